This is an optimization exercise on Yosys and OpenROAD, whose aim is small area, not a production implementation. The RTL was checked by simulation tests, not by an equivalence proof against the original design. Order is by start time. A run may have started before the one above it ended, and the first run may already hold edits. Some runs may be left out. An edit can pass the tests and still lose a function that they never use. Power is estimated from default activity; no workload was simulated. The flow treats the clock pin as an ideal source, which a real chip does not have.

==> flow/design.v <==
module FA(input a, b, c, output s, co);
    assign s = a ^ b ^ c;
    assign co = (a & b) | (a & c) | (b & c);
endmodule
module HA(input a, b, output s, co);
    assign s = a ^ b;
    assign co = a & b;
endmodule
module BPP(input one, two, neg, x1, x0, output pp);
    assign pp = ((one & x1) | (two & x0)) ^ neg;
endmodule
module ALU (
    input [31:0] in1, in2,
    input [2:0] op,
    input sub,
    output [31:0] alu_result,
    output zero_flag
);
    wire mulm = (op == 3'd2);
    wire srlm = (op == 3'd5);
    wire shm  = (op == 3'd1) | srlm;
    wire addm = ~mulm & ~shm;               
    wire subm = (op == 3'd3) | ((op == 3'd0) & sub);
    wire [31:0] a = in1, b = in2;
    wire [31:0] X;
    genvar gi;
    generate for (gi = 0; gi < 32; gi = gi + 1) begin : g_x
        assign X[gi] = srlm ? a[31-gi] : a[gi];
    end endgenerate
    wire [4:0] sa = b[4:0];
    wire one0 = (mulm & (b[0] ^ 1'b0)) | (shm & ((sa == 5'd0))) | addm;
    wire two0 = (mulm & ((b[1] & ~b[0] & ~1'b0) | (~b[1] & b[0] & 1'b0))) | (shm & (sa == 5'd1));
    wire neg0 = (mulm & b[1]) | (shm & (sa == 5'd1));
    wire one1 = (mulm & (b[2] ^ b[1])) | (shm & ((sa == 5'd2) | (sa == 5'd1)));
    wire two1 = (mulm & ((b[3] & ~b[2] & ~b[1]) | (~b[3] & b[2] & b[1]))) | (shm & (sa == 5'd3));
    wire neg1 = (mulm & b[3]) | (shm & (sa == 5'd3));
    wire one2 = (mulm & (b[4] ^ b[3])) | (shm & ((sa == 5'd4) | (sa == 5'd3)));
    wire two2 = (mulm & ((b[5] & ~b[4] & ~b[3]) | (~b[5] & b[4] & b[3]))) | (shm & (sa == 5'd5));
    wire neg2 = (mulm & b[5]) | (shm & (sa == 5'd5));
    wire one3 = (mulm & (b[6] ^ b[5])) | (shm & ((sa == 5'd6) | (sa == 5'd5)));
    wire two3 = (mulm & ((b[7] & ~b[6] & ~b[5]) | (~b[7] & b[6] & b[5]))) | (shm & (sa == 5'd7));
    wire neg3 = (mulm & b[7]) | (shm & (sa == 5'd7));
    wire one4 = (mulm & (b[8] ^ b[7])) | (shm & ((sa == 5'd8) | (sa == 5'd7)));
    wire two4 = (mulm & ((b[9] & ~b[8] & ~b[7]) | (~b[9] & b[8] & b[7]))) | (shm & (sa == 5'd9));
    wire neg4 = (mulm & b[9]) | (shm & (sa == 5'd9));
    wire one5 = (mulm & (b[10] ^ b[9])) | (shm & ((sa == 5'd10) | (sa == 5'd9)));
    wire two5 = (mulm & ((b[11] & ~b[10] & ~b[9]) | (~b[11] & b[10] & b[9]))) | (shm & (sa == 5'd11));
    wire neg5 = (mulm & b[11]) | (shm & (sa == 5'd11));
    wire one6 = (mulm & (b[12] ^ b[11])) | (shm & ((sa == 5'd12) | (sa == 5'd11)));
    wire two6 = (mulm & ((b[13] & ~b[12] & ~b[11]) | (~b[13] & b[12] & b[11]))) | (shm & (sa == 5'd13));
    wire neg6 = (mulm & b[13]) | (shm & (sa == 5'd13));
    wire one7 = (mulm & (b[14] ^ b[13])) | (shm & ((sa == 5'd14) | (sa == 5'd13)));
    wire two7 = (mulm & ((b[15] & ~b[14] & ~b[13]) | (~b[15] & b[14] & b[13]))) | (shm & (sa == 5'd15));
    wire neg7 = (mulm & b[15]) | (shm & (sa == 5'd15));
    wire one8 = (mulm & (b[16] ^ b[15])) | (shm & ((sa == 5'd16) | (sa == 5'd15)));
    wire two8 = (mulm & ((b[17] & ~b[16] & ~b[15]) | (~b[17] & b[16] & b[15]))) | (shm & (sa == 5'd17));
    wire neg8 = (mulm & b[17]) | (shm & (sa == 5'd17));
    wire one9 = (mulm & (b[18] ^ b[17])) | (shm & ((sa == 5'd18) | (sa == 5'd17)));
    wire two9 = (mulm & ((b[19] & ~b[18] & ~b[17]) | (~b[19] & b[18] & b[17]))) | (shm & (sa == 5'd19));
    wire neg9 = (mulm & b[19]) | (shm & (sa == 5'd19));
    wire one10 = (mulm & (b[20] ^ b[19])) | (shm & ((sa == 5'd20) | (sa == 5'd19)));
    wire two10 = (mulm & ((b[21] & ~b[20] & ~b[19]) | (~b[21] & b[20] & b[19]))) | (shm & (sa == 5'd21));
    wire neg10 = (mulm & b[21]) | (shm & (sa == 5'd21));
    wire one11 = (mulm & (b[22] ^ b[21])) | (shm & ((sa == 5'd22) | (sa == 5'd21)));
    wire two11 = (mulm & ((b[23] & ~b[22] & ~b[21]) | (~b[23] & b[22] & b[21]))) | (shm & (sa == 5'd23));
    wire neg11 = (mulm & b[23]) | (shm & (sa == 5'd23));
    wire one12 = (mulm & (b[24] ^ b[23])) | (shm & ((sa == 5'd24) | (sa == 5'd23)));
    wire two12 = (mulm & ((b[25] & ~b[24] & ~b[23]) | (~b[25] & b[24] & b[23]))) | (shm & (sa == 5'd25));
    wire neg12 = (mulm & b[25]) | (shm & (sa == 5'd25));
    wire one13 = (mulm & (b[26] ^ b[25])) | (shm & ((sa == 5'd26) | (sa == 5'd25)));
    wire two13 = (mulm & ((b[27] & ~b[26] & ~b[25]) | (~b[27] & b[26] & b[25]))) | (shm & (sa == 5'd27));
    wire neg13 = (mulm & b[27]) | (shm & (sa == 5'd27));
    wire one14 = (mulm & (b[28] ^ b[27])) | (shm & ((sa == 5'd28) | (sa == 5'd27)));
    wire two14 = (mulm & ((b[29] & ~b[28] & ~b[27]) | (~b[29] & b[28] & b[27]))) | (shm & (sa == 5'd29));
    wire neg14 = (mulm & b[29]) | (shm & (sa == 5'd29));
    wire one15 = (mulm & (b[30] ^ b[29])) | (shm & ((sa == 5'd30) | (sa == 5'd29)));
    wire two15 = (mulm & ((b[31] & ~b[30] & ~b[29]) | (~b[31] & b[30] & b[29]))) | (shm & (sa == 5'd31));
    wire neg15 = (mulm & b[31]) | (shm & (sa == 5'd31));
    wire nx1 = neg1 | subm;
    wire pp0_0;
    BPP u_pp0_0(.one(one0), .two(two0), .neg(neg0), .x1(X[0]), .x0(1'b0), .pp(pp0_0));
    wire pp0_1;
    BPP u_pp0_1(.one(one0), .two(two0), .neg(neg0), .x1(X[1]), .x0(X[0]), .pp(pp0_1));
    wire pp0_2;
    BPP u_pp0_2(.one(one0), .two(two0), .neg(neg0), .x1(X[2]), .x0(X[1]), .pp(pp0_2));
    wire pp0_3;
    BPP u_pp0_3(.one(one0), .two(two0), .neg(neg0), .x1(X[3]), .x0(X[2]), .pp(pp0_3));
    wire pp0_4;
    BPP u_pp0_4(.one(one0), .two(two0), .neg(neg0), .x1(X[4]), .x0(X[3]), .pp(pp0_4));
    wire pp0_5;
    BPP u_pp0_5(.one(one0), .two(two0), .neg(neg0), .x1(X[5]), .x0(X[4]), .pp(pp0_5));
    wire pp0_6;
    BPP u_pp0_6(.one(one0), .two(two0), .neg(neg0), .x1(X[6]), .x0(X[5]), .pp(pp0_6));
    wire pp0_7;
    BPP u_pp0_7(.one(one0), .two(two0), .neg(neg0), .x1(X[7]), .x0(X[6]), .pp(pp0_7));
    wire pp0_8;
    BPP u_pp0_8(.one(one0), .two(two0), .neg(neg0), .x1(X[8]), .x0(X[7]), .pp(pp0_8));
    wire pp0_9;
    BPP u_pp0_9(.one(one0), .two(two0), .neg(neg0), .x1(X[9]), .x0(X[8]), .pp(pp0_9));
    wire pp0_10;
    BPP u_pp0_10(.one(one0), .two(two0), .neg(neg0), .x1(X[10]), .x0(X[9]), .pp(pp0_10));
    wire pp0_11;
    BPP u_pp0_11(.one(one0), .two(two0), .neg(neg0), .x1(X[11]), .x0(X[10]), .pp(pp0_11));
    wire pp0_12;
    BPP u_pp0_12(.one(one0), .two(two0), .neg(neg0), .x1(X[12]), .x0(X[11]), .pp(pp0_12));
    wire pp0_13;
    BPP u_pp0_13(.one(one0), .two(two0), .neg(neg0), .x1(X[13]), .x0(X[12]), .pp(pp0_13));
    wire pp0_14;
    BPP u_pp0_14(.one(one0), .two(two0), .neg(neg0), .x1(X[14]), .x0(X[13]), .pp(pp0_14));
    wire pp0_15;
    BPP u_pp0_15(.one(one0), .two(two0), .neg(neg0), .x1(X[15]), .x0(X[14]), .pp(pp0_15));
    wire pp0_16;
    BPP u_pp0_16(.one(one0), .two(two0), .neg(neg0), .x1(X[16]), .x0(X[15]), .pp(pp0_16));
    wire pp0_17;
    BPP u_pp0_17(.one(one0), .two(two0), .neg(neg0), .x1(X[17]), .x0(X[16]), .pp(pp0_17));
    wire pp0_18;
    BPP u_pp0_18(.one(one0), .two(two0), .neg(neg0), .x1(X[18]), .x0(X[17]), .pp(pp0_18));
    wire pp0_19;
    BPP u_pp0_19(.one(one0), .two(two0), .neg(neg0), .x1(X[19]), .x0(X[18]), .pp(pp0_19));
    wire pp0_20;
    BPP u_pp0_20(.one(one0), .two(two0), .neg(neg0), .x1(X[20]), .x0(X[19]), .pp(pp0_20));
    wire pp0_21;
    BPP u_pp0_21(.one(one0), .two(two0), .neg(neg0), .x1(X[21]), .x0(X[20]), .pp(pp0_21));
    wire pp0_22;
    BPP u_pp0_22(.one(one0), .two(two0), .neg(neg0), .x1(X[22]), .x0(X[21]), .pp(pp0_22));
    wire pp0_23;
    BPP u_pp0_23(.one(one0), .two(two0), .neg(neg0), .x1(X[23]), .x0(X[22]), .pp(pp0_23));
    wire pp0_24;
    BPP u_pp0_24(.one(one0), .two(two0), .neg(neg0), .x1(X[24]), .x0(X[23]), .pp(pp0_24));
    wire pp0_25;
    BPP u_pp0_25(.one(one0), .two(two0), .neg(neg0), .x1(X[25]), .x0(X[24]), .pp(pp0_25));
    wire pp0_26;
    BPP u_pp0_26(.one(one0), .two(two0), .neg(neg0), .x1(X[26]), .x0(X[25]), .pp(pp0_26));
    wire pp0_27;
    BPP u_pp0_27(.one(one0), .two(two0), .neg(neg0), .x1(X[27]), .x0(X[26]), .pp(pp0_27));
    wire pp0_28;
    BPP u_pp0_28(.one(one0), .two(two0), .neg(neg0), .x1(X[28]), .x0(X[27]), .pp(pp0_28));
    wire pp0_29;
    BPP u_pp0_29(.one(one0), .two(two0), .neg(neg0), .x1(X[29]), .x0(X[28]), .pp(pp0_29));
    wire pp0_30;
    BPP u_pp0_30(.one(one0), .two(two0), .neg(neg0), .x1(X[30]), .x0(X[29]), .pp(pp0_30));
    wire pp0_31;
    BPP u_pp0_31(.one(one0), .two(two0), .neg(neg0), .x1(X[31]), .x0(X[30]), .pp(pp0_31));
    wire pp1_2 = ((one1 & X[0]) | (addm & b[2])) ^ nx1;
    wire pp1_3 = ((one1 & X[1]) | (two1 & X[0]) | (addm & b[3])) ^ nx1;
    wire pp1_4 = ((one1 & X[2]) | (two1 & X[1]) | (addm & b[4])) ^ nx1;
    wire pp1_5 = ((one1 & X[3]) | (two1 & X[2]) | (addm & b[5])) ^ nx1;
    wire pp1_6 = ((one1 & X[4]) | (two1 & X[3]) | (addm & b[6])) ^ nx1;
    wire pp1_7 = ((one1 & X[5]) | (two1 & X[4]) | (addm & b[7])) ^ nx1;
    wire pp1_8 = ((one1 & X[6]) | (two1 & X[5]) | (addm & b[8])) ^ nx1;
    wire pp1_9 = ((one1 & X[7]) | (two1 & X[6]) | (addm & b[9])) ^ nx1;
    wire pp1_10 = ((one1 & X[8]) | (two1 & X[7]) | (addm & b[10])) ^ nx1;
    wire pp1_11 = ((one1 & X[9]) | (two1 & X[8]) | (addm & b[11])) ^ nx1;
    wire pp1_12 = ((one1 & X[10]) | (two1 & X[9]) | (addm & b[12])) ^ nx1;
    wire pp1_13 = ((one1 & X[11]) | (two1 & X[10]) | (addm & b[13])) ^ nx1;
    wire pp1_14 = ((one1 & X[12]) | (two1 & X[11]) | (addm & b[14])) ^ nx1;
    wire pp1_15 = ((one1 & X[13]) | (two1 & X[12]) | (addm & b[15])) ^ nx1;
    wire pp1_16 = ((one1 & X[14]) | (two1 & X[13]) | (addm & b[16])) ^ nx1;
    wire pp1_17 = ((one1 & X[15]) | (two1 & X[14]) | (addm & b[17])) ^ nx1;
    wire pp1_18 = ((one1 & X[16]) | (two1 & X[15]) | (addm & b[18])) ^ nx1;
    wire pp1_19 = ((one1 & X[17]) | (two1 & X[16]) | (addm & b[19])) ^ nx1;
    wire pp1_20 = ((one1 & X[18]) | (two1 & X[17]) | (addm & b[20])) ^ nx1;
    wire pp1_21 = ((one1 & X[19]) | (two1 & X[18]) | (addm & b[21])) ^ nx1;
    wire pp1_22 = ((one1 & X[20]) | (two1 & X[19]) | (addm & b[22])) ^ nx1;
    wire pp1_23 = ((one1 & X[21]) | (two1 & X[20]) | (addm & b[23])) ^ nx1;
    wire pp1_24 = ((one1 & X[22]) | (two1 & X[21]) | (addm & b[24])) ^ nx1;
    wire pp1_25 = ((one1 & X[23]) | (two1 & X[22]) | (addm & b[25])) ^ nx1;
    wire pp1_26 = ((one1 & X[24]) | (two1 & X[23]) | (addm & b[26])) ^ nx1;
    wire pp1_27 = ((one1 & X[25]) | (two1 & X[24]) | (addm & b[27])) ^ nx1;
    wire pp1_28 = ((one1 & X[26]) | (two1 & X[25]) | (addm & b[28])) ^ nx1;
    wire pp1_29 = ((one1 & X[27]) | (two1 & X[26]) | (addm & b[29])) ^ nx1;
    wire pp1_30 = ((one1 & X[28]) | (two1 & X[27]) | (addm & b[30])) ^ nx1;
    wire pp1_31 = ((one1 & X[29]) | (two1 & X[28]) | (addm & b[31])) ^ nx1;
    wire pp2_4;
    BPP u_pp2_4(.one(one2), .two(two2), .neg(neg2), .x1(X[0]), .x0(1'b0), .pp(pp2_4));
    wire pp2_5;
    BPP u_pp2_5(.one(one2), .two(two2), .neg(neg2), .x1(X[1]), .x0(X[0]), .pp(pp2_5));
    wire pp2_6;
    BPP u_pp2_6(.one(one2), .two(two2), .neg(neg2), .x1(X[2]), .x0(X[1]), .pp(pp2_6));
    wire pp2_7;
    BPP u_pp2_7(.one(one2), .two(two2), .neg(neg2), .x1(X[3]), .x0(X[2]), .pp(pp2_7));
    wire pp2_8;
    BPP u_pp2_8(.one(one2), .two(two2), .neg(neg2), .x1(X[4]), .x0(X[3]), .pp(pp2_8));
    wire pp2_9;
    BPP u_pp2_9(.one(one2), .two(two2), .neg(neg2), .x1(X[5]), .x0(X[4]), .pp(pp2_9));
    wire pp2_10;
    BPP u_pp2_10(.one(one2), .two(two2), .neg(neg2), .x1(X[6]), .x0(X[5]), .pp(pp2_10));
    wire pp2_11;
    BPP u_pp2_11(.one(one2), .two(two2), .neg(neg2), .x1(X[7]), .x0(X[6]), .pp(pp2_11));
    wire pp2_12;
    BPP u_pp2_12(.one(one2), .two(two2), .neg(neg2), .x1(X[8]), .x0(X[7]), .pp(pp2_12));
    wire pp2_13;
    BPP u_pp2_13(.one(one2), .two(two2), .neg(neg2), .x1(X[9]), .x0(X[8]), .pp(pp2_13));
    wire pp2_14;
    BPP u_pp2_14(.one(one2), .two(two2), .neg(neg2), .x1(X[10]), .x0(X[9]), .pp(pp2_14));
    wire pp2_15;
    BPP u_pp2_15(.one(one2), .two(two2), .neg(neg2), .x1(X[11]), .x0(X[10]), .pp(pp2_15));
    wire pp2_16;
    BPP u_pp2_16(.one(one2), .two(two2), .neg(neg2), .x1(X[12]), .x0(X[11]), .pp(pp2_16));
    wire pp2_17;
    BPP u_pp2_17(.one(one2), .two(two2), .neg(neg2), .x1(X[13]), .x0(X[12]), .pp(pp2_17));
    wire pp2_18;
    BPP u_pp2_18(.one(one2), .two(two2), .neg(neg2), .x1(X[14]), .x0(X[13]), .pp(pp2_18));
    wire pp2_19;
    BPP u_pp2_19(.one(one2), .two(two2), .neg(neg2), .x1(X[15]), .x0(X[14]), .pp(pp2_19));
    wire pp2_20;
    BPP u_pp2_20(.one(one2), .two(two2), .neg(neg2), .x1(X[16]), .x0(X[15]), .pp(pp2_20));
    wire pp2_21;
    BPP u_pp2_21(.one(one2), .two(two2), .neg(neg2), .x1(X[17]), .x0(X[16]), .pp(pp2_21));
    wire pp2_22;
    BPP u_pp2_22(.one(one2), .two(two2), .neg(neg2), .x1(X[18]), .x0(X[17]), .pp(pp2_22));
    wire pp2_23;
    BPP u_pp2_23(.one(one2), .two(two2), .neg(neg2), .x1(X[19]), .x0(X[18]), .pp(pp2_23));
    wire pp2_24;
    BPP u_pp2_24(.one(one2), .two(two2), .neg(neg2), .x1(X[20]), .x0(X[19]), .pp(pp2_24));
    wire pp2_25;
    BPP u_pp2_25(.one(one2), .two(two2), .neg(neg2), .x1(X[21]), .x0(X[20]), .pp(pp2_25));
    wire pp2_26;
    BPP u_pp2_26(.one(one2), .two(two2), .neg(neg2), .x1(X[22]), .x0(X[21]), .pp(pp2_26));
    wire pp2_27;
    BPP u_pp2_27(.one(one2), .two(two2), .neg(neg2), .x1(X[23]), .x0(X[22]), .pp(pp2_27));
    wire pp2_28;
    BPP u_pp2_28(.one(one2), .two(two2), .neg(neg2), .x1(X[24]), .x0(X[23]), .pp(pp2_28));
    wire pp2_29;
    BPP u_pp2_29(.one(one2), .two(two2), .neg(neg2), .x1(X[25]), .x0(X[24]), .pp(pp2_29));
    wire pp2_30;
    BPP u_pp2_30(.one(one2), .two(two2), .neg(neg2), .x1(X[26]), .x0(X[25]), .pp(pp2_30));
    wire pp2_31;
    BPP u_pp2_31(.one(one2), .two(two2), .neg(neg2), .x1(X[27]), .x0(X[26]), .pp(pp2_31));
    wire pp3_6;
    BPP u_pp3_6(.one(one3), .two(two3), .neg(neg3), .x1(X[0]), .x0(1'b0), .pp(pp3_6));
    wire pp3_7;
    BPP u_pp3_7(.one(one3), .two(two3), .neg(neg3), .x1(X[1]), .x0(X[0]), .pp(pp3_7));
    wire pp3_8;
    BPP u_pp3_8(.one(one3), .two(two3), .neg(neg3), .x1(X[2]), .x0(X[1]), .pp(pp3_8));
    wire pp3_9;
    BPP u_pp3_9(.one(one3), .two(two3), .neg(neg3), .x1(X[3]), .x0(X[2]), .pp(pp3_9));
    wire pp3_10;
    BPP u_pp3_10(.one(one3), .two(two3), .neg(neg3), .x1(X[4]), .x0(X[3]), .pp(pp3_10));
    wire pp3_11;
    BPP u_pp3_11(.one(one3), .two(two3), .neg(neg3), .x1(X[5]), .x0(X[4]), .pp(pp3_11));
    wire pp3_12;
    BPP u_pp3_12(.one(one3), .two(two3), .neg(neg3), .x1(X[6]), .x0(X[5]), .pp(pp3_12));
    wire pp3_13;
    BPP u_pp3_13(.one(one3), .two(two3), .neg(neg3), .x1(X[7]), .x0(X[6]), .pp(pp3_13));
    wire pp3_14;
    BPP u_pp3_14(.one(one3), .two(two3), .neg(neg3), .x1(X[8]), .x0(X[7]), .pp(pp3_14));
    wire pp3_15;
    BPP u_pp3_15(.one(one3), .two(two3), .neg(neg3), .x1(X[9]), .x0(X[8]), .pp(pp3_15));
    wire pp3_16;
    BPP u_pp3_16(.one(one3), .two(two3), .neg(neg3), .x1(X[10]), .x0(X[9]), .pp(pp3_16));
    wire pp3_17;
    BPP u_pp3_17(.one(one3), .two(two3), .neg(neg3), .x1(X[11]), .x0(X[10]), .pp(pp3_17));
    wire pp3_18;
    BPP u_pp3_18(.one(one3), .two(two3), .neg(neg3), .x1(X[12]), .x0(X[11]), .pp(pp3_18));
    wire pp3_19;
    BPP u_pp3_19(.one(one3), .two(two3), .neg(neg3), .x1(X[13]), .x0(X[12]), .pp(pp3_19));
    wire pp3_20;
    BPP u_pp3_20(.one(one3), .two(two3), .neg(neg3), .x1(X[14]), .x0(X[13]), .pp(pp3_20));
    wire pp3_21;
    BPP u_pp3_21(.one(one3), .two(two3), .neg(neg3), .x1(X[15]), .x0(X[14]), .pp(pp3_21));
    wire pp3_22;
    BPP u_pp3_22(.one(one3), .two(two3), .neg(neg3), .x1(X[16]), .x0(X[15]), .pp(pp3_22));
    wire pp3_23;
    BPP u_pp3_23(.one(one3), .two(two3), .neg(neg3), .x1(X[17]), .x0(X[16]), .pp(pp3_23));
    wire pp3_24;
    BPP u_pp3_24(.one(one3), .two(two3), .neg(neg3), .x1(X[18]), .x0(X[17]), .pp(pp3_24));
    wire pp3_25;
    BPP u_pp3_25(.one(one3), .two(two3), .neg(neg3), .x1(X[19]), .x0(X[18]), .pp(pp3_25));
    wire pp3_26;
    BPP u_pp3_26(.one(one3), .two(two3), .neg(neg3), .x1(X[20]), .x0(X[19]), .pp(pp3_26));
    wire pp3_27;
    BPP u_pp3_27(.one(one3), .two(two3), .neg(neg3), .x1(X[21]), .x0(X[20]), .pp(pp3_27));
    wire pp3_28;
    BPP u_pp3_28(.one(one3), .two(two3), .neg(neg3), .x1(X[22]), .x0(X[21]), .pp(pp3_28));
    wire pp3_29;
    BPP u_pp3_29(.one(one3), .two(two3), .neg(neg3), .x1(X[23]), .x0(X[22]), .pp(pp3_29));
    wire pp3_30;
    BPP u_pp3_30(.one(one3), .two(two3), .neg(neg3), .x1(X[24]), .x0(X[23]), .pp(pp3_30));
    wire pp3_31;
    BPP u_pp3_31(.one(one3), .two(two3), .neg(neg3), .x1(X[25]), .x0(X[24]), .pp(pp3_31));
    wire pp4_8;
    BPP u_pp4_8(.one(one4), .two(two4), .neg(neg4), .x1(X[0]), .x0(1'b0), .pp(pp4_8));
    wire pp4_9;
    BPP u_pp4_9(.one(one4), .two(two4), .neg(neg4), .x1(X[1]), .x0(X[0]), .pp(pp4_9));
    wire pp4_10;
    BPP u_pp4_10(.one(one4), .two(two4), .neg(neg4), .x1(X[2]), .x0(X[1]), .pp(pp4_10));
    wire pp4_11;
    BPP u_pp4_11(.one(one4), .two(two4), .neg(neg4), .x1(X[3]), .x0(X[2]), .pp(pp4_11));
    wire pp4_12;
    BPP u_pp4_12(.one(one4), .two(two4), .neg(neg4), .x1(X[4]), .x0(X[3]), .pp(pp4_12));
    wire pp4_13;
    BPP u_pp4_13(.one(one4), .two(two4), .neg(neg4), .x1(X[5]), .x0(X[4]), .pp(pp4_13));
    wire pp4_14;
    BPP u_pp4_14(.one(one4), .two(two4), .neg(neg4), .x1(X[6]), .x0(X[5]), .pp(pp4_14));
    wire pp4_15;
    BPP u_pp4_15(.one(one4), .two(two4), .neg(neg4), .x1(X[7]), .x0(X[6]), .pp(pp4_15));
    wire pp4_16;
    BPP u_pp4_16(.one(one4), .two(two4), .neg(neg4), .x1(X[8]), .x0(X[7]), .pp(pp4_16));
    wire pp4_17;
    BPP u_pp4_17(.one(one4), .two(two4), .neg(neg4), .x1(X[9]), .x0(X[8]), .pp(pp4_17));
    wire pp4_18;
    BPP u_pp4_18(.one(one4), .two(two4), .neg(neg4), .x1(X[10]), .x0(X[9]), .pp(pp4_18));
    wire pp4_19;
    BPP u_pp4_19(.one(one4), .two(two4), .neg(neg4), .x1(X[11]), .x0(X[10]), .pp(pp4_19));
    wire pp4_20;
    BPP u_pp4_20(.one(one4), .two(two4), .neg(neg4), .x1(X[12]), .x0(X[11]), .pp(pp4_20));
    wire pp4_21;
    BPP u_pp4_21(.one(one4), .two(two4), .neg(neg4), .x1(X[13]), .x0(X[12]), .pp(pp4_21));
    wire pp4_22;
    BPP u_pp4_22(.one(one4), .two(two4), .neg(neg4), .x1(X[14]), .x0(X[13]), .pp(pp4_22));
    wire pp4_23;
    BPP u_pp4_23(.one(one4), .two(two4), .neg(neg4), .x1(X[15]), .x0(X[14]), .pp(pp4_23));
    wire pp4_24;
    BPP u_pp4_24(.one(one4), .two(two4), .neg(neg4), .x1(X[16]), .x0(X[15]), .pp(pp4_24));
    wire pp4_25;
    BPP u_pp4_25(.one(one4), .two(two4), .neg(neg4), .x1(X[17]), .x0(X[16]), .pp(pp4_25));
    wire pp4_26;
    BPP u_pp4_26(.one(one4), .two(two4), .neg(neg4), .x1(X[18]), .x0(X[17]), .pp(pp4_26));
    wire pp4_27;
    BPP u_pp4_27(.one(one4), .two(two4), .neg(neg4), .x1(X[19]), .x0(X[18]), .pp(pp4_27));
    wire pp4_28;
    BPP u_pp4_28(.one(one4), .two(two4), .neg(neg4), .x1(X[20]), .x0(X[19]), .pp(pp4_28));
    wire pp4_29;
    BPP u_pp4_29(.one(one4), .two(two4), .neg(neg4), .x1(X[21]), .x0(X[20]), .pp(pp4_29));
    wire pp4_30;
    BPP u_pp4_30(.one(one4), .two(two4), .neg(neg4), .x1(X[22]), .x0(X[21]), .pp(pp4_30));
    wire pp4_31;
    BPP u_pp4_31(.one(one4), .two(two4), .neg(neg4), .x1(X[23]), .x0(X[22]), .pp(pp4_31));
    wire pp5_10;
    BPP u_pp5_10(.one(one5), .two(two5), .neg(neg5), .x1(X[0]), .x0(1'b0), .pp(pp5_10));
    wire pp5_11;
    BPP u_pp5_11(.one(one5), .two(two5), .neg(neg5), .x1(X[1]), .x0(X[0]), .pp(pp5_11));
    wire pp5_12;
    BPP u_pp5_12(.one(one5), .two(two5), .neg(neg5), .x1(X[2]), .x0(X[1]), .pp(pp5_12));
    wire pp5_13;
    BPP u_pp5_13(.one(one5), .two(two5), .neg(neg5), .x1(X[3]), .x0(X[2]), .pp(pp5_13));
    wire pp5_14;
    BPP u_pp5_14(.one(one5), .two(two5), .neg(neg5), .x1(X[4]), .x0(X[3]), .pp(pp5_14));
    wire pp5_15;
    BPP u_pp5_15(.one(one5), .two(two5), .neg(neg5), .x1(X[5]), .x0(X[4]), .pp(pp5_15));
    wire pp5_16;
    BPP u_pp5_16(.one(one5), .two(two5), .neg(neg5), .x1(X[6]), .x0(X[5]), .pp(pp5_16));
    wire pp5_17;
    BPP u_pp5_17(.one(one5), .two(two5), .neg(neg5), .x1(X[7]), .x0(X[6]), .pp(pp5_17));
    wire pp5_18;
    BPP u_pp5_18(.one(one5), .two(two5), .neg(neg5), .x1(X[8]), .x0(X[7]), .pp(pp5_18));
    wire pp5_19;
    BPP u_pp5_19(.one(one5), .two(two5), .neg(neg5), .x1(X[9]), .x0(X[8]), .pp(pp5_19));
    wire pp5_20;
    BPP u_pp5_20(.one(one5), .two(two5), .neg(neg5), .x1(X[10]), .x0(X[9]), .pp(pp5_20));
    wire pp5_21;
    BPP u_pp5_21(.one(one5), .two(two5), .neg(neg5), .x1(X[11]), .x0(X[10]), .pp(pp5_21));
    wire pp5_22;
    BPP u_pp5_22(.one(one5), .two(two5), .neg(neg5), .x1(X[12]), .x0(X[11]), .pp(pp5_22));
    wire pp5_23;
    BPP u_pp5_23(.one(one5), .two(two5), .neg(neg5), .x1(X[13]), .x0(X[12]), .pp(pp5_23));
    wire pp5_24;
    BPP u_pp5_24(.one(one5), .two(two5), .neg(neg5), .x1(X[14]), .x0(X[13]), .pp(pp5_24));
    wire pp5_25;
    BPP u_pp5_25(.one(one5), .two(two5), .neg(neg5), .x1(X[15]), .x0(X[14]), .pp(pp5_25));
    wire pp5_26;
    BPP u_pp5_26(.one(one5), .two(two5), .neg(neg5), .x1(X[16]), .x0(X[15]), .pp(pp5_26));
    wire pp5_27;
    BPP u_pp5_27(.one(one5), .two(two5), .neg(neg5), .x1(X[17]), .x0(X[16]), .pp(pp5_27));
    wire pp5_28;
    BPP u_pp5_28(.one(one5), .two(two5), .neg(neg5), .x1(X[18]), .x0(X[17]), .pp(pp5_28));
    wire pp5_29;
    BPP u_pp5_29(.one(one5), .two(two5), .neg(neg5), .x1(X[19]), .x0(X[18]), .pp(pp5_29));
    wire pp5_30;
    BPP u_pp5_30(.one(one5), .two(two5), .neg(neg5), .x1(X[20]), .x0(X[19]), .pp(pp5_30));
    wire pp5_31;
    BPP u_pp5_31(.one(one5), .two(two5), .neg(neg5), .x1(X[21]), .x0(X[20]), .pp(pp5_31));
    wire pp6_12;
    BPP u_pp6_12(.one(one6), .two(two6), .neg(neg6), .x1(X[0]), .x0(1'b0), .pp(pp6_12));
    wire pp6_13;
    BPP u_pp6_13(.one(one6), .two(two6), .neg(neg6), .x1(X[1]), .x0(X[0]), .pp(pp6_13));
    wire pp6_14;
    BPP u_pp6_14(.one(one6), .two(two6), .neg(neg6), .x1(X[2]), .x0(X[1]), .pp(pp6_14));
    wire pp6_15;
    BPP u_pp6_15(.one(one6), .two(two6), .neg(neg6), .x1(X[3]), .x0(X[2]), .pp(pp6_15));
    wire pp6_16;
    BPP u_pp6_16(.one(one6), .two(two6), .neg(neg6), .x1(X[4]), .x0(X[3]), .pp(pp6_16));
    wire pp6_17;
    BPP u_pp6_17(.one(one6), .two(two6), .neg(neg6), .x1(X[5]), .x0(X[4]), .pp(pp6_17));
    wire pp6_18;
    BPP u_pp6_18(.one(one6), .two(two6), .neg(neg6), .x1(X[6]), .x0(X[5]), .pp(pp6_18));
    wire pp6_19;
    BPP u_pp6_19(.one(one6), .two(two6), .neg(neg6), .x1(X[7]), .x0(X[6]), .pp(pp6_19));
    wire pp6_20;
    BPP u_pp6_20(.one(one6), .two(two6), .neg(neg6), .x1(X[8]), .x0(X[7]), .pp(pp6_20));
    wire pp6_21;
    BPP u_pp6_21(.one(one6), .two(two6), .neg(neg6), .x1(X[9]), .x0(X[8]), .pp(pp6_21));
    wire pp6_22;
    BPP u_pp6_22(.one(one6), .two(two6), .neg(neg6), .x1(X[10]), .x0(X[9]), .pp(pp6_22));
    wire pp6_23;
    BPP u_pp6_23(.one(one6), .two(two6), .neg(neg6), .x1(X[11]), .x0(X[10]), .pp(pp6_23));
    wire pp6_24;
    BPP u_pp6_24(.one(one6), .two(two6), .neg(neg6), .x1(X[12]), .x0(X[11]), .pp(pp6_24));
    wire pp6_25;
    BPP u_pp6_25(.one(one6), .two(two6), .neg(neg6), .x1(X[13]), .x0(X[12]), .pp(pp6_25));
    wire pp6_26;
    BPP u_pp6_26(.one(one6), .two(two6), .neg(neg6), .x1(X[14]), .x0(X[13]), .pp(pp6_26));
    wire pp6_27;
    BPP u_pp6_27(.one(one6), .two(two6), .neg(neg6), .x1(X[15]), .x0(X[14]), .pp(pp6_27));
    wire pp6_28;
    BPP u_pp6_28(.one(one6), .two(two6), .neg(neg6), .x1(X[16]), .x0(X[15]), .pp(pp6_28));
    wire pp6_29;
    BPP u_pp6_29(.one(one6), .two(two6), .neg(neg6), .x1(X[17]), .x0(X[16]), .pp(pp6_29));
    wire pp6_30;
    BPP u_pp6_30(.one(one6), .two(two6), .neg(neg6), .x1(X[18]), .x0(X[17]), .pp(pp6_30));
    wire pp6_31;
    BPP u_pp6_31(.one(one6), .two(two6), .neg(neg6), .x1(X[19]), .x0(X[18]), .pp(pp6_31));
    wire pp7_14;
    BPP u_pp7_14(.one(one7), .two(two7), .neg(neg7), .x1(X[0]), .x0(1'b0), .pp(pp7_14));
    wire pp7_15;
    BPP u_pp7_15(.one(one7), .two(two7), .neg(neg7), .x1(X[1]), .x0(X[0]), .pp(pp7_15));
    wire pp7_16;
    BPP u_pp7_16(.one(one7), .two(two7), .neg(neg7), .x1(X[2]), .x0(X[1]), .pp(pp7_16));
    wire pp7_17;
    BPP u_pp7_17(.one(one7), .two(two7), .neg(neg7), .x1(X[3]), .x0(X[2]), .pp(pp7_17));
    wire pp7_18;
    BPP u_pp7_18(.one(one7), .two(two7), .neg(neg7), .x1(X[4]), .x0(X[3]), .pp(pp7_18));
    wire pp7_19;
    BPP u_pp7_19(.one(one7), .two(two7), .neg(neg7), .x1(X[5]), .x0(X[4]), .pp(pp7_19));
    wire pp7_20;
    BPP u_pp7_20(.one(one7), .two(two7), .neg(neg7), .x1(X[6]), .x0(X[5]), .pp(pp7_20));
    wire pp7_21;
    BPP u_pp7_21(.one(one7), .two(two7), .neg(neg7), .x1(X[7]), .x0(X[6]), .pp(pp7_21));
    wire pp7_22;
    BPP u_pp7_22(.one(one7), .two(two7), .neg(neg7), .x1(X[8]), .x0(X[7]), .pp(pp7_22));
    wire pp7_23;
    BPP u_pp7_23(.one(one7), .two(two7), .neg(neg7), .x1(X[9]), .x0(X[8]), .pp(pp7_23));
    wire pp7_24;
    BPP u_pp7_24(.one(one7), .two(two7), .neg(neg7), .x1(X[10]), .x0(X[9]), .pp(pp7_24));
    wire pp7_25;
    BPP u_pp7_25(.one(one7), .two(two7), .neg(neg7), .x1(X[11]), .x0(X[10]), .pp(pp7_25));
    wire pp7_26;
    BPP u_pp7_26(.one(one7), .two(two7), .neg(neg7), .x1(X[12]), .x0(X[11]), .pp(pp7_26));
    wire pp7_27;
    BPP u_pp7_27(.one(one7), .two(two7), .neg(neg7), .x1(X[13]), .x0(X[12]), .pp(pp7_27));
    wire pp7_28;
    BPP u_pp7_28(.one(one7), .two(two7), .neg(neg7), .x1(X[14]), .x0(X[13]), .pp(pp7_28));
    wire pp7_29;
    BPP u_pp7_29(.one(one7), .two(two7), .neg(neg7), .x1(X[15]), .x0(X[14]), .pp(pp7_29));
    wire pp7_30;
    BPP u_pp7_30(.one(one7), .two(two7), .neg(neg7), .x1(X[16]), .x0(X[15]), .pp(pp7_30));
    wire pp7_31;
    BPP u_pp7_31(.one(one7), .two(two7), .neg(neg7), .x1(X[17]), .x0(X[16]), .pp(pp7_31));
    wire pp8_16;
    BPP u_pp8_16(.one(one8), .two(two8), .neg(neg8), .x1(X[0]), .x0(1'b0), .pp(pp8_16));
    wire pp8_17;
    BPP u_pp8_17(.one(one8), .two(two8), .neg(neg8), .x1(X[1]), .x0(X[0]), .pp(pp8_17));
    wire pp8_18;
    BPP u_pp8_18(.one(one8), .two(two8), .neg(neg8), .x1(X[2]), .x0(X[1]), .pp(pp8_18));
    wire pp8_19;
    BPP u_pp8_19(.one(one8), .two(two8), .neg(neg8), .x1(X[3]), .x0(X[2]), .pp(pp8_19));
    wire pp8_20;
    BPP u_pp8_20(.one(one8), .two(two8), .neg(neg8), .x1(X[4]), .x0(X[3]), .pp(pp8_20));
    wire pp8_21;
    BPP u_pp8_21(.one(one8), .two(two8), .neg(neg8), .x1(X[5]), .x0(X[4]), .pp(pp8_21));
    wire pp8_22;
    BPP u_pp8_22(.one(one8), .two(two8), .neg(neg8), .x1(X[6]), .x0(X[5]), .pp(pp8_22));
    wire pp8_23;
    BPP u_pp8_23(.one(one8), .two(two8), .neg(neg8), .x1(X[7]), .x0(X[6]), .pp(pp8_23));
    wire pp8_24;
    BPP u_pp8_24(.one(one8), .two(two8), .neg(neg8), .x1(X[8]), .x0(X[7]), .pp(pp8_24));
    wire pp8_25;
    BPP u_pp8_25(.one(one8), .two(two8), .neg(neg8), .x1(X[9]), .x0(X[8]), .pp(pp8_25));
    wire pp8_26;
    BPP u_pp8_26(.one(one8), .two(two8), .neg(neg8), .x1(X[10]), .x0(X[9]), .pp(pp8_26));
    wire pp8_27;
    BPP u_pp8_27(.one(one8), .two(two8), .neg(neg8), .x1(X[11]), .x0(X[10]), .pp(pp8_27));
    wire pp8_28;
    BPP u_pp8_28(.one(one8), .two(two8), .neg(neg8), .x1(X[12]), .x0(X[11]), .pp(pp8_28));
    wire pp8_29;
    BPP u_pp8_29(.one(one8), .two(two8), .neg(neg8), .x1(X[13]), .x0(X[12]), .pp(pp8_29));
    wire pp8_30;
    BPP u_pp8_30(.one(one8), .two(two8), .neg(neg8), .x1(X[14]), .x0(X[13]), .pp(pp8_30));
    wire pp8_31;
    BPP u_pp8_31(.one(one8), .two(two8), .neg(neg8), .x1(X[15]), .x0(X[14]), .pp(pp8_31));
    wire pp9_18;
    BPP u_pp9_18(.one(one9), .two(two9), .neg(neg9), .x1(X[0]), .x0(1'b0), .pp(pp9_18));
    wire pp9_19;
    BPP u_pp9_19(.one(one9), .two(two9), .neg(neg9), .x1(X[1]), .x0(X[0]), .pp(pp9_19));
    wire pp9_20;
    BPP u_pp9_20(.one(one9), .two(two9), .neg(neg9), .x1(X[2]), .x0(X[1]), .pp(pp9_20));
    wire pp9_21;
    BPP u_pp9_21(.one(one9), .two(two9), .neg(neg9), .x1(X[3]), .x0(X[2]), .pp(pp9_21));
    wire pp9_22;
    BPP u_pp9_22(.one(one9), .two(two9), .neg(neg9), .x1(X[4]), .x0(X[3]), .pp(pp9_22));
    wire pp9_23;
    BPP u_pp9_23(.one(one9), .two(two9), .neg(neg9), .x1(X[5]), .x0(X[4]), .pp(pp9_23));
    wire pp9_24;
    BPP u_pp9_24(.one(one9), .two(two9), .neg(neg9), .x1(X[6]), .x0(X[5]), .pp(pp9_24));
    wire pp9_25;
    BPP u_pp9_25(.one(one9), .two(two9), .neg(neg9), .x1(X[7]), .x0(X[6]), .pp(pp9_25));
    wire pp9_26;
    BPP u_pp9_26(.one(one9), .two(two9), .neg(neg9), .x1(X[8]), .x0(X[7]), .pp(pp9_26));
    wire pp9_27;
    BPP u_pp9_27(.one(one9), .two(two9), .neg(neg9), .x1(X[9]), .x0(X[8]), .pp(pp9_27));
    wire pp9_28;
    BPP u_pp9_28(.one(one9), .two(two9), .neg(neg9), .x1(X[10]), .x0(X[9]), .pp(pp9_28));
    wire pp9_29;
    BPP u_pp9_29(.one(one9), .two(two9), .neg(neg9), .x1(X[11]), .x0(X[10]), .pp(pp9_29));
    wire pp9_30;
    BPP u_pp9_30(.one(one9), .two(two9), .neg(neg9), .x1(X[12]), .x0(X[11]), .pp(pp9_30));
    wire pp9_31;
    BPP u_pp9_31(.one(one9), .two(two9), .neg(neg9), .x1(X[13]), .x0(X[12]), .pp(pp9_31));
    wire pp10_20;
    BPP u_pp10_20(.one(one10), .two(two10), .neg(neg10), .x1(X[0]), .x0(1'b0), .pp(pp10_20));
    wire pp10_21;
    BPP u_pp10_21(.one(one10), .two(two10), .neg(neg10), .x1(X[1]), .x0(X[0]), .pp(pp10_21));
    wire pp10_22;
    BPP u_pp10_22(.one(one10), .two(two10), .neg(neg10), .x1(X[2]), .x0(X[1]), .pp(pp10_22));
    wire pp10_23;
    BPP u_pp10_23(.one(one10), .two(two10), .neg(neg10), .x1(X[3]), .x0(X[2]), .pp(pp10_23));
    wire pp10_24;
    BPP u_pp10_24(.one(one10), .two(two10), .neg(neg10), .x1(X[4]), .x0(X[3]), .pp(pp10_24));
    wire pp10_25;
    BPP u_pp10_25(.one(one10), .two(two10), .neg(neg10), .x1(X[5]), .x0(X[4]), .pp(pp10_25));
    wire pp10_26;
    BPP u_pp10_26(.one(one10), .two(two10), .neg(neg10), .x1(X[6]), .x0(X[5]), .pp(pp10_26));
    wire pp10_27;
    BPP u_pp10_27(.one(one10), .two(two10), .neg(neg10), .x1(X[7]), .x0(X[6]), .pp(pp10_27));
    wire pp10_28;
    BPP u_pp10_28(.one(one10), .two(two10), .neg(neg10), .x1(X[8]), .x0(X[7]), .pp(pp10_28));
    wire pp10_29;
    BPP u_pp10_29(.one(one10), .two(two10), .neg(neg10), .x1(X[9]), .x0(X[8]), .pp(pp10_29));
    wire pp10_30;
    BPP u_pp10_30(.one(one10), .two(two10), .neg(neg10), .x1(X[10]), .x0(X[9]), .pp(pp10_30));
    wire pp10_31;
    BPP u_pp10_31(.one(one10), .two(two10), .neg(neg10), .x1(X[11]), .x0(X[10]), .pp(pp10_31));
    wire pp11_22;
    BPP u_pp11_22(.one(one11), .two(two11), .neg(neg11), .x1(X[0]), .x0(1'b0), .pp(pp11_22));
    wire pp11_23;
    BPP u_pp11_23(.one(one11), .two(two11), .neg(neg11), .x1(X[1]), .x0(X[0]), .pp(pp11_23));
    wire pp11_24;
    BPP u_pp11_24(.one(one11), .two(two11), .neg(neg11), .x1(X[2]), .x0(X[1]), .pp(pp11_24));
    wire pp11_25;
    BPP u_pp11_25(.one(one11), .two(two11), .neg(neg11), .x1(X[3]), .x0(X[2]), .pp(pp11_25));
    wire pp11_26;
    BPP u_pp11_26(.one(one11), .two(two11), .neg(neg11), .x1(X[4]), .x0(X[3]), .pp(pp11_26));
    wire pp11_27;
    BPP u_pp11_27(.one(one11), .two(two11), .neg(neg11), .x1(X[5]), .x0(X[4]), .pp(pp11_27));
    wire pp11_28;
    BPP u_pp11_28(.one(one11), .two(two11), .neg(neg11), .x1(X[6]), .x0(X[5]), .pp(pp11_28));
    wire pp11_29;
    BPP u_pp11_29(.one(one11), .two(two11), .neg(neg11), .x1(X[7]), .x0(X[6]), .pp(pp11_29));
    wire pp11_30;
    BPP u_pp11_30(.one(one11), .two(two11), .neg(neg11), .x1(X[8]), .x0(X[7]), .pp(pp11_30));
    wire pp11_31;
    BPP u_pp11_31(.one(one11), .two(two11), .neg(neg11), .x1(X[9]), .x0(X[8]), .pp(pp11_31));
    wire pp12_24;
    BPP u_pp12_24(.one(one12), .two(two12), .neg(neg12), .x1(X[0]), .x0(1'b0), .pp(pp12_24));
    wire pp12_25;
    BPP u_pp12_25(.one(one12), .two(two12), .neg(neg12), .x1(X[1]), .x0(X[0]), .pp(pp12_25));
    wire pp12_26;
    BPP u_pp12_26(.one(one12), .two(two12), .neg(neg12), .x1(X[2]), .x0(X[1]), .pp(pp12_26));
    wire pp12_27;
    BPP u_pp12_27(.one(one12), .two(two12), .neg(neg12), .x1(X[3]), .x0(X[2]), .pp(pp12_27));
    wire pp12_28;
    BPP u_pp12_28(.one(one12), .two(two12), .neg(neg12), .x1(X[4]), .x0(X[3]), .pp(pp12_28));
    wire pp12_29;
    BPP u_pp12_29(.one(one12), .two(two12), .neg(neg12), .x1(X[5]), .x0(X[4]), .pp(pp12_29));
    wire pp12_30;
    BPP u_pp12_30(.one(one12), .two(two12), .neg(neg12), .x1(X[6]), .x0(X[5]), .pp(pp12_30));
    wire pp12_31;
    BPP u_pp12_31(.one(one12), .two(two12), .neg(neg12), .x1(X[7]), .x0(X[6]), .pp(pp12_31));
    wire pp13_26;
    BPP u_pp13_26(.one(one13), .two(two13), .neg(neg13), .x1(X[0]), .x0(1'b0), .pp(pp13_26));
    wire pp13_27;
    BPP u_pp13_27(.one(one13), .two(two13), .neg(neg13), .x1(X[1]), .x0(X[0]), .pp(pp13_27));
    wire pp13_28;
    BPP u_pp13_28(.one(one13), .two(two13), .neg(neg13), .x1(X[2]), .x0(X[1]), .pp(pp13_28));
    wire pp13_29;
    BPP u_pp13_29(.one(one13), .two(two13), .neg(neg13), .x1(X[3]), .x0(X[2]), .pp(pp13_29));
    wire pp13_30;
    BPP u_pp13_30(.one(one13), .two(two13), .neg(neg13), .x1(X[4]), .x0(X[3]), .pp(pp13_30));
    wire pp13_31;
    BPP u_pp13_31(.one(one13), .two(two13), .neg(neg13), .x1(X[5]), .x0(X[4]), .pp(pp13_31));
    wire pp14_28;
    BPP u_pp14_28(.one(one14), .two(two14), .neg(neg14), .x1(X[0]), .x0(1'b0), .pp(pp14_28));
    wire pp14_29;
    BPP u_pp14_29(.one(one14), .two(two14), .neg(neg14), .x1(X[1]), .x0(X[0]), .pp(pp14_29));
    wire pp14_30;
    BPP u_pp14_30(.one(one14), .two(two14), .neg(neg14), .x1(X[2]), .x0(X[1]), .pp(pp14_30));
    wire pp14_31;
    BPP u_pp14_31(.one(one14), .two(two14), .neg(neg14), .x1(X[3]), .x0(X[2]), .pp(pp14_31));
    wire pp15_30;
    BPP u_pp15_30(.one(one15), .two(two15), .neg(neg15), .x1(X[0]), .x0(1'b0), .pp(pp15_30));
    wire pp15_31;
    BPP u_pp15_31(.one(one15), .two(two15), .neg(neg15), .x1(X[1]), .x0(X[0]), .pp(pp15_31));
    wire ns0 = neg0 | (addm & (b[0] ^ subm));
    wire e1 = addm & (b[1] ^ subm);
    wire s1, c2;
    FA u_s1(.a(pp0_0), .b(ns0), .c(subm), .s(s1), .co(c2));
    wire s3, c4;
    HA u_s3(.a(pp0_1), .b(e1), .s(s3), .co(c4));
    wire s5, c6;
    FA u_s5(.a(pp0_2), .b(pp1_2), .c(neg1), .s(s5), .co(c6));
    wire s7, c8;
    HA u_s7(.a(pp0_3), .b(pp1_3), .s(s7), .co(c8));
    wire s9, c10;
    FA u_s9(.a(pp0_4), .b(pp1_4), .c(pp2_4), .s(s9), .co(c10));
    wire s11, c12;
    FA u_s11(.a(pp0_5), .b(pp1_5), .c(pp2_5), .s(s11), .co(c12));
    wire s13, c14;
    FA u_s13(.a(pp0_6), .b(pp1_6), .c(pp2_6), .s(s13), .co(c14));
    wire s15, c16;
    FA u_s15(.a(pp0_7), .b(pp1_7), .c(pp2_7), .s(s15), .co(c16));
    wire s17, c18;
    FA u_s17(.a(pp0_8), .b(pp1_8), .c(pp2_8), .s(s17), .co(c18));
    wire s19, c20;
    FA u_s19(.a(pp0_9), .b(pp1_9), .c(pp2_9), .s(s19), .co(c20));
    wire s21, c22;
    FA u_s21(.a(pp0_10), .b(pp1_10), .c(pp2_10), .s(s21), .co(c22));
    wire s23, c24;
    FA u_s23(.a(pp0_11), .b(pp1_11), .c(pp2_11), .s(s23), .co(c24));
    wire s25, c26;
    FA u_s25(.a(pp0_12), .b(pp1_12), .c(pp2_12), .s(s25), .co(c26));
    wire s27, c28;
    FA u_s27(.a(pp0_13), .b(pp1_13), .c(pp2_13), .s(s27), .co(c28));
    wire s29, c30;
    FA u_s29(.a(pp0_14), .b(pp1_14), .c(pp2_14), .s(s29), .co(c30));
    wire s31, c32;
    FA u_s31(.a(pp0_15), .b(pp1_15), .c(pp2_15), .s(s31), .co(c32));
    wire s33, c34;
    FA u_s33(.a(pp0_16), .b(pp1_16), .c(pp2_16), .s(s33), .co(c34));
    wire s35, c36;
    FA u_s35(.a(pp0_17), .b(pp1_17), .c(pp2_17), .s(s35), .co(c36));
    wire s37, c38;
    FA u_s37(.a(pp0_18), .b(pp1_18), .c(pp2_18), .s(s37), .co(c38));
    wire s39, c40;
    FA u_s39(.a(pp0_19), .b(pp1_19), .c(pp2_19), .s(s39), .co(c40));
    wire s41, c42;
    FA u_s41(.a(pp0_20), .b(pp1_20), .c(pp2_20), .s(s41), .co(c42));
    wire s43, c44;
    FA u_s43(.a(pp0_21), .b(pp1_21), .c(pp2_21), .s(s43), .co(c44));
    wire s45, c46;
    FA u_s45(.a(pp0_22), .b(pp1_22), .c(pp2_22), .s(s45), .co(c46));
    wire s47, c48;
    FA u_s47(.a(pp0_23), .b(pp1_23), .c(pp2_23), .s(s47), .co(c48));
    wire s49, c50;
    FA u_s49(.a(pp0_24), .b(pp1_24), .c(pp2_24), .s(s49), .co(c50));
    wire s51, c52;
    FA u_s51(.a(pp0_25), .b(pp1_25), .c(pp2_25), .s(s51), .co(c52));
    wire s53, c54;
    FA u_s53(.a(pp0_26), .b(pp1_26), .c(pp2_26), .s(s53), .co(c54));
    wire s55, c56;
    FA u_s55(.a(pp0_27), .b(pp1_27), .c(pp2_27), .s(s55), .co(c56));
    wire s57, c58;
    FA u_s57(.a(pp0_28), .b(pp1_28), .c(pp2_28), .s(s57), .co(c58));
    wire s59, c60;
    FA u_s59(.a(pp0_29), .b(pp1_29), .c(pp2_29), .s(s59), .co(c60));
    wire s61, c62;
    FA u_s61(.a(pp0_30), .b(pp1_30), .c(pp2_30), .s(s61), .co(c62));
    wire s63, c64;
    FA u_s63(.a(pp0_31), .b(pp1_31), .c(pp2_31), .s(s63), .co(c64));
    wire s65, c66;
    HA u_s65(.a(neg2), .b(c8), .s(s65), .co(c66));
    wire s67, c68;
    HA u_s67(.a(c10), .b(c66), .s(s67), .co(c68));
    wire s69, c70;
    FA u_s69(.a(pp3_6), .b(neg3), .c(c12), .s(s69), .co(c70));
    wire s71, c72;
    HA u_s71(.a(s13), .b(c68), .s(s71), .co(c72));
    wire s73, c74;
    FA u_s73(.a(pp3_7), .b(c14), .c(s15), .s(s73), .co(c74));
    wire s75, c76;
    HA u_s75(.a(c70), .b(c72), .s(s75), .co(c76));
    wire s77, c78;
    FA u_s77(.a(pp3_8), .b(pp4_8), .c(neg4), .s(s77), .co(c78));
    wire s79, c80;
    FA u_s79(.a(c16), .b(s17), .c(s77), .s(s79), .co(c80));
    wire s81, c82;
    HA u_s81(.a(c74), .b(s79), .s(s81), .co(c82));
    wire s83, c84;
    FA u_s83(.a(pp3_9), .b(pp4_9), .c(c18), .s(s83), .co(c84));
    wire s85, c86;
    FA u_s85(.a(c78), .b(s19), .c(c80), .s(s85), .co(c86));
    wire s87, c88;
    HA u_s87(.a(s83), .b(c82), .s(s87), .co(c88));
    wire s89, c90;
    FA u_s89(.a(pp3_10), .b(pp4_10), .c(pp5_10), .s(s89), .co(c90));
    wire s91, c92;
    FA u_s91(.a(neg5), .b(c20), .c(s21), .s(s91), .co(c92));
    wire s93, c94;
    FA u_s93(.a(s89), .b(c84), .c(s91), .s(s93), .co(c94));
    wire s95, c96;
    HA u_s95(.a(c86), .b(c88), .s(s95), .co(c96));
    wire s97, c98;
    FA u_s97(.a(pp3_11), .b(pp4_11), .c(pp5_11), .s(s97), .co(c98));
    wire s99, c100;
    FA u_s99(.a(c22), .b(c90), .c(s23), .s(s99), .co(c100));
    wire s101, c102;
    FA u_s101(.a(s97), .b(c92), .c(s99), .s(s101), .co(c102));
    wire s103, c104;
    HA u_s103(.a(c94), .b(s101), .s(s103), .co(c104));
    wire s105, c106;
    FA u_s105(.a(pp3_12), .b(pp4_12), .c(pp5_12), .s(s105), .co(c106));
    wire s107, c108;
    FA u_s107(.a(pp6_12), .b(neg6), .c(c24), .s(s107), .co(c108));
    wire s109, c110;
    FA u_s109(.a(c98), .b(s25), .c(s105), .s(s109), .co(c110));
    wire s111, c112;
    FA u_s111(.a(c100), .b(s107), .c(s109), .s(s111), .co(c112));
    wire s113, c114;
    HA u_s113(.a(c102), .b(s111), .s(s113), .co(c114));
    wire s115, c116;
    FA u_s115(.a(pp3_13), .b(pp4_13), .c(pp5_13), .s(s115), .co(c116));
    wire s117, c118;
    FA u_s117(.a(pp6_13), .b(c26), .c(c106), .s(s117), .co(c118));
    wire s119, c120;
    FA u_s119(.a(s27), .b(s115), .c(c108), .s(s119), .co(c120));
    wire s121, c122;
    FA u_s121(.a(c110), .b(s117), .c(s119), .s(s121), .co(c122));
    wire s123, c124;
    HA u_s123(.a(c112), .b(c114), .s(s123), .co(c124));
    wire s125, c126;
    FA u_s125(.a(pp3_14), .b(pp4_14), .c(pp5_14), .s(s125), .co(c126));
    wire s127, c128;
    FA u_s127(.a(pp6_14), .b(pp7_14), .c(neg7), .s(s127), .co(c128));
    wire s129, c130;
    FA u_s129(.a(c28), .b(c116), .c(s29), .s(s129), .co(c130));
    wire s131, c132;
    FA u_s131(.a(s125), .b(s127), .c(c118), .s(s131), .co(c132));
    wire s133, c134;
    FA u_s133(.a(s129), .b(c120), .c(s131), .s(s133), .co(c134));
    wire s135, c136;
    HA u_s135(.a(c122), .b(s133), .s(s135), .co(c136));
    wire s137, c138;
    FA u_s137(.a(pp3_15), .b(pp4_15), .c(pp5_15), .s(s137), .co(c138));
    wire s139, c140;
    FA u_s139(.a(pp6_15), .b(pp7_15), .c(c30), .s(s139), .co(c140));
    wire s141, c142;
    FA u_s141(.a(c126), .b(c128), .c(s31), .s(s141), .co(c142));
    wire s143, c144;
    FA u_s143(.a(s137), .b(c130), .c(s139), .s(s143), .co(c144));
    wire s145, c146;
    FA u_s145(.a(s141), .b(c132), .c(s143), .s(s145), .co(c146));
    wire s147, c148;
    HA u_s147(.a(c134), .b(s145), .s(s147), .co(c148));
    wire s149, c150;
    FA u_s149(.a(pp3_16), .b(pp4_16), .c(pp5_16), .s(s149), .co(c150));
    wire s151, c152;
    FA u_s151(.a(pp6_16), .b(pp7_16), .c(pp8_16), .s(s151), .co(c152));
    wire s153, c154;
    FA u_s153(.a(neg8), .b(c32), .c(c138), .s(s153), .co(c154));
    wire s155, c156;
    FA u_s155(.a(s33), .b(s149), .c(s151), .s(s155), .co(c156));
    wire s157, c158;
    FA u_s157(.a(c140), .b(c142), .c(s153), .s(s157), .co(c158));
    wire s159, c160;
    FA u_s159(.a(s155), .b(c144), .c(s157), .s(s159), .co(c160));
    wire s161, c162;
    HA u_s161(.a(c146), .b(s159), .s(s161), .co(c162));
    wire s163, c164;
    FA u_s163(.a(pp3_17), .b(pp4_17), .c(pp5_17), .s(s163), .co(c164));
    wire s165, c166;
    FA u_s165(.a(pp6_17), .b(pp7_17), .c(pp8_17), .s(s165), .co(c166));
    wire s167, c168;
    FA u_s167(.a(c34), .b(c150), .c(c152), .s(s167), .co(c168));
    wire s169, c170;
    FA u_s169(.a(s35), .b(s163), .c(s165), .s(s169), .co(c170));
    wire s171, c172;
    FA u_s171(.a(c154), .b(c156), .c(s167), .s(s171), .co(c172));
    wire s173, c174;
    FA u_s173(.a(s169), .b(c158), .c(s171), .s(s173), .co(c174));
    wire s175, c176;
    HA u_s175(.a(c160), .b(s173), .s(s175), .co(c176));
    wire s177, c178;
    FA u_s177(.a(pp3_18), .b(pp4_18), .c(pp5_18), .s(s177), .co(c178));
    wire s179, c180;
    FA u_s179(.a(pp6_18), .b(pp7_18), .c(pp8_18), .s(s179), .co(c180));
    wire s181, c182;
    FA u_s181(.a(pp9_18), .b(neg9), .c(c36), .s(s181), .co(c182));
    wire s183, c184;
    FA u_s183(.a(c164), .b(c166), .c(s37), .s(s183), .co(c184));
    wire s185, c186;
    FA u_s185(.a(s177), .b(s179), .c(c168), .s(s185), .co(c186));
    wire s187, c188;
    FA u_s187(.a(c170), .b(s181), .c(s183), .s(s187), .co(c188));
    wire s189, c190;
    FA u_s189(.a(c172), .b(s185), .c(s187), .s(s189), .co(c190));
    wire s191, c192;
    HA u_s191(.a(c174), .b(s189), .s(s191), .co(c192));
    wire s193, c194;
    FA u_s193(.a(pp3_19), .b(pp4_19), .c(pp5_19), .s(s193), .co(c194));
    wire s195, c196;
    FA u_s195(.a(pp6_19), .b(pp7_19), .c(pp8_19), .s(s195), .co(c196));
    wire s197, c198;
    FA u_s197(.a(pp9_19), .b(c38), .c(c178), .s(s197), .co(c198));
    wire s199, c200;
    FA u_s199(.a(c180), .b(s39), .c(s193), .s(s199), .co(c200));
    wire s201, c202;
    FA u_s201(.a(s195), .b(c182), .c(c184), .s(s201), .co(c202));
    wire s203, c204;
    FA u_s203(.a(s197), .b(s199), .c(c186), .s(s203), .co(c204));
    wire s205, c206;
    FA u_s205(.a(c188), .b(s201), .c(s203), .s(s205), .co(c206));
    wire s207, c208;
    HA u_s207(.a(c190), .b(c192), .s(s207), .co(c208));
    wire s209, c210;
    FA u_s209(.a(pp3_20), .b(pp4_20), .c(pp5_20), .s(s209), .co(c210));
    wire s211, c212;
    FA u_s211(.a(pp6_20), .b(pp7_20), .c(pp8_20), .s(s211), .co(c212));
    wire s213, c214;
    FA u_s213(.a(pp9_20), .b(pp10_20), .c(neg10), .s(s213), .co(c214));
    wire s215, c216;
    FA u_s215(.a(c40), .b(c194), .c(c196), .s(s215), .co(c216));
    wire s217, c218;
    FA u_s217(.a(s41), .b(s209), .c(s211), .s(s217), .co(c218));
    wire s219, c220;
    FA u_s219(.a(s213), .b(c198), .c(c200), .s(s219), .co(c220));
    wire s221, c222;
    FA u_s221(.a(s215), .b(s217), .c(c202), .s(s221), .co(c222));
    wire s223, c224;
    FA u_s223(.a(s219), .b(c204), .c(s221), .s(s223), .co(c224));
    wire s225, c226;
    HA u_s225(.a(c206), .b(s223), .s(s225), .co(c226));
    wire s227, c228;
    FA u_s227(.a(pp3_21), .b(pp4_21), .c(pp5_21), .s(s227), .co(c228));
    wire s229, c230;
    FA u_s229(.a(pp6_21), .b(pp7_21), .c(pp8_21), .s(s229), .co(c230));
    wire s231, c232;
    FA u_s231(.a(pp9_21), .b(pp10_21), .c(c42), .s(s231), .co(c232));
    wire s233, c234;
    FA u_s233(.a(c210), .b(c212), .c(c214), .s(s233), .co(c234));
    wire s235, c236;
    FA u_s235(.a(s43), .b(s227), .c(s229), .s(s235), .co(c236));
    wire s237, c238;
    FA u_s237(.a(c216), .b(c218), .c(s231), .s(s237), .co(c238));
    wire s239, c240;
    FA u_s239(.a(s233), .b(s235), .c(c220), .s(s239), .co(c240));
    wire s241, c242;
    FA u_s241(.a(s237), .b(c222), .c(s239), .s(s241), .co(c242));
    wire s243, c244;
    HA u_s243(.a(c224), .b(s241), .s(s243), .co(c244));
    wire s245, c246;
    FA u_s245(.a(pp3_22), .b(pp4_22), .c(pp5_22), .s(s245), .co(c246));
    wire s247, c248;
    FA u_s247(.a(pp6_22), .b(pp7_22), .c(pp8_22), .s(s247), .co(c248));
    wire s249, c250;
    FA u_s249(.a(pp9_22), .b(pp10_22), .c(pp11_22), .s(s249), .co(c250));
    wire s251, c252;
    FA u_s251(.a(neg11), .b(c44), .c(c228), .s(s251), .co(c252));
    wire s253, c254;
    FA u_s253(.a(c230), .b(s45), .c(s245), .s(s253), .co(c254));
    wire s255, c256;
    FA u_s255(.a(s247), .b(s249), .c(c232), .s(s255), .co(c256));
    wire s257, c258;
    FA u_s257(.a(c234), .b(c236), .c(s251), .s(s257), .co(c258));
    wire s259, c260;
    FA u_s259(.a(s253), .b(c238), .c(s255), .s(s259), .co(c260));
    wire s261, c262;
    FA u_s261(.a(s257), .b(c240), .c(s259), .s(s261), .co(c262));
    wire s263, c264;
    HA u_s263(.a(c242), .b(s261), .s(s263), .co(c264));
    wire s265, c266;
    FA u_s265(.a(pp3_23), .b(pp4_23), .c(pp5_23), .s(s265), .co(c266));
    wire s267, c268;
    FA u_s267(.a(pp6_23), .b(pp7_23), .c(pp8_23), .s(s267), .co(c268));
    wire s269, c270;
    FA u_s269(.a(pp9_23), .b(pp10_23), .c(pp11_23), .s(s269), .co(c270));
    wire s271, c272;
    FA u_s271(.a(c46), .b(c246), .c(c248), .s(s271), .co(c272));
    wire s273, c274;
    FA u_s273(.a(c250), .b(s47), .c(s265), .s(s273), .co(c274));
    wire s275, c276;
    FA u_s275(.a(s267), .b(s269), .c(c252), .s(s275), .co(c276));
    wire s277, c278;
    FA u_s277(.a(c254), .b(s271), .c(s273), .s(s277), .co(c278));
    wire s279, c280;
    FA u_s279(.a(c256), .b(c258), .c(s275), .s(s279), .co(c280));
    wire s281, c282;
    FA u_s281(.a(s277), .b(c260), .c(s279), .s(s281), .co(c282));
    wire s283, c284;
    HA u_s283(.a(c262), .b(s281), .s(s283), .co(c284));
    wire s285, c286;
    FA u_s285(.a(pp3_24), .b(pp4_24), .c(pp5_24), .s(s285), .co(c286));
    wire s287, c288;
    FA u_s287(.a(pp6_24), .b(pp7_24), .c(pp8_24), .s(s287), .co(c288));
    wire s289, c290;
    FA u_s289(.a(pp9_24), .b(pp10_24), .c(pp11_24), .s(s289), .co(c290));
    wire s291, c292;
    FA u_s291(.a(pp12_24), .b(neg12), .c(c48), .s(s291), .co(c292));
    wire s293, c294;
    FA u_s293(.a(c266), .b(c268), .c(c270), .s(s293), .co(c294));
    wire s295, c296;
    FA u_s295(.a(s49), .b(s285), .c(s287), .s(s295), .co(c296));
    wire s297, c298;
    FA u_s297(.a(s289), .b(c272), .c(c274), .s(s297), .co(c298));
    wire s299, c300;
    FA u_s299(.a(s291), .b(s293), .c(s295), .s(s299), .co(c300));
    wire s301, c302;
    FA u_s301(.a(c276), .b(c278), .c(s297), .s(s301), .co(c302));
    wire s303, c304;
    FA u_s303(.a(s299), .b(c280), .c(s301), .s(s303), .co(c304));
    wire s305, c306;
    HA u_s305(.a(c282), .b(s303), .s(s305), .co(c306));
    wire s307, c308;
    FA u_s307(.a(pp3_25), .b(pp4_25), .c(pp5_25), .s(s307), .co(c308));
    wire s309, c310;
    FA u_s309(.a(pp6_25), .b(pp7_25), .c(pp8_25), .s(s309), .co(c310));
    wire s311, c312;
    FA u_s311(.a(pp9_25), .b(pp10_25), .c(pp11_25), .s(s311), .co(c312));
    wire s313, c314;
    FA u_s313(.a(pp12_25), .b(c50), .c(c286), .s(s313), .co(c314));
    wire s315, c316;
    FA u_s315(.a(c288), .b(c290), .c(s51), .s(s315), .co(c316));
    wire s317, c318;
    FA u_s317(.a(s307), .b(s309), .c(s311), .s(s317), .co(c318));
    wire s319, c320;
    FA u_s319(.a(c292), .b(c294), .c(c296), .s(s319), .co(c320));
    wire s321, c322;
    FA u_s321(.a(s313), .b(s315), .c(s317), .s(s321), .co(c322));
    wire s323, c324;
    FA u_s323(.a(c298), .b(c300), .c(s319), .s(s323), .co(c324));
    wire s325, c326;
    FA u_s325(.a(s321), .b(c302), .c(s323), .s(s325), .co(c326));
    wire s327, c328;
    HA u_s327(.a(c304), .b(s325), .s(s327), .co(c328));
    wire s329, c330;
    FA u_s329(.a(pp3_26), .b(pp4_26), .c(pp5_26), .s(s329), .co(c330));
    wire s331, c332;
    FA u_s331(.a(pp6_26), .b(pp7_26), .c(pp8_26), .s(s331), .co(c332));
    wire s333, c334;
    FA u_s333(.a(pp9_26), .b(pp10_26), .c(pp11_26), .s(s333), .co(c334));
    wire s335, c336;
    FA u_s335(.a(pp12_26), .b(pp13_26), .c(neg13), .s(s335), .co(c336));
    wire s337, c338;
    FA u_s337(.a(c52), .b(c308), .c(c310), .s(s337), .co(c338));
    wire s339, c340;
    FA u_s339(.a(c312), .b(s53), .c(s329), .s(s339), .co(c340));
    wire s341, c342;
    FA u_s341(.a(s331), .b(s333), .c(s335), .s(s341), .co(c342));
    wire s343, c344;
    FA u_s343(.a(c314), .b(c316), .c(c318), .s(s343), .co(c344));
    wire s345, c346;
    FA u_s345(.a(s337), .b(s339), .c(s341), .s(s345), .co(c346));
    wire s347, c348;
    FA u_s347(.a(c320), .b(c322), .c(s343), .s(s347), .co(c348));
    wire s349, c350;
    FA u_s349(.a(s345), .b(c324), .c(s347), .s(s349), .co(c350));
    wire s351, c352;
    HA u_s351(.a(c326), .b(s349), .s(s351), .co(c352));
    wire s353, c354;
    FA u_s353(.a(pp3_27), .b(pp4_27), .c(pp5_27), .s(s353), .co(c354));
    wire s355, c356;
    FA u_s355(.a(pp6_27), .b(pp7_27), .c(pp8_27), .s(s355), .co(c356));
    wire s357, c358;
    FA u_s357(.a(pp9_27), .b(pp10_27), .c(pp11_27), .s(s357), .co(c358));
    wire s359, c360;
    FA u_s359(.a(pp12_27), .b(pp13_27), .c(c54), .s(s359), .co(c360));
    wire s361, c362;
    FA u_s361(.a(c330), .b(c332), .c(c334), .s(s361), .co(c362));
    wire s363, c364;
    FA u_s363(.a(c336), .b(s55), .c(s353), .s(s363), .co(c364));
    wire s365, c366;
    FA u_s365(.a(s355), .b(s357), .c(c338), .s(s365), .co(c366));
    wire s367, c368;
    FA u_s367(.a(c340), .b(c342), .c(s359), .s(s367), .co(c368));
    wire s369, c370;
    FA u_s369(.a(s361), .b(s363), .c(c344), .s(s369), .co(c370));
    wire s371, c372;
    FA u_s371(.a(s365), .b(c346), .c(s367), .s(s371), .co(c372));
    wire s373, c374;
    FA u_s373(.a(s369), .b(c348), .c(s371), .s(s373), .co(c374));
    wire s375, c376;
    HA u_s375(.a(c350), .b(s373), .s(s375), .co(c376));
    wire s377, c378;
    FA u_s377(.a(pp3_28), .b(pp4_28), .c(pp5_28), .s(s377), .co(c378));
    wire s379, c380;
    FA u_s379(.a(pp6_28), .b(pp7_28), .c(pp8_28), .s(s379), .co(c380));
    wire s381, c382;
    FA u_s381(.a(pp9_28), .b(pp10_28), .c(pp11_28), .s(s381), .co(c382));
    wire s383, c384;
    FA u_s383(.a(pp12_28), .b(pp13_28), .c(pp14_28), .s(s383), .co(c384));
    wire s385, c386;
    FA u_s385(.a(neg14), .b(c56), .c(c354), .s(s385), .co(c386));
    wire s387, c388;
    FA u_s387(.a(c356), .b(c358), .c(s57), .s(s387), .co(c388));
    wire s389, c390;
    FA u_s389(.a(s377), .b(s379), .c(s381), .s(s389), .co(c390));
    wire s391, c392;
    FA u_s391(.a(s383), .b(c360), .c(c362), .s(s391), .co(c392));
    wire s393, c394;
    FA u_s393(.a(c364), .b(s385), .c(s387), .s(s393), .co(c394));
    wire s395, c396;
    FA u_s395(.a(s389), .b(c366), .c(c368), .s(s395), .co(c396));
    wire s397, c398;
    FA u_s397(.a(s391), .b(s393), .c(c370), .s(s397), .co(c398));
    wire s399, c400;
    FA u_s399(.a(s395), .b(c372), .c(s397), .s(s399), .co(c400));
    wire s401, c402;
    HA u_s401(.a(c374), .b(c376), .s(s401), .co(c402));
    wire s403, c404;
    FA u_s403(.a(pp3_29), .b(pp4_29), .c(pp5_29), .s(s403), .co(c404));
    wire s405, c406;
    FA u_s405(.a(pp6_29), .b(pp7_29), .c(pp8_29), .s(s405), .co(c406));
    wire s407, c408;
    FA u_s407(.a(pp9_29), .b(pp10_29), .c(pp11_29), .s(s407), .co(c408));
    wire s409, c410;
    FA u_s409(.a(pp12_29), .b(pp13_29), .c(pp14_29), .s(s409), .co(c410));
    wire s411, c412;
    FA u_s411(.a(c58), .b(c378), .c(c380), .s(s411), .co(c412));
    wire s413, c414;
    FA u_s413(.a(c382), .b(c384), .c(s59), .s(s413), .co(c414));
    wire s415, c416;
    FA u_s415(.a(s403), .b(s405), .c(s407), .s(s415), .co(c416));
    wire s417, c418;
    FA u_s417(.a(s409), .b(c386), .c(c388), .s(s417), .co(c418));
    wire s419, c420;
    FA u_s419(.a(c390), .b(s411), .c(s413), .s(s419), .co(c420));
    wire s421, c422;
    FA u_s421(.a(s415), .b(c392), .c(c394), .s(s421), .co(c422));
    wire s423, c424;
    FA u_s423(.a(s417), .b(s419), .c(c396), .s(s423), .co(c424));
    wire s425, c426;
    FA u_s425(.a(s421), .b(c398), .c(s423), .s(s425), .co(c426));
    wire s427, c428;
    HA u_s427(.a(c400), .b(s425), .s(s427), .co(c428));
    wire s429, c430;
    FA u_s429(.a(pp3_30), .b(pp4_30), .c(pp5_30), .s(s429), .co(c430));
    wire s431, c432;
    FA u_s431(.a(pp6_30), .b(pp7_30), .c(pp8_30), .s(s431), .co(c432));
    wire s433, c434;
    FA u_s433(.a(pp9_30), .b(pp10_30), .c(pp11_30), .s(s433), .co(c434));
    wire s435, c436;
    FA u_s435(.a(pp12_30), .b(pp13_30), .c(pp14_30), .s(s435), .co(c436));
    wire s437, c438;
    FA u_s437(.a(pp15_30), .b(neg15), .c(c60), .s(s437), .co(c438));
    wire s439, c440;
    FA u_s439(.a(c404), .b(c406), .c(c408), .s(s439), .co(c440));
    wire s441, c442;
    FA u_s441(.a(c410), .b(s61), .c(s429), .s(s441), .co(c442));
    wire s443, c444;
    FA u_s443(.a(s431), .b(s433), .c(s435), .s(s443), .co(c444));
    wire s445, c446;
    FA u_s445(.a(c412), .b(c414), .c(c416), .s(s445), .co(c446));
    wire s447, c448;
    FA u_s447(.a(s437), .b(s439), .c(s441), .s(s447), .co(c448));
    wire s449, c450;
    FA u_s449(.a(s443), .b(c418), .c(c420), .s(s449), .co(c450));
    wire s451, c452;
    FA u_s451(.a(s445), .b(s447), .c(c422), .s(s451), .co(c452));
    wire s453, c454;
    FA u_s453(.a(s449), .b(c424), .c(s451), .s(s453), .co(c454));
    wire s455, c456;
    HA u_s455(.a(c426), .b(s453), .s(s455), .co(c456));
    wire s457 = pp3_31 ^ pp4_31;
    wire s458 = pp5_31 ^ pp6_31;
    wire s459 = pp7_31 ^ pp8_31;
    wire s460 = pp9_31 ^ pp10_31;
    wire s461 = pp11_31 ^ pp12_31;
    wire s462 = pp13_31 ^ pp14_31;
    wire s463 = pp15_31 ^ s457;
    wire s464 = s458 ^ s459;
    wire s465 = s460 ^ s461;
    wire s466 = s462 ^ c62;
    wire s467 = c430 ^ c432;
    wire s468 = c434 ^ c436;
    wire s469 = s463 ^ s464;
    wire s470 = s465 ^ s63;
    wire s471 = s466 ^ s467;
    wire s472 = s468 ^ s469;
    wire s473 = s470 ^ c438;
    wire s474 = c440 ^ s471;
    wire s475 = s472 ^ c442;
    wire s476 = c444 ^ s473;
    wire s477 = s474 ^ s475;
    wire s478 = s476 ^ c446;
    wire s479 = s477 ^ c448;
    wire s480 = s478 ^ s479;
    wire s481 = s480 ^ c450;
    wire s482 = s481 ^ c452;
    wire s483 = s482 ^ c454;
    wire [31:0] P;
    wire [31:0] G0, P0;
    assign G0[0] = s1 & 1'b0;
    assign P0[0] = s1 ^ 1'b0;
    assign G0[1] = c2 & s3;
    assign P0[1] = c2 ^ s3;
    assign G0[2] = c4 & s5;
    assign P0[2] = c4 ^ s5;
    assign G0[3] = c6 & s7;
    assign P0[3] = c6 ^ s7;
    assign G0[4] = s9 & s65;
    assign P0[4] = s9 ^ s65;
    assign G0[5] = s11 & s67;
    assign P0[5] = s11 ^ s67;
    assign G0[6] = s69 & s71;
    assign P0[6] = s69 ^ s71;
    assign G0[7] = s73 & s75;
    assign P0[7] = s73 ^ s75;
    assign G0[8] = c76 & s81;
    assign P0[8] = c76 ^ s81;
    assign G0[9] = s85 & s87;
    assign P0[9] = s85 ^ s87;
    assign G0[10] = s93 & s95;
    assign P0[10] = s93 ^ s95;
    assign G0[11] = c96 & s103;
    assign P0[11] = c96 ^ s103;
    assign G0[12] = c104 & s113;
    assign P0[12] = c104 ^ s113;
    assign G0[13] = s121 & s123;
    assign P0[13] = s121 ^ s123;
    assign G0[14] = c124 & s135;
    assign P0[14] = c124 ^ s135;
    assign G0[15] = c136 & s147;
    assign P0[15] = c136 ^ s147;
    assign G0[16] = c148 & s161;
    assign P0[16] = c148 ^ s161;
    assign G0[17] = c162 & s175;
    assign P0[17] = c162 ^ s175;
    assign G0[18] = c176 & s191;
    assign P0[18] = c176 ^ s191;
    assign G0[19] = s205 & s207;
    assign P0[19] = s205 ^ s207;
    assign G0[20] = c208 & s225;
    assign P0[20] = c208 ^ s225;
    assign G0[21] = c226 & s243;
    assign P0[21] = c226 ^ s243;
    assign G0[22] = c244 & s263;
    assign P0[22] = c244 ^ s263;
    assign G0[23] = c264 & s283;
    assign P0[23] = c264 ^ s283;
    assign G0[24] = c284 & s305;
    assign P0[24] = c284 ^ s305;
    assign G0[25] = c306 & s327;
    assign P0[25] = c306 ^ s327;
    assign G0[26] = c328 & s351;
    assign P0[26] = c328 ^ s351;
    assign G0[27] = c352 & s375;
    assign P0[27] = c352 ^ s375;
    assign G0[28] = s399 & s401;
    assign P0[28] = s399 ^ s401;
    assign G0[29] = c402 & s427;
    assign P0[29] = c402 ^ s427;
    assign G0[30] = c428 & s455;
    assign P0[30] = c428 ^ s455;
    assign G0[31] = s483 & c456;
    assign P0[31] = s483 ^ c456;
    wire g484 = G0[1] | (P0[1] & G0[0]);
    wire p485 = P0[1] & P0[0];
    wire g486 = G0[3] | (P0[3] & G0[2]);
    wire p487 = P0[3] & P0[2];
    wire g488 = G0[5] | (P0[5] & G0[4]);
    wire p489 = P0[5] & P0[4];
    wire g490 = G0[7] | (P0[7] & G0[6]);
    wire p491 = P0[7] & P0[6];
    wire g492 = G0[9] | (P0[9] & G0[8]);
    wire p493 = P0[9] & P0[8];
    wire g494 = G0[11] | (P0[11] & G0[10]);
    wire p495 = P0[11] & P0[10];
    wire g496 = G0[13] | (P0[13] & G0[12]);
    wire p497 = P0[13] & P0[12];
    wire g498 = G0[15] | (P0[15] & G0[14]);
    wire p499 = P0[15] & P0[14];
    wire g500 = G0[17] | (P0[17] & G0[16]);
    wire p501 = P0[17] & P0[16];
    wire g502 = G0[19] | (P0[19] & G0[18]);
    wire p503 = P0[19] & P0[18];
    wire g504 = G0[21] | (P0[21] & G0[20]);
    wire p505 = P0[21] & P0[20];
    wire g506 = G0[23] | (P0[23] & G0[22]);
    wire p507 = P0[23] & P0[22];
    wire g508 = G0[25] | (P0[25] & G0[24]);
    wire p509 = P0[25] & P0[24];
    wire g510 = G0[27] | (P0[27] & G0[26]);
    wire p511 = P0[27] & P0[26];
    wire g512 = G0[29] | (P0[29] & G0[28]);
    wire p513 = P0[29] & P0[28];
    wire g514 = G0[31] | (P0[31] & G0[30]);
    wire p515 = P0[31] & P0[30];
    wire g516 = g486 | (p487 & g484);
    wire p517 = p487 & p485;
    wire g518 = g490 | (p491 & g488);
    wire p519 = p491 & p489;
    wire g520 = g494 | (p495 & g492);
    wire p521 = p495 & p493;
    wire g522 = g498 | (p499 & g496);
    wire p523 = p499 & p497;
    wire g524 = g502 | (p503 & g500);
    wire p525 = p503 & p501;
    wire g526 = g506 | (p507 & g504);
    wire p527 = p507 & p505;
    wire g528 = g510 | (p511 & g508);
    wire p529 = p511 & p509;
    wire g530 = g514 | (p515 & g512);
    wire p531 = p515 & p513;
    wire g532 = g518 | (p519 & g516);
    wire p533 = p519 & p517;
    wire g534 = g522 | (p523 & g520);
    wire p535 = p523 & p521;
    wire g536 = g526 | (p527 & g524);
    wire p537 = p527 & p525;
    wire g538 = g530 | (p531 & g528);
    wire p539 = p531 & p529;
    wire g540 = g534 | (p535 & g532);
    wire p541 = p535 & p533;
    wire g542 = g538 | (p539 & g536);
    wire p543 = p539 & p537;
    wire g544 = g542 | (p543 & g540);
    wire p545 = p543 & p541;
    wire g546 = g536 | (p537 & g540);
    wire p547 = p537 & p541;
    wire g548 = g520 | (p521 & g532);
    wire p549 = p521 & p533;
    wire g550 = g524 | (p525 & g540);
    wire p551 = p525 & p541;
    wire g552 = g528 | (p529 & g546);
    wire p553 = p529 & p547;
    wire g554 = g488 | (p489 & g516);
    wire p555 = p489 & p517;
    wire g556 = g492 | (p493 & g532);
    wire p557 = p493 & p533;
    wire g558 = g496 | (p497 & g548);
    wire p559 = p497 & p549;
    wire g560 = g500 | (p501 & g540);
    wire p561 = p501 & p541;
    wire g562 = g504 | (p505 & g550);
    wire p563 = p505 & p551;
    wire g564 = g508 | (p509 & g546);
    wire p565 = p509 & p547;
    wire g566 = g512 | (p513 & g552);
    wire p567 = p513 & p553;
    wire g568 = G0[2] | (P0[2] & g484);
    wire p569 = P0[2] & p485;
    wire g570 = G0[4] | (P0[4] & g516);
    wire p571 = P0[4] & p517;
    wire g572 = G0[6] | (P0[6] & g554);
    wire p573 = P0[6] & p555;
    wire g574 = G0[8] | (P0[8] & g532);
    wire p575 = P0[8] & p533;
    wire g576 = G0[10] | (P0[10] & g556);
    wire p577 = P0[10] & p557;
    wire g578 = G0[12] | (P0[12] & g548);
    wire p579 = P0[12] & p549;
    wire g580 = G0[14] | (P0[14] & g558);
    wire p581 = P0[14] & p559;
    wire g582 = G0[16] | (P0[16] & g540);
    wire p583 = P0[16] & p541;
    wire g584 = G0[18] | (P0[18] & g560);
    wire p585 = P0[18] & p561;
    wire g586 = G0[20] | (P0[20] & g550);
    wire p587 = P0[20] & p551;
    wire g588 = G0[22] | (P0[22] & g562);
    wire p589 = P0[22] & p563;
    wire g590 = G0[24] | (P0[24] & g546);
    wire p591 = P0[24] & p547;
    wire g592 = G0[26] | (P0[26] & g564);
    wire p593 = P0[26] & p565;
    wire g594 = G0[28] | (P0[28] & g552);
    wire p595 = P0[28] & p553;
    wire g596 = G0[30] | (P0[30] & g566);
    wire p597 = P0[30] & p567;
    assign P[0] = P0[0];
    assign P[1] = P0[1] ^ G0[0];
    assign P[2] = P0[2] ^ g484;
    assign P[3] = P0[3] ^ g568;
    assign P[4] = P0[4] ^ g516;
    assign P[5] = P0[5] ^ g570;
    assign P[6] = P0[6] ^ g554;
    assign P[7] = P0[7] ^ g572;
    assign P[8] = P0[8] ^ g532;
    assign P[9] = P0[9] ^ g574;
    assign P[10] = P0[10] ^ g556;
    assign P[11] = P0[11] ^ g576;
    assign P[12] = P0[12] ^ g548;
    assign P[13] = P0[13] ^ g578;
    assign P[14] = P0[14] ^ g558;
    assign P[15] = P0[15] ^ g580;
    assign P[16] = P0[16] ^ g540;
    assign P[17] = P0[17] ^ g582;
    assign P[18] = P0[18] ^ g560;
    assign P[19] = P0[19] ^ g584;
    assign P[20] = P0[20] ^ g550;
    assign P[21] = P0[21] ^ g586;
    assign P[22] = P0[22] ^ g562;
    assign P[23] = P0[23] ^ g588;
    assign P[24] = P0[24] ^ g546;
    assign P[25] = P0[25] ^ g590;
    assign P[26] = P0[26] ^ g564;
    assign P[27] = P0[27] ^ g592;
    assign P[28] = P0[28] ^ g552;
    assign P[29] = P0[29] ^ g594;
    assign P[30] = P0[30] ^ g566;
    assign P[31] = P0[31] ^ g596;
    wire [31:0] xo, an;
    assign xo[0] = s1; assign an[0] = c2;
    assign xo[1] = s3; assign an[1] = c4;
    assign xo[2] = s5; assign an[2] = c6;
    assign xo[3] = s7; assign an[3] = c8;
    assign xo[4] = s9; assign an[4] = c10;
    assign xo[5] = s11; assign an[5] = c12;
    assign xo[6] = s13; assign an[6] = c14;
    assign xo[7] = s15; assign an[7] = c16;
    assign xo[8] = s17; assign an[8] = c18;
    assign xo[9] = s19; assign an[9] = c20;
    assign xo[10] = s21; assign an[10] = c22;
    assign xo[11] = s23; assign an[11] = c24;
    assign xo[12] = s25; assign an[12] = c26;
    assign xo[13] = s27; assign an[13] = c28;
    assign xo[14] = s29; assign an[14] = c30;
    assign xo[15] = s31; assign an[15] = c32;
    assign xo[16] = s33; assign an[16] = c34;
    assign xo[17] = s35; assign an[17] = c36;
    assign xo[18] = s37; assign an[18] = c38;
    assign xo[19] = s39; assign an[19] = c40;
    assign xo[20] = s41; assign an[20] = c42;
    assign xo[21] = s43; assign an[21] = c44;
    assign xo[22] = s45; assign an[22] = c46;
    assign xo[23] = s47; assign an[23] = c48;
    assign xo[24] = s49; assign an[24] = c50;
    assign xo[25] = s51; assign an[25] = c52;
    assign xo[26] = s53; assign an[26] = c54;
    assign xo[27] = s55; assign an[27] = c56;
    assign xo[28] = s57; assign an[28] = c58;
    assign xo[29] = s59; assign an[29] = c60;
    assign xo[30] = s61; assign an[30] = c62;
    assign xo[31] = s63; assign an[31] = c64;
    wire ltu = xo[31] ? P[31] : b[31];
    wire big = |b[31:5];
    wire selp = (op == 3'd0) | (op == 3'd2) | ((op == 3'd1) & ~big);
    wire selr = srlm & ~big;
    wire sel_x = (op == 3'd4) | (op == 3'd6);
    wire sel_g = (op == 3'd7) | (op == 3'd6);
    wire sel_l = (op == 3'd3);
    wire [31:0] r;
    generate for (gi = 0; gi < 32; gi = gi + 1) begin : g_r
        if (gi == 0) assign r[gi] = (selp & P[gi]) | (selr & P[31-gi]) | (sel_x & xo[gi]) | (sel_g & an[gi]) | (sel_l & ltu);
        else         assign r[gi] = (selp & P[gi]) | (selr & P[31-gi]) | (sel_x & xo[gi]) | (sel_g & an[gi]);
    end endgenerate
    assign alu_result = r;
    assign zero_flag = ~|r;
endmodule
module AO3(
    input s0, d0, s1, d1, s2, d2,
    output y
);
    assign y = ~((s0 & d0) | (s1 & d1) | (s2 & d2));
endmodule
module AO2(
    input s0, d0, s1, d1,
    output y
);
    assign y = ~((s0 & d0) | (s1 & d1));
endmodule
module RDBIT(
    input [31:0] sel,
    input [31:0] d,
    output q
);
    wire [10:0] y;
    genvar k;
    generate for (k = 0; k < 10; k = k + 1) begin : g_ao
        AO3 u(.s0(sel[3*k]), .d0(d[3*k]), .s1(sel[3*k+1]), .d1(d[3*k+1]), .s2(sel[3*k+2]), .d2(d[3*k+2]), .y(y[k]));
    end endgenerate
    AO2 u10(.s0(sel[30]), .d0(d[30]), .s1(sel[31]), .d1(d[31]), .y(y[10]));
    assign q = ~&y;
endmodule
module REG_FILE(
    input [4:0] read_reg_num1,
    input [4:0] read_reg_num2,
    input [4:0] write_reg,
    input [31:0] write_data,
    output [31:0] read_data1,
    output [31:0] read_data2,
    input regwrite,
    input clock,
    input reset
);
    reg [31:0] mem [0:31];
    reg [31:0] valid;
    function [5:0] rval(input [4:0] n);
        rval = (n < 10) ? {1'b0, n} : (n < 20) ? 6'h10 + n - 10 : (n < 30) ? 6'h20 + n - 20 : 6'h30 + n - 30;
    endfunction
    wire [31:0] wsel = regwrite ? (32'd1 << write_reg) : 32'd0;
    integer i;
    always @(posedge clock)
        for (i = 0; i < 32; i = i + 1)
            if (wsel[i]) mem[i] <= write_data;
    always @(posedge clock, posedge reset)
        if (reset) valid <= 32'd0;
        else       valid <= valid | wsel;
    wire [31:0] dec1 = 32'd1 << read_reg_num1;
    wire [31:0] dec2 = 32'd1 << read_reg_num2;
    wire [31:0] s1 = dec1 & valid;
    wire [31:0] s2 = dec2 & valid;
    reg [5:0] rv1, rv2;
    integer j;
    always @(*) begin
        rv1 = 6'd0; rv2 = 6'd0;
        for (j = 0; j < 32; j = j + 1) begin
            rv1 = rv1 | ({6{dec1[j] & ~valid[j]}} & rval(j));
            rv2 = rv2 | ({6{dec2[j] & ~valid[j]}} & rval(j));
        end
    end
    wire [31:0] q1, q2;
    genvar b, r;
    generate for (b = 0; b < 32; b = b + 1) begin : g_bit
        wire [31:0] col;
        for (r = 0; r < 32; r = r + 1) begin : g_col
            assign col[r] = mem[r][b];
        end
        RDBIT p1(.sel(s1), .d(col), .q(q1[b]));
        RDBIT p2(.sel(s2), .d(col), .q(q2[b]));
    end endgenerate
    assign read_data1 = q1 | {26'd0, rv1};
    assign read_data2 = q2 | {26'd0, rv2};
endmodule
module DATAPATH(
    input [4:0] read_reg_num1,
    input [4:0] read_reg_num2,
    input [4:0] write_reg,
    input [2:0] op,
    input sub,
    input regwrite,
    input clock,
    input reset,
    output [31:0] alu_result,
    output zero_flag
);
    wire [31:0] read_data1, read_data2;
    REG_FILE reg_file_module(read_reg_num1, read_reg_num2, write_reg, alu_result,
                             read_data1, read_data2, regwrite, clock, reset);
    ALU alu_module(read_data1, read_data2, op, sub, alu_result, zero_flag);
endmodule
module CONTROL(
    input [6:0] funct7,
    input [2:0] funct3,
    input [6:0] opcode,
    output [2:0] op,
    output sub,
    output regwrite_control
);
    wire rtype = (opcode == 7'b0110011);
    wire f7_0  = (funct7 == 7'd0);
    wire f7_32 = (funct7 == 7'd32);
    wire slt = ~rtype | (funct3 == 3'd0 & ~f7_0 & ~f7_32);
    assign op  = slt ? 3'd3 : funct3;
    assign sub = ~f7_0;    
    assign regwrite_control = rtype;
endmodule
module IFU(
    input clock, reset,
    output [31:0] PC_out
);
    reg [29:0] pc;
    assign PC_out = {pc, 2'b00};
    always @(posedge clock, posedge reset)
        if (reset) pc <= 30'd0;
        else       pc <= pc + 30'd1;
endmodule
module PROCESSOR(
    input clock,
    input reset,
    output [31:0] instr_addr,
    input [31:0] instr,
    output [31:0] alu_result,
    output zero
);
    wire [2:0] op;
    wire sub, regwrite;
    IFU IFU_module(clock, reset, instr_addr);
    CONTROL control_module(instr[31:25], instr[14:12], instr[6:0], op, sub, regwrite);
    DATAPATH datapath_module(instr[19:15], instr[24:20], instr[11:7], op, sub, regwrite,
                             clock, reset, alu_result, zero);
endmodule
==> flow/run.sh <==
#!/bin/bash
# synth_recipe.tcl (not shown) runs the flow's synth.tcl, then flattens the netlist and writes it again
# the make line also repeats each setting of config.mk as NAME=value (left out here)
make -C /OpenROAD-flow-scripts/flow DESIGN_CONFIG=/design/flow/config.mk WORK_HOME=/design/flow/orfs CLKGATE_MAP_FILE= SYNTH_SCRIPT=/design/flow/synth_recipe.tcl finish
==> flow/config.mk <==
export PLATFORM = sky130hd
export DESIGN_NAME = PROCESSOR
export DESIGN_NICKNAME = PROCESSOR
export VERILOG_FILES = /design/flow/design.v
export SDC_FILE = /design/flow/constraint.sdc
export NUM_CORES = 4
export LEC_CHECK = 0
export CAP_MARGIN = 20
export CORE_MARGIN = 2
export CORE_UTILIZATION = 55
export PLACE_DENSITY = 0.65
export SLEW_MARGIN = 20
export SYNTH_HIERARCHICAL = 1
export SYNTH_MINIMUM_KEEP_SIZE = 0
==> flow/constraint.sdc <==
create_clock -name core_clock -period 22.0 [get_ports {clock}]
set_input_delay 4.4000 -clock core_clock [delete_from_list [all_inputs] [get_ports {clock}]]
set_output_delay 4.4000 -clock core_clock [all_outputs]
set_load 0.01 [all_outputs]
==> results.toml, run 1 <==
[drt]
drtIter0Drc = 10990
wl_per_cell_um = 42.65
drc = 0
viasPerCell = 7.935
vias = 46080
routed_wl_mm = 247.7
drtPass1Iterations = 14
ant_nets = 0

[place]
globalplace.congestion = 1.033
dp_hpwl_mm = 173.6
post_dp_cell_area_um2 = 63470
pre_cts_ws_ps = 558.0
io_buffers = 96

[worst_setup_path]
slowest_delay_ps = 650
end_kind = "primary output"
worstPathArrival_ps = 17290
worst-r2r-cell-count = 35
cp_slowest_cell = "clkdlybuf4s50_1"
regToRegEndpoint = "datapath_module.reg_file_module.mem[3][0]"
path_max_fanout = 13
r2r-start = "datapath_module.reg_file_module.valid[20]"
worst-setup-path-type = "in -> out"
crit_top_cell = "fa_1"
startpoint_type = "input port"
worstPathRequired_ps = 17600
reg2reg_setup_slack_ps = 9850

[clock_tree]
cts_root_buf = "clkbuf_16"
clockBufferDepth = 3
numCtsBuffers = 106
clkTransAtPathRegs_ps = 60
clock_sinks = 1086
clk_latency_ps = 760
hold_buffers = 0
htreeDepth = 3
cts_tree = "yes"

[run]
max_cap_viol_count = 0

[pwr]
ir_drop_mv = 0.08621
swShare = 0.2394
p_int_mw = 3.317
powerDensity_nw_per_um2 = 65.13
p_comb_frac = 0.075
p_switching_mw = 1.044
power_frac_clock = 0.411
leakage_nw = 24.30
power_mw = 4.362
p_seq_frac = 0.514

[timing]
fmax_mhz = 46.10
rsz0062_at_grt = "no"
slew_headroom = 0.1830
fin_crit_sh = 0.9860
period_minus_slack_ps = 21690
skew_ps = 104.2
fin_setup_tns_ps = 0
worst_pin_slew_ps = 1225
drv_slew = 0
setup_viol = 0
whs_ps = 495.6
timing.final.ws_setup_ps = 308.2
hold_viol = 0

[synth]
ys_types = 83
ys_seq_area_frac = 0.5543
yosys.area.top_type = "edfxtp_1"
yosysTopAreaCellShare = 0.5276
async_reset_ff_frac = 0.05709
synth-seq-cells = 1086
ys_top_cells_by_area = "edfxtp_1 (53%), a222oi_1 (11%), fa_1 (7.4%)"
synth_cells = 3924
synthFlopType = "edfxtp_1"
yosysWarnings = 9
synth-edff-count = 1024
syn_avg_cell_area_um2 = 14.85
syn-cell-area_um2 = 58280

[grt]
grt.overflow.total = 0
grt_pass1_vias = 43730
track_usage = 0.4507
grt_pass1_wl_mm = 339.9
grt_max_degree = 35
antenna_found_initial = 39

[floorplan]
io_pins = 99
core.rowCount = 119
dieHeight_um = 329.5
core_um2 = 105100
initial_utilization = 0.5544
die_area_um2 = 108600
die_w_um = 329.5

[outcome]
status = "complete, no violations"

[layout]
num-fill-cells = 7805
multiInputGateArea_um2 = 25880
final_nets = 4628
drive_above_1_share = 0.2087
area_growth_pct = 14.92
stdcell_area_um2 = 66970
register_area_um2 = 32300

[worst_hold_path]
hold_end = "IFU_module.pc[0]"
min_path_cells = 1
hp-class = "reg -> reg"
hp-start = "IFU_module.pc[0]"
## critical path, delay by kind of cell
kind | cells | cell delay, ps
and+or+nand+nor | 13 | 4840
adders and majority gates | 8 | 3210
buffers and inverters | 5 | 1900
AOI/OAI and AO/OA | 7 | 1630
xor gates and xnor gates | 6 | 1230
## flip-flops by register name, summed over array words and instances, names as in the netlist
| name | cells |
|---|---|
| IFU_module.pc | 30 |
| datapath_module.reg_file_module.mem | 1024 |
| datapath_module.reg_file_module.valid | 32 |
## modules after synthesis, one instance, submodules excluded, excerpt
module | times used | area (um^2) | cells | flops+latches
ALU | 1 | 4612 | 672 | 0
AO2 | 64 | 12.51 | 1 | 0
BPP | 242 | 21.27 | 2 | 0
RDBIT | 64 | 23.77 | 4 | 0
REG_FILE | 1 | 34020 | 1455 | 1056
CONTROL | 1 | 78.83 | 12 | 0
IFU | 1 | 1341 | 113 | 30
## power groups by stage
stage | clock, mW | combinational [mW] | sequential [mW]
floorplan | 0 | 0.153 | 2.28
global placement | 0 | 0.316 | 2.29
detailed placement | 0 | 0.316 | 2.29
CTS | 1.79 | 0.317 | 2.24
global route | 1.88 | 0.336 | 2.24
finish | 1.79 | 0.326 | 2.24
## synthesized netlist by cell type, drive strengths merged (6+ instances only)
library cell / number
dfrtp: 62
ha: 72
nand2: 99
nand4: 145
a21o: 8
nor2b: 10
mux2i: 53
or3: 69
and3b: 6
buf: 82
nand4b: 7
xnor2: 287
nand2b: 16
nor3: 34
edfxtp: 1024
nand3: 103
nor3b: 8
fa: 214
nor2: 86
a22o: 6
inv: 106
or2: 34
o221ai: 57
and2: 6
o22ai: 15
nor4: 10
a22oi: 341
a222oi: 643
a21oi: 32
clkbuf: 42
o21ai: 46
and3: 71
xor2: 59
## how the worst max path moves through the flow
stage / from / to / slack (ps)
final: instr[22] / alu_result[31] / 310
after global routing: instr[22] / alu_result[31] / 30
after CTS: instr[22] / alu_result[31] / 510
after detailed placement: instr[22] / alu_result[31] / 560
after global placement: instr[22] / zero / 420
after floorplan: instr[20] / zero / 310
## layout make-up
| class | count | area share |
|---|---|---|
| Sequential cell | 1086 | 0.4823 |
| Multi-Input combinational cell | 2623 | 0.3864 |
| Timing Repair Buffer | 385 | 0.04745 |
| Clock buffer | 127 | 0.04078 |
| Tap cell | 1391 | 0.02599 |
| Clock inverter | 71 | 0.01044 |
| Inverter | 106 | 0.005941 |
| Antenna cell | 18 | 0.0006726 |
## metal layers
| metal | global-route usage | up-vias | wire length [um] |
|---|---|---|---|
| li1 | - | 17960 | - |
| met1 | 0.6026 | 23090 | 87530 |
| met2 | 0.6370 | 4218 | 102600 |
| met3 | 0.1630 | 772 | 40100 |
| met4 | 0.2533 | 38 | 17240 |
| met5 | 0.01130 | - | 246 |
## repair_timing
item / 4_1_cts / 5_1_grt
buffers inserted: 0 / 2
gates resized for setup: 0 / 2
hold endpoints to repair: 0 / 0
setup endpoints to repair: 0 / 2
## per-stage QoR
stage	utilization	cells
finish	0.6371	5807
global route	0.6368	5793
CTS	0.6365	5787
detailed placement	0.6038	5589
global placement	0.6038	5589
floorplan	-	3939
## layout by cell type (no fill, tap or decap), drive strengths merged, types with 10 or more instances in the layout
cell,instances
nor2b,10
o22ai,15
clkbuf,127
edfxtp,1024
clkinv,56
a222oi,643
nand2,99
ha,72
nor4,10
or2,34
nor2,86
xnor2,287
a21oi,32
a22oi,341
and3,71
nor3,34
or3,69
buf,290
fa,214
nand2b,16
diode,18
mux2i,53
nand4,145
conb,17
dfrtp,62
clkdlybuf4s50,95
nand3,103
o21ai,46
o221ai,57
xor2,59
inv,109
## cells by family (layout without fill, tap and decap cells)
group | count (synthesis) | in the layout | synth area share
xor gates and xnor gates | 346 | 346 | 0.05200
DFF | 1086 | 1086 | 0.5543
adders and majority gates | 286 | 286 | 0.08897
muxes | 57 | 57 | 0.009876
and+or+nand+nor | 719 | 719 | 0.06879
AOI/OAI and AO/OA | 1198 | 1198 | 0.2066
buffers and inverters | 230 | 689 | 0.01934
other | 2 | 35 | 0.0001289
==> run 2: too many edits to list; what changed since run 1 <==
flow/design.v: 1471 -> 1761 lines; modules unchanged: 9
  FA1: new, 4 lines
  PPN: new, 3 lines
  ALU: edited, 1327 -> 1604 lines, shown in part
  IFU: edited, 10 -> 19 lines
  removed: BPP
==> module FA1 as of run 2 <==
module FA1(input a, b, output s, co);
    assign s = ~(a ^ b);
    assign co = a | b;
endmodule
==> module PPN as of run 2 <==
module PPN(input s1, x1, s2, x2, s3, x3, output n);
    assign n = ~((s1 & x1) | (s2 & x2) | (s3 & x3));
endmodule
==> module ALU, changes in run 2, first 47 of 2746 lines <==
@@ -18,1297 +18,1574 @@
     end endgenerate
+    wire [31:0] T;
+    assign T[0] = X[0];
+    wire tp1, tg2;
+    HA u_tp1(.a(X[1]), .b(X[0]), .s(tp1), .co(tg2));
+    wire tp3, tg4;
+    HA u_tp3(.a(X[2]), .b(X[1]), .s(tp3), .co(tg4));
+    wire tp5, tg6;
+    HA u_tp5(.a(X[3]), .b(X[2]), .s(tp5), .co(tg6));
+    wire tp7, tg8;
+    HA u_tp7(.a(X[4]), .b(X[3]), .s(tp7), .co(tg8));
+    wire tp9, tg10;
+    HA u_tp9(.a(X[5]), .b(X[4]), .s(tp9), .co(tg10));
+    wire tp11, tg12;
+    HA u_tp11(.a(X[6]), .b(X[5]), .s(tp11), .co(tg12));
+    wire tp13, tg14;
+    HA u_tp13(.a(X[7]), .b(X[6]), .s(tp13), .co(tg14));
+    wire tp15, tg16;
+    HA u_tp15(.a(X[8]), .b(X[7]), .s(tp15), .co(tg16));
+    wire tp17, tg18;
+    HA u_tp17(.a(X[9]), .b(X[8]), .s(tp17), .co(tg18));
+    wire tp19, tg20;
+    HA u_tp19(.a(X[10]), .b(X[9]), .s(tp19), .co(tg20));
+    wire tp21, tg22;
+    HA u_tp21(.a(X[11]), .b(X[10]), .s(tp21), .co(tg22));
+    wire tp23, tg24;
+    HA u_tp23(.a(X[12]), .b(X[11]), .s(tp23), .co(tg24));
+    wire tp25, tg26;
+    HA u_tp25(.a(X[13]), .b(X[12]), .s(tp25), .co(tg26));
+    wire tp27, tg28;
+    HA u_tp27(.a(X[14]), .b(X[13]), .s(tp27), .co(tg28));
+    wire tp29, tg30;
+    HA u_tp29(.a(X[15]), .b(X[14]), .s(tp29), .co(tg30));
+    wire tp31, tg32;
+    HA u_tp31(.a(X[16]), .b(X[15]), .s(tp31), .co(tg32));
+    wire tp33, tg34;
+    HA u_tp33(.a(X[17]), .b(X[16]), .s(tp33), .co(tg34));
+    wire tp35, tg36;
+    HA u_tp35(.a(X[18]), .b(X[17]), .s(tp35), .co(tg36));
+    wire tp37, tg38;
+    HA u_tp37(.a(X[19]), .b(X[18]), .s(tp37), .co(tg38));
+    wire tp39, tg40;
+    HA u_tp39(.a(X[20]), .b(X[19]), .s(tp39), .co(tg40));
+    wire tp41, tg42;
+    HA u_tp41(.a(X[21]), .b(X[20]), .s(tp41), .co(tg42));
+    wire tp43, tg44;
==> module IFU as of run 2 <==
module IFU(
    input clock, reset,
    output [31:0] PC_out
);
    reg [29:0] pc;
    wire [29:0] nxt;
    wire [30:0] c;
    assign c[0] = 1'b1;
    assign nxt[0] = ~pc[0];
    assign c[1] = pc[0];
    genvar i;
    generate for (i = 1; i < 30; i = i + 1) begin : g_inc
        HA u(.a(pc[i]), .b(c[i]), .s(nxt[i]), .co(c[i+1]));
    end endgenerate
    assign PC_out = {pc, 2'b00};
    always @(posedge clock, posedge reset)
        if (reset) pc <= 30'd0;
        else       pc <= nxt;
endmodule
removed: flow/run.sh
==> flow/flow/run.sh (new file) <==
#!/bin/bash
# Layout: the standard flow (standard synthesis unchanged), with two changes:
# the port buffers use buf_2 instead of the flow's default pick, and a
# power-recovery pass after global routing downsizes cells off the critical paths.
set -euo pipefail
bash standard.sh finish RECOVER_POWER=100 "BUFFER_PORTS_ARGS=-buffer_cell sky130_fd_sc_hd__buf_2" > make_finish.log 2>&1
==> flow/standard.sh (new file) <==
#!/bin/bash
# synth_recipe.tcl (not shown) runs the flow's synth.tcl, then flattens the netlist and writes it again
# the make line also repeats each setting of config.mk as NAME=value (left out here)
make -C /OpenROAD-flow-scripts/flow DESIGN_CONFIG=/design/flow/config.mk WORK_HOME=/design/flow/orfs CLKGATE_MAP_FILE= SYNTH_SCRIPT=/design/flow/synth_recipe.tcl "${@:-finish}"
--- a/flow/config.mk
+++ b/flow/config.mk
@@ -9,4 +9,4 @@
 export CORE_MARGIN = 2
-export CORE_UTILIZATION = 55
-export PLACE_DENSITY = 0.65
+export CORE_UTILIZATION = 50
+export PLACE_DENSITY = 0.6
 export SLEW_MARGIN = 20
==> run 2 against run 1 <==
Compared with the run above:
- the layout now fails its checks (capacitance limit, slew limit)
- critical endpoint is now alu_result[5]
- sequential power about the same
- highest routed layer unchanged
- setup slack gained 53 ps
- global-route usage is 4.8 points lower
- largest cell class unchanged
==> results.toml, run 2 <==
[worst_setup_path]
startpoint_type = "input port"
worstPathArrival_ps = 17240
worst-r2r-cell-count = 35
crit_family = "compound AO/OA/AOI/OAI gates"
regToRegEndpoint = "datapath_module.reg_file_module.mem[27][5]"
crit_top_cell = "fa_1"
worst-setup-path-type = "in -> out"
crit_end = "alu_result[5]"
cp_slowest_cell = "o221ai_1"
end_kind = "primary output"
r2r-start = "datapath_module.reg_file_module.valid[3]"
path_buf_inv = 5
critPathLaunch = "instr[15]"
crit_cells = 41
worstPathRequired_ps = 17600
path_max_fanout = 20
slowest_delay_ps = 1100
reg2reg_setup_slack_ps = 8070

[timing]
timing.final.ws_setup_ps = 361.0
fmax_mhz = 46.21
setup_viol = 0
whs_ps = 450.6
skew_ps = 42.92
rsz0062_at_grt = "no"
fin_setup_tns_ps = 0
fin_crit_sh = 0.9836
worst_pin_slew_ps = 3220
slew_headroom = -1.147
hold_viol = 0
drv_slew = 1532
period_minus_slack_ps = 21640

[floorplan]
die_w_um = 338.9
die_area_um2 = 114800
io_pins = 99
core.rowCount = 122
core_um2 = 111000
initial_utilization = 0.5053
dieHeight_um = 338.9

[drt]
routed_wl_mm = 237.0
wl_per_cell_um = 42.10
ant_nets = 0
vias = 45810
drtIter0Drc = 12960
drc = 0
drtPass1Iterations = 17
viasPerCell = 8.138

[run]
max_cap_viol_count = 51

[clock_tree]
clk_latency_ps = 730
clock_sinks = 1086
cts_tree = "yes"
clkTransAtPathRegs_ps = 60
cts_root_buf = "clkbuf_16"
hold_buffers = 0
cts-resized-gates = 0
numCtsBuffers = 108
clockBufferDepth = 3
htreeDepth = 3
postCtsSetupBuffers = 0

[layout]
drive_above_1_share = 0.1357
final_nets = 4404
area_growth_pct = 12.98
final_common_cell = "edfxtp_1"
largestRegisters = "datapath_module.reg_file_module.mem (1024), datapath_module.reg_file_module.valid (32), IFU_module.pc (30)"
max_flop_register = "datapath_module.reg_file_module.mem"
largest_reg_flops = 1024
stdcell_area_um2 = 63350
num-fill-cells = 8948
layout_common_cells = "edfxtp_1 (1024), a222oi_1 (868), fa_1 (202)"

[place]
post_dp_cell_area_um2 = 60370
io_buffers = 96
pre_cts_ws_ps = 864.2
globalplace.congestion = 1.039
dp_hpwl_mm = 158.0

[synth]
synth.most_common_cell = "edfxtp_1"
yosysTopAreaCellShare = 0.5484
synthFlopType = "edfxtp_1"
synth_common_cells = "edfxtp_1 (1024), a222oi_1 (868), fa_1 (202), nand4_1 (141), ha_1 (127)"
syn_avg_cell_area_um2 = 15.13
yosysWarnings = 9
ys_types = 88
syn-cell-area_um2 = 56070
ys_seq_area_frac = 0.5760
synth_cells = 3707
synth-seq-cells = 1086
ys_top_cells_by_area = "edfxtp_1 (55%), a222oi_1 (15%), fa_1 (7.2%)"
yosys.area.top_type = "edfxtp_1"
async_reset_ff_frac = 0.05709
synth-edff-count = 1024

[pwr]
powerDensity_nw_per_um2 = 69.73
leakage_nw = 22.67
power_mw = 4.417
ir_drop_mv = 0.07347

[outcome]
check.faults = "capacitance limit, slew limit"
status = "complete, but fails checks"

[grt]
antenna_found_initial = 18
grt_pass1_vias = 43530
grt_max_degree = 48
grt.overflow.total = 0
track_usage = 0.4023
grt_pass1_wl_mm = 331.0

[worst_hold_path]
hp-class = "reg -> reg"
## run 2: Yosys stat by module (local to each module, per instance), excerpt
module,cells,times used,cell area [um^2]
AO3,1,640,10.01
CONTROL,12,1,78.83
ALU,729,1,5090
FA,1,199,20.02
REG_FILE,1455,1,34020
RDBIT,4,64,23.77
HA,1,89,12.51
IFU,36,1,784.5
## run 2: cells by family after synthesis
family	synth area share
other	0.0001339
multiplexers	0.01006
XOR/XNOR	0.01727
adder cells (fa/ha/maj)	0.1005
flip-flops	0.5760
buffers and inverters	0.01607
AND/OR/NAND/NOR	0.07080
AO/OA/AOI/OAI	0.2092
## run 2: worst min path at each step
| stage | startpoint | slack, ps | cells after the start | endpoint |
|---|---|---|---|---|
| floorplan | IFU_module.pc[0] | 420 | 1 | IFU_module.pc[0] |
| global placement | IFU_module.pc[0] | 430 | 1 | IFU_module.pc[0] |
| detailed placement | IFU_module.pc[0] | 440 | 1 | IFU_module.pc[0] |
| CTS | IFU_module.pc[0] | 450 | 1 | IFU_module.pc[0] |
| global route | IFU_module.pc[0] | 480 | 1 | IFU_module.pc[0] |
| finish | IFU_module.pc[0] | 450 | 1 | IFU_module.pc[0] |
## run 2: where the power goes
group | total (mW) | internal (mW) | switching (mW)
clock network | 1.90 | 1.09 | 0.805
registers | 2.24 | 2.24 | 0.00223
logic | 0.279 | 0.0847 | 0.194
## run 2: metrics by stage
| step | instances | utilization |
|---|---|---|
| floorplan | 3721 | - |
| global route | 5625 | 0.5708 |
| finish | 5629 | 0.5709 |
| global placement | 5418 | 0.5439 |
| detailed placement | 5419 | 0.5440 |
| CTS | 5623 | 0.5768 |
## run 2: cell type report
| type | count | area, um^2 | area share |
|---|---|---|---|
| clock buffers | 147 | 2932 | 0.04627 |
| diodes | 6 | 15.01 | 0.0002370 |
| multi-input cells | 2456 | 23370 | 0.3688 |
| inverters | 58 | 217.7 | 0.003436 |
| well taps | 1488 | 1862 | 0.02939 |
| clock inverters | 57 | 704.4 | 0.01112 |
| flip-flops and latches | 1086 | 32300 | 0.5099 |
| repair buffers | 331 | 1956 | 0.03087 |
## run 2: layer usage
| layer | global-route usage | vias to the layer above | routed length, um | part of all wire |
|---|---|---|---|---|
| li1 | - | 17790 | - | - |
| met1 | 0.5381 | 22770 | 81590 | 0.34 |
| met2 | 0.5839 | 4413 | 99870 | 0.42 |
| met3 | 0.1256 | 811 | 38470 | 0.16 |
| met4 | 0.2226 | 22 | 16910 | 0.071 |
| met5 | 0 | - | 151 | 0.00064 |
==> inputs of run 3 (changes only) <==
==> flow/flow/run.sh (replaced) <==
#!/bin/bash
# Layout: the standard flow (standard synthesis unchanged), with these changes:
# the port buffers use buf_2 instead of the flow's default pick; clock-tree
# synthesis clusters more flip-flops per leaf buffer and adds no dummy loads;
# no other change.
set -euo pipefail
bash standard.sh finish \
  "BUFFER_PORTS_ARGS=-buffer_cell sky130_fd_sc_hd__buf_2" \
  "CTS_ARGS=-sink_clustering_enable -repair_clock_nets -sink_clustering_size 30 -sink_clustering_max_diameter 120 -dont_use_dummy_load" \
  > make_finish.log 2>&1
--- a/flow/config.mk
+++ b/flow/config.mk
@@ -7,7 +7,7 @@
 export LEC_CHECK = 0
-export CAP_MARGIN = 20
+export CAP_MARGIN = 10
 export CORE_MARGIN = 2
-export CORE_UTILIZATION = 50
-export PLACE_DENSITY = 0.6
-export SLEW_MARGIN = 20
+export CORE_UTILIZATION = 45
+export PLACE_DENSITY = 0.55
+export SLEW_MARGIN = 10
 export SYNTH_HIERARCHICAL = 1
==> run 3 against run 2 <==
Compared with the run above:
- the run now finishes clean
- combinational power rose by 7.9%
- largest power group unchanged
- highest routed layer unchanged
- sequential cell count did not move
- utilization fell by 7.1 points
- register-to-register slack improved by 1400 ps
- wire length rose by 2.3%
- clock skew rose by 53 ps
- setup slack improved by 120 ps
- sequential share of layout area rose by 1.3 points
- cell count barely moved
==> results.toml, run 3 <==
[worst_setup_path]
reg2reg_setup_slack_ps = 9430
crit_family = "adder cells"
slowest_delay_ps = 1080
r2r-start = "datapath_module.reg_file_module.valid[29]"
worst-r2r-cell-count = 38
startpoint_type = "input port"
worst-setup-path-type = "in -> out"
cp_slowest_cell = "nor3b_1"
regToRegEndpoint = "datapath_module.reg_file_module.mem[2][30]"
end_kind = "primary output"
path_max_fanout = 17
crit_top_cell = "fa_1"
worstPathRequired_ps = 17600
worstPathArrival_ps = 17120
critPathLaunch = "instr[19]"
path_buf_inv = 6

[floorplan]
io_pins = 99
core_um2 = 123600
die_area_um2 = 127400
initial_utilization = 0.4535
die_w_um = 357
dieHeight_um = 357
core.rowCount = 129

[clock_tree]
clock_sinks = 1086
clkTransAtPathRegs_ps = 110
htreeDepth = 2
cts-resized-gates = 0
postCtsSetupBuffers = 0
cts_root_buf = "clkbuf_16"
clockBufferDepth = 3
cts_tree = "yes"
clk_latency_ps = 700
numCtsBuffers = 43
hold_buffers = 0

[synth]
ys_types = 88
synthFlopType = "edfxtp_1"
synth-edff-count = 1024
synth_cells = 3707
syn-cell-area_um2 = 56070
synth_common_cells = "edfxtp_1 (1024), a222oi_1 (868), fa_1 (202), nand4_1 (141), ha_1 (127)"
async_reset_ff_frac = 0.05709
ys_top_cells_by_area = "edfxtp_1 (55%), a222oi_1 (15%), fa_1 (7.2%)"
yosys.area.top_type = "edfxtp_1"
synth.most_common_cell = "edfxtp_1"
synth-seq-cells = 1086
syn_avg_cell_area_um2 = 15.13
yosysTopAreaCellShare = 0.5484
ys_seq_area_frac = 0.5760
yosysWarnings = 9

[grt]
grt_pass1_wl_mm = 334.1
grt_pass1_vias = 42760
grt.overflow.total = 0
grt_max_degree = 48
track_usage = 0.3718
antenna_found_initial = 23

[timing]
hold_viol = 0
period_minus_slack_ps = 21520
whs_ps = 451.5
setup_viol = 0
drv_slew = 0
timing.final.ws_setup_ps = 479.3
fin_crit_sh = 0.9782
fmax_mhz = 46.47
worst_pin_slew_ps = 1309
slew_headroom = 0.1257
fin_setup_tns_ps = 0
rsz0062_at_grt = "no"
skew_ps = 96.23

[layout]
area_growth_pct = 10.14
largestRegisters = "datapath_module.reg_file_module.mem (1024), datapath_module.reg_file_module.valid (32), IFU_module.pc (30)"
max_flop_register = "datapath_module.reg_file_module.mem"
layout_common_cells = "edfxtp_1 (1024), a222oi_1 (868), buf_4 (240)"
drive_above_1_share = 0.1540
final_util = 0.4995
final_common_cell = "edfxtp_1"
largest_reg_flops = 1024
layout.cells.non_filler = 5627
stdcell_area_um2 = 61760
final_nets = 4345

[worst_hold_path]
hp-class = "reg -> reg"
hold_end = "IFU_module.pc[0]"
hp-start = "IFU_module.pc[0]"
min_path_cells = 1

[drt]
drtPass1Iterations = 17
vias = 45210
ant_nets = 0
viasPerCell = 8.034
drc = 0
drtIter0Drc = 12010
wl_per_cell_um = 43.10
routed_wl_mm = 242.5

[run]
max_cap_viol_count = 0

[pwr]
leakage_nw = 22.04
power_mw = 3.501
ir_drop_mv = 0.08546
powerDensity_nw_per_um2 = 56.68

[place]
io_buffers = 96
globalplace.congestion = 1.009
dp_hpwl_mm = 165.0
post_dp_cell_area_um2 = 60660
pre_cts_ws_ps = 771.2
dpl.cell_count = 5574

[outcome]
status = "complete, no violations"
-- run 3: cell count changes in the layout (fill, tap and decap cells not counted), moves of 17 or more --
| cell | delta |
|---|---|
| buf_2 | +63 |
| buf_4 | +61 |
| clkbuf_1 | -152 |
| clkbuf_16 | -67 |
| clkinv_2 | -17 |
-- run 3: layout make-up --
type / count / area [um^2]
Antenna cell: 10 / 25.02
Timing Repair Buffer: 337 / 2302
Fill cell: 10670 / 61880
Tap cell: 1637 / 2048
Sequential cell: 1086 / 32300
Multi-Input combinational cell: 2456 / 23790
Clock buffer: 43 / 1076
Inverter: 58 / 217.7
-- run 3: how the worst max path moves through the flow --
stage / endpoint / cells after the start
2_1_floorplan: zero / 39
3_3_place_gp: zero / 44
3_5_place_dp: zero / 45
4_1_cts: zero / 45
5_1_grt: zero / 44
6_report: zero / 42
-- run 3: modules after synthesis (local to each module, per instance), excerpt --
module | cells | times used
PPN | 1 | 227
RDBIT | 4 | 64
REG_FILE | 1455 | 1
IFU | 36 | 1
AO3 | 1 | 640
CONTROL | 12 | 1
ALU | 729 | 1
FA | 1 | 199
HA | 1 | 89
AO2 | 1 | 64
-- run 3: cell families after synthesis --
group           after synthesis  synth area share
compound gates             1247            0.2092
flops                      1086            0.5760
simple gates                700           0.07080
fa+ha+maj                   329            0.1005
buf+inv                     179           0.01607
xor+xnor                    108           0.01727
mux                          56           0.01006
other cells                   2         0.0001339
-- run 3: metal layers --
| layer | track usage | part of all wire | up-vias |
|---|---|---|---|
| li1 | - | - | 17580 |
| met3 | 0.1033 | 0.15 | 728 |
| met5 | 0.01148 | 0.0017 | - |
| met2 | 0.5566 | 0.43 | 4096 |
| met1 | 0.4953 | 0.36 | 22780 |
| met4 | 0.1907 | 0.065 | 26 |
-- run 3: power breakdown --
part	total, mW	internal [mW]	leakage, nW	switching [mW]
sequential	2.24	2.24	12.2	0.00214
combinational	0.301	0.0883	9.32	0.213
clock	0.961	0.354	0.530	0.607
-- run 3: worst register-to-register path, delay by kind of cell (launching register included) --
| family | cells | cell delay, ps |
|---|---|---|
| mux | 1 | 320 |
| buf+inv | 5 | 1320 |
| compound gates | 12 | 3340 |
| xor+xnor | 2 | 690 |
| flops | 1 | 570 |
| simple gates | 8 | 2090 |
| fa+ha+maj | 10 | 4040 |
==> inputs of run 4 (changes only) <==
--- a/flow/design.v
+++ b/flow/design.v
@@ -1631,2 +1631,22 @@
 endmodule
+module AO2R(
+    input s0, d0, s1, d1, r,
+    output y
+);
+    assign y = ~((s0 & d0) | (s1 & d1) | r);
+endmodule
+module RDBITR(
+    input [31:0] sel,
+    input [31:0] d,
+    input r,
+    output q
+);
+    wire [10:0] y;
+    genvar k;
+    generate for (k = 0; k < 10; k = k + 1) begin : g_ao
+        AO3 u(.s0(sel[3*k]), .d0(d[3*k]), .s1(sel[3*k+1]), .d1(d[3*k+1]), .s2(sel[3*k+2]), .d2(d[3*k+2]), .y(y[k]));
+    end endgenerate
+    AO2R u10(.s0(sel[30]), .d0(d[30]), .s1(sel[31]), .d1(d[31]), .r(r), .y(y[10]));
+    assign q = ~&y;
+endmodule
 module RDBIT(
@@ -1688,7 +1708,12 @@
         end
-        RDBIT p1(.sel(s1), .d(col), .q(q1[b]));
-        RDBIT p2(.sel(s2), .d(col), .q(q2[b]));
+        if (b < 6) begin : g_r
+            RDBITR p1(.sel(s1), .d(col), .r(rv1[b]), .q(q1[b]));
+            RDBITR p2(.sel(s2), .d(col), .r(rv2[b]), .q(q2[b]));
+        end else begin : g_n
+            RDBIT p1(.sel(s1), .d(col), .q(q1[b]));
+            RDBIT p2(.sel(s2), .d(col), .q(q2[b]));
+        end
     end endgenerate
-    assign read_data1 = q1 | {26'd0, rv1};
-    assign read_data2 = q2 | {26'd0, rv2};
+    assign read_data1 = q1;
+    assign read_data2 = q2;
 endmodule
==> flow/flow/run.sh (replaced) <==
#!/bin/bash
# Layout: the standard flow (standard synthesis unchanged), with these changes:
# the port buffers use buf_2 instead of the flow's default pick; clock-tree
# synthesis clusters more flip-flops per leaf buffer and adds no dummy loads.
set -euo pipefail
bash standard.sh finish \
  "BUFFER_PORTS_ARGS=-buffer_cell sky130_fd_sc_hd__buf_2" \
  "CTS_ARGS=-sink_clustering_enable -repair_clock_nets -sink_clustering_size 25 -sink_clustering_max_diameter 110 -dont_use_dummy_load" \
  > make_finish.log 2>&1
--- a/flow/config.mk
+++ b/flow/config.mk
@@ -11,2 +11,3 @@
 export PLACE_DENSITY = 0.55
+export SETUP_SLACK_MARGIN = 0.1
 export SLEW_MARGIN = 10
==> run 4 against run 3 <==
Compared with the run above:
- non-clock buffer count decreased by 47
- synthesized cell count shrank 1.3%
- utilization about the same
==> results.toml, run 4 <==
[outcome]
status = "complete, no violations"

[worst_setup_path]
cp_slowest_cell = "mux2i_1"
worstPathArrival_ps = 16930
regToRegEndpoint = "datapath_module.reg_file_module.mem[28][26]"
worstPathRequired_ps = 17600
worst-setup-path-type = "in -> out"
end_kind = "primary output"
r2r-start = "datapath_module.reg_file_module.valid[15]"
path_max_fanout = 35
startpoint_type = "input port"
critPathLaunch = "instr[6]"
slowest_delay_ps = 920
worst-r2r-cell-count = 34
reg2reg_setup_slack_ps = 9890

[clock_tree]
clk_latency_ps = 710
clock_sinks = 1086
cts_root_buf = "clkbuf_16"
htreeDepth = 2
numCtsBuffers = 51
clockBufferDepth = 3
cts-resized-gates = 0
hold_buffers = 0
postCtsSetupBuffers = 0
clkTransAtPathRegs_ps = 100
cts_tree = "yes"

[run]
max_cap_viol_count = 0

[drt]
wl_per_cell_um = 42.82
drtPass1Iterations = 23
drc = 0
ant_nets = 0
vias = 44900
routed_wl_mm = 239.3
viasPerCell = 8.036
drtIter0Drc = 11730

[layout]
final_util = 0.4997
largestRegisters = "datapath_module.reg_file_module.mem (1024), datapath_module.reg_file_module.valid (32), IFU_module.pc (30)"
final_common_cell = "edfxtp_1"
drive_above_1_share = 0.1491
layout.cells.non_filler = 5587
stdcell_area_um2 = 61630
max_flop_register = "datapath_module.reg_file_module.mem"
largest_reg_flops = 1024
final_nets = 4309
layout_common_cells = "edfxtp_1 (1024), a222oi_1 (869), fa_1 (202)"
area_growth_pct = 10.61

[floorplan]
die_area_um2 = 126600
core.rowCount = 129
die_w_um = 355.9
core_um2 = 123300
initial_utilization = 0.4518
dieHeight_um = 355.9
io_pins = 99

[pwr]
powerDensity_nw_per_um2 = 59.13
leakage_nw = 21.79
power_mw = 3.644
ir_drop_mv = 0.06702

[place]
dp_hpwl_mm = 157.7
dpl.cell_count = 5530
globalplace.congestion = 1.030
post_dp_cell_area_um2 = 60330
pre_cts_ws_ps = 1003
io_buffers = 96

[synth]
yosysTopAreaCellShare = 0.5519
synthFlopType = "edfxtp_1"
yosysWarnings = 9
yosys.area.top_type = "edfxtp_1"
synth.most_common_cell = "edfxtp_1"
synth-seq-cells = 1086
synth-edff-count = 1024
syn-cell-area_um2 = 55710
ys_top_cells_by_area = "edfxtp_1 (55%), a222oi_1 (16%), fa_1 (7.3%)"
synth_common_cells = "edfxtp_1 (1024), a222oi_1 (869), fa_1 (202), nand4_1 (144), ha_1 (127)"
async_reset_ff_frac = 0.05709
syn_avg_cell_area_um2 = 15.23
ys_seq_area_frac = 0.5798
synth_cells = 3657
ys_types = 82

[timing]
rsz0062_at_grt = "no"
timing.final.ws_setup_ps = 667.0
whs_ps = 449.2
skew_ps = 127.3
fin_setup_tns_ps = 0
slew_headroom = 0.1991
setup_viol = 0
hold_viol = 0
fmax_mhz = 46.88
fin_crit_sh = 0.9697
worst_pin_slew_ps = 1168
period_minus_slack_ps = 21330
drv_slew = 0

[grt]
grt_pass1_vias = 42800
grt.overflow.total = 0
track_usage = 0.3678
grt_max_degree = 48
grt_pass1_wl_mm = 329.3
antenna_found_initial = 34

[worst_hold_path]
min_path_cells = 1
hold_end = "IFU_module.pc[0]"
hp-start = "IFU_module.pc[0]"
hp-class = "reg -> reg"
run 4: modules after synthesis, one instance, submodules excluded, a selection:
module	cells inside	cell area (um^2)	flops+latches
ALU	729	5090	0
AO2	1	12.51	0
AO2R	1	15.01	0
AO3	1	10.01	0
CONTROL	12	78.83	0
FA	1	20.02	0
HA	1	12.51	0
IFU	36	784.5	30
PPN	1	10.01	0
RDBIT	4	23.77	0
RDBITR	4	23.77	0
REG_FILE	1405	33630	1056
run 4: cell families after synthesis:
family / synth area share
xor gates and xnor gates: 0.01738
buffers and inverters: 0.009297
adders and majority gates: 0.1011
AOI/OAI and AO/OA: 0.2112
and+or+nand+nor: 0.07276
DFF: 0.5798
muxes: 0.008354
other: 0.0001348
run 4: power by group:
part | switching (mW) | internal [mW] | leakage [nW] | total (mW)
logic | 0.257 | 0.101 | 8.98 | 0.357
clock network | 0.632 | 0.414 | 0.628 | 1.05
registers | 0.00188 | 2.24 | 12.2 | 2.24
total | 0.891 | 2.75 | 21.8 | 3.64
run 4: worst max path at each step:
stage,end,slack [ps],depth (start not counted)
2_1_floorplan,zero,2390,37
3_3_place_gp,zero,990,38
6_report,zero,670,37
4_1_cts,zero,950,38
3_5_place_dp,zero,1000,37
5_1_grt,zero,170,38
run 4: cell type report:
cell class	instances	area, um^2
multi-input combinational	2458	23830
fill	10620	61690
sequential	1086	32300
timing repair buffer	290	1937
antenna	6	15.01
tap	1637	2048
clock buffer	51	1276
inverter	59	221.5
run 4: layer usage:
layer	track usage	up-vias	part of all wire
li1	-	17550	-
met1	0.4790	22630	0.36
met2	0.5547	3967	0.44
met3	0.1185	720	0.15
met4	0.1819	32	0.059
met5	0	-	0.00087
run 4: worst max-delay path, delay by kind of cell:
family          cells  cell delay (ps)
xor+xnor            2              640
buf+inv             5             1110
simple gates       10             3540
mux                 1              920
fa+ha+maj           7             2990
compound gates     12             3250
==> inputs of run 5 (changes only) <==
--- a/flow/flow/run.sh
+++ b/flow/flow/run.sh
@@ -7,3 +7,3 @@
   "BUFFER_PORTS_ARGS=-buffer_cell sky130_fd_sc_hd__buf_2" \
-  "CTS_ARGS=-sink_clustering_enable -repair_clock_nets -sink_clustering_size 25 -sink_clustering_max_diameter 110 -dont_use_dummy_load" \
+  "CTS_ARGS=-sink_clustering_enable -repair_clock_nets -sink_clustering_size 30 -sink_clustering_max_diameter 100 -dont_use_dummy_load" \
   > make_finish.log 2>&1
==> run 5 against run 4 <==
Compared with the run above:
- first-iteration DRC count is 3.7% higher
- sequential cell count stayed put
- die area stayed put
- worst hold slack better by 1.4 ps
- global-route usage is 0.065 points lower
- highest routed layer unchanged
==> results.toml, run 5 <==
[timing]
timing.final.ws_setup_ps = 617.3
rsz0062_at_grt = "no"
fin_crit_sh = 0.9719
fin_setup_tns_ps = 0
worst_pin_slew_ps = 1214
hold_viol = 0
skew_ps = 76.76
period_minus_slack_ps = 21380
fmax_mhz = 46.77
drv_slew = 0
slew_headroom = 0.1910
setup_viol = 0

[synth]
ys_types = 82
syn-cell-area_um2 = 55710
async_reset_ff_frac = 0.05709
yosys.area.top_type = "edfxtp_1"
synth-edff-count = 1024
synth-seq-cells = 1086
synth_cells = 3657
synthFlopType = "edfxtp_1"
ys_seq_area_frac = 0.5798
syn_avg_cell_area_um2 = 15.23
synth_common_cells = "edfxtp_1 (1024), a222oi_1 (869), fa_1 (202), nand4_1 (144), ha_1 (127)"
yosysTopAreaCellShare = 0.5519
ys_top_cells_by_area = "edfxtp_1 (55%), a222oi_1 (16%), fa_1 (7.3%)"
synth.most_common_cell = "edfxtp_1"
yosysWarnings = 9

[floorplan]
io_pins = 99
initial_utilization = 0.4518
die_area_um2 = 126600
dieHeight_um = 355.9
core.rowCount = 129
core_um2 = 123300
die_w_um = 355.9

[worst_setup_path]
r2r-start = "datapath_module.reg_file_module.valid[15]"
worst-r2r-cell-count = 34
worstPathArrival_ps = 16980
worstPathRequired_ps = 17600
slowest_delay_ps = 880
startpoint_type = "input port"
reg2reg_setup_slack_ps = 9990
path_buf_inv = 5
cp_slowest_cell = "mux2i_1"
crit_family = "simple AND/OR/NAND/NOR gates"
crit_cells = 37
worst-setup-path-type = "in -> out"
critPathLaunch = "instr[6]"
end_kind = "primary output"
path_max_fanout = 35

[clock_tree]
hold_buffers = 0
clockBufferDepth = 3
clock_sinks = 1086
clkTransAtPathRegs_ps = 110
postCtsSetupBuffers = 0
cts_tree = "yes"
clk_latency_ps = 690
numCtsBuffers = 44
htreeDepth = 2
cts_root_buf = "clkbuf_16"
cts-resized-gates = 0

[drt]
drtIter0Drc = 12160
drtPass1Iterations = 22
wl_per_cell_um = 42.77
drc = 0
routed_wl_mm = 238.8
viasPerCell = 8.048
vias = 44930
ant_nets = 0

[pwr]
leakage_nw = 21.70
p_switching_mw = 0.8754
p_seq_frac = 0.626
p_int_mw = 2.700
p_comb_frac = 0.100
power_frac_clock = 0.274
swShare = 0.2448
powerDensity_nw_per_um2 = 58.18
ir_drop_mv = 0.07704

[worst_hold_path]
hp-class = "reg -> reg"
min_path_cells = 1
hp-start = "IFU_module.pc[0]"

[layout]
largest_reg_flops = 1024
final_nets = 4302
final_common_cell = "edfxtp_1"
largestRegisters = "datapath_module.reg_file_module.mem (1024), datapath_module.reg_file_module.valid (32), IFU_module.pc (30)"
stdcell_area_um2 = 61460
drive_above_1_share = 0.1476
max_flop_register = "datapath_module.reg_file_module.mem"
area_growth_pct = 10.31
layout_common_cells = "edfxtp_1 (1024), a222oi_1 (869), fa_1 (202)"

[grt]
antenna_found_initial = 31
grt_max_degree = 48
grt_pass1_wl_mm = 328.6
grt_pass1_vias = 42590
grt.overflow.total = 0
track_usage = 0.3671

[place]
pre_cts_ws_ps = 1003
dp_hpwl_mm = 157.7
post_dp_cell_area_um2 = 60330
globalplace.congestion = 1.030
io_buffers = 96

[outcome]
status = "complete, no violations"

[run]
max_cap_viol_count = 0
[run 5: per-module statistics from Yosys (local to each module, per instance), excerpt]
module,cells inside,times used,flip-flops and latches
ALU,729,1,0
AO2,1,52,0
AO2R,1,12,0
AO3,1,640,0
CONTROL,12,1,0
FA,1,199,0
HA,1,89,0
IFU,36,1,30
RDBIT,4,52,0
RDBITR,4,12,0
REG_FILE,1405,1,1056
[run 5: final timing paths]
path,to
worst min-delay path,IFU_module.pc[0]
min in group asynchronous,IFU_module.pc[0]
worst min register to register,IFU_module.pc[0]
max in group asynchronous,datapath_module.reg_file_module.valid[4]
worst max register to register,datapath_module.reg_file_module.mem[1][26]
worst max-delay path,zero
[run 5: layout make-up]
cell class	count	area (um^2)
antenna	9	22.52
timing repair buffer	290	1937
sequential	1086	32300
fill	10640	61860
inverter	59	221.5
clock buffer	44	1101
multi-input combinational	2458	23830
tap	1637	2048
[run 5: routing by layer]
metal  vias up  wire (um)  GRT usage
li1      17520          -          -
met4        28      14140     0.1770
met3       738      35610     0.1200
met5         -        170          0
met1     22700      85460     0.4791
met2      3949     103400     0.5535
[run 5: logic make-up after synthesis]
group	count (synthesis)	synth area share
AO/OA/AOI/OAI	1249	0.2112
XOR/XNOR	108	0.01738
adder cells (fa/ha/maj)	329	0.1011
buffers and inverters	127	0.009297
flip-flops	1086	0.5798
multiplexers	46	0.008354
other	2	0.0001348
AND/OR/NAND/NOR	710	0.07276
[run 5: power by group through the flow]
stage	logic, mW	clock network [mW]	registers [mW]
after floorplan	0.192	0	2.29
after global routing	0.373	1.05	2.24
final	0.357	0.979	2.24
after global placement	0.343	0	2.29
after CTS	0.346	0.987	2.24
after detailed placement	0.344	0	2.29
[run 5: metrics by stage]
stage               utilization  instances  total power [mW]  hold slack (ps)
floorplan                     -       3671             2.478            420.5
global placement         0.4893       5530             2.630            430.1
detailed placement       0.4893       5530             2.630            436.5
CTS                      0.4982       5574             3.573            454.1
global route             0.4982       5574             3.664            473.0
finish                   0.4984       5583             3.576            450.6
==> inputs of run 6 (changes only) <==
--- a/flow/config.mk
+++ b/flow/config.mk
@@ -7,3 +7,3 @@
 export LEC_CHECK = 0
-export CAP_MARGIN = 10
+export CAP_MARGIN = 5
 export CORE_MARGIN = 2
@@ -12,3 +12,3 @@
 export SETUP_SLACK_MARGIN = 0.1
-export SLEW_MARGIN = 10
+export SLEW_MARGIN = 5
 export SYNTH_HIERARCHICAL = 1
==> run 6 against run 5 <==
Compared with the run above:
- register-to-register slack is essentially flat
- critical path depth unchanged
- setup slack improved by 12 ps
- sequential share of layout area hardly changed
- die area did not move
- via count is essentially flat
- highest routed layer unchanged
- worst hold slack is essentially flat
- largest power group unchanged
- count of clock-buffer cells in the layout stayed put
- utilization about the same
==> results.toml, run 6 <==
[outcome]
status = "complete, no violations"

[layout]
final_nets = 4302
layout_common_cells = "edfxtp_1 (1024), a222oi_1 (869), fa_1 (202)"
max_flop_register = "datapath_module.reg_file_module.mem"
layout.cells.non_filler = 5582
largest_reg_flops = 1024
area_growth_pct = 10.31
drive_above_1_share = 0.1473
largestRegisters = "datapath_module.reg_file_module.mem (1024), datapath_module.reg_file_module.valid (32), IFU_module.pc (30)"
final_common_cell = "edfxtp_1"

[pwr]
p_seq_frac = 0.627
swShare = 0.2447
powerDensity_nw_per_um2 = 58.18
power_frac_clock = 0.274
ir_drop_mv = 0.07709
p_comb_frac = 0.100
power_mw = 3.575
leakage_nw = 21.70
p_switching_mw = 0.8750
p_int_mw = 2.700

[timing]
skew_ps = 78.22
fin_setup_tns_ps = 0
rsz0062_at_grt = "no"
setup_viol = 0
fmax_mhz = 46.79
whs_ps = 450.7
hold_viol = 0
drv_slew = 0
period_minus_slack_ps = 21370
slew_headroom = 0.1660
worst_pin_slew_ps = 1251
timing.final.ws_setup_ps = 629.7
fin_crit_sh = 0.9714

[synth]
synth_cells = 3657
synthFlopType = "edfxtp_1"
yosys.area.top_type = "edfxtp_1"
ys_top_cells_by_area = "edfxtp_1 (55%), a222oi_1 (16%), fa_1 (7.3%)"
syn-cell-area_um2 = 55710
ys_types = 82
async_reset_ff_frac = 0.05709
synth.most_common_cell = "edfxtp_1"
yosysWarnings = 9
synth-edff-count = 1024
synth_common_cells = "edfxtp_1 (1024), a222oi_1 (869), fa_1 (202), nand4_1 (144), ha_1 (127)"
yosysTopAreaCellShare = 0.5519
syn_avg_cell_area_um2 = 15.23
ys_seq_area_frac = 0.5798
synth-seq-cells = 1086

[worst_setup_path]
end_kind = "primary output"
reg2reg_setup_slack_ps = 9990
worst-r2r-cell-count = 34
r2r-start = "datapath_module.reg_file_module.valid[25]"
worstPathArrival_ps = 16970
regToRegEndpoint = "datapath_module.reg_file_module.mem[0][26]"
path_buf_inv = 5
worstPathRequired_ps = 17600
worst-setup-path-type = "in -> out"
path_max_fanout = 35
slowest_delay_ps = 870
cp_slowest_cell = "nand2_2"
crit_family = "simple AND/OR/NAND/NOR gates"
startpoint_type = "input port"

[grt]
grt_max_degree = 48
grt_pass1_wl_mm = 328.6
track_usage = 0.3671
grt_pass1_vias = 42590
antenna_found_initial = 31
grt.overflow.total = 0

[drt]
viasPerCell = 8.057
wl_per_cell_um = 42.79
routed_wl_mm = 238.8
ant_nets = 0
drc = 0
drtPass1Iterations = 21
drtIter0Drc = 12160
vias = 44970

[clock_tree]
hold_buffers = 0
cts-resized-gates = 0
clkTransAtPathRegs_ps = 110
clock_sinks = 1086
cts_tree = "yes"
htreeDepth = 2
numCtsBuffers = 44
postCtsSetupBuffers = 0
cts_root_buf = "clkbuf_16"
clk_latency_ps = 690
clockBufferDepth = 3

[run]
max_cap_viol_count = 0

[floorplan]
die_w_um = 355.9
die_area_um2 = 126600
core_um2 = 123300
io_pins = 99
core.rowCount = 129
dieHeight_um = 355.9
initial_utilization = 0.4518

[place]
pre_cts_ws_ps = 1003
io_buffers = 96
dp_hpwl_mm = 157.7
globalplace.congestion = 1.030
dpl.cell_count = 5530

[worst_hold_path]
hp-class = "reg -> reg"
min_path_cells = 1
hold_end = "IFU_module.pc[0]"
hp-start = "IFU_module.pc[0]"
run 6: cell counts after synthesis:
No cell type changed its count.
run 6: worst max path at each step:
| stage | from | endpoint | slack, ps | cells past startpoint |
|---|---|---|---|---|
| after floorplan | instr[16] | zero | 2390 | 37 |
| after global placement | instr[6] | zero | 990 | 38 |
| after detailed placement | instr[6] | zero | 1000 | 37 |
| after CTS | instr[6] | zero | 950 | 38 |
| after global routing | instr[6] | zero | 190 | 38 |
| final | instr[6] | zero | 630 | 37 |
run 6: metal layers:
metal  wire (um)  vias to the layer above  GRT usage
li1            -                    17520          -
met1       85150                    22710     0.4791
met2      103100                     3936     0.5535
met3       35780                      786     0.1200
met4       14610                       28     0.1770
met5         170                        -          0
run 6: cell families after synthesis:
group,share of synthesized area
AO/OA/AOI/OAI,0.2112
adder cells (fa/ha/maj),0.1011
flip-flops,0.5798
other,0.0001348
XOR/XNOR,0.01738
buffers and inverters,0.009297
multiplexers,0.008354
AND/OR/NAND/NOR,0.07276
run 6: through the flow:
stage | instance area, um^2 | util
after detailed placement | 60330 | 0.4893
after floorplan | 55770 | -
after global placement | 60330 | 0.4893
after CTS | 61440 | 0.4982
after global routing | 61440 | 0.4982
final | 61460 | 0.4984
run 6: per-module statistics from Yosys (local to each module, per instance), excerpt:
module,cells inside,copies in the design
AO2,1,52
REG_FILE,1405,1
IFU,36,1
CONTROL,12,1
HA,1,89
AO3,1,640
FA,1,199
RDBITR,4,12
ALU,729,1
PPN,1,227
run 6: power by group through the flow:
| stage | combinational (mW) | clock [mW] | sequential [mW] |
|---|---|---|---|
| 2_1_floorplan | 0.192 | 0 | 2.29 |
| 3_3_place_gp | 0.343 | 0 | 2.29 |
| 3_5_place_dp | 0.344 | 0 | 2.29 |
| 4_1_cts | 0.346 | 0.987 | 2.24 |
| 5_1_grt | 0.373 | 1.05 | 2.24 |
| 6_report | 0.357 | 0.978 | 2.24 |
run 6: layout make-up:
class	count	area [um^2]
flip-flops and latches	1086	32300
clock buffers	44	1101
fillers	10640	61860
well taps	1637	2048
multi-input cells	2458	23830
repair buffers	290	1937
inverters	59	221.5
diodes	8	20.02

[re-timing with driven ports]
The results above use ideal ports. As a check the final layouts listed here were re-extracted and re-timed, cells and wires unchanged. Step 1 sets driving cells, clkbuf_16 on the clock port and buf_2 on the other inputs (assumed; they add their load-dependent delay and slew). Step 2 moves the port delays by t, midway between the first and last clock arrival at a register: inputs arrive t later, outputs are due t later. That takes back most of the time a late clock gives input paths. Three values: no drivers, after step 1, after step 2; two values: the first two.
| run | t, ns | setup slack, ns | worst setup path after step 2 | clock arrival spread, ns | worst register clock-pin slew, ns |
|---|---|---|---|---|---|
| run 1 | 0.788 | 0.308 / 0.221 / 0.221 | input to output | 0.105 / 0.104 | 0.08 / 0.08 |
| run 2 | 0.776 | 0.361 / 0.230 / 0.230 | input to output | 0.043 / 0.043 | 0.07 / 0.07 |
| run 3 | 0.722 | 0.479 / 0.343 / 0.343 | input to output | 0.097 / 0.096 | 0.12 / 0.12 |
| run 4 | 0.712 | 0.667 / 0.646 / 0.646 | input to output | 0.127 / 0.127 | 0.11 / 0.11 |
| run 5 | 0.734 | 0.617 / 0.596 / 0.596 | input to output | 0.077 / 0.077 | 0.12 / 0.12 |
| run 6 | 0.734 | 0.630 / 0.608 / 0.608 | input to output | 0.079 / 0.078 | 0.12 / 0.12 |
The setup slack of run 3, which loses most, moves by -0.136 ns with the drivers and by -0.136 ns with both steps.
